What follows belongs to an exercise in optimizing a design on an open flow for small area; a production flow would make more cautious choices. The RTL was checked by simulation tests, not by an equivalence proof against the original design. Runs are listed by start time; runs that overlapped did not see each other's results, and the first one shown may already differ from the original design. Some runs may be left out. An edit can pass the tests and still lose a function that they never use. The clock port is modelled as an ideal driver; clocking choices that lean on that would not hold on a real chip. No activity file was given, so power comes from the tool's default toggle rates.

==> design.v <==
module DECODER (
input wire [2:0]	destreg_i,
output wire [7:0]	destreg_o
);
assign destreg_o = 8'b00000001 << destreg_i;
endmodule
module REG_32 #(parameter W_width = 32) (
input wire			CLK,
input wire			we_i,
input wire [W_width-1:0]	writeData,
output reg [W_width-1:0]	outreg
);
always@(posedge CLK) begin
if (we_i) begin
	outreg	<= writeData;
end
end
endmodule
module REG_SET #(parameter W_width = 32) (
input wire			CLK, RST,
input wire			regWrite,
input wire [7:0]		decOut_i,
input wire [W_width-1:0]	writeData_i,
output reg [7:0]		valid_o,
output wire [8*W_width-1:0]	R_o
);
wire [7:0] we = decOut_i & {8{regWrite}};
always@(posedge CLK or negedge RST) begin
if(!RST) begin
	valid_o	<= 8'b0;
end
else begin
	valid_o	<= valid_o | we;
end
end
genvar i;
generate
for (i = 0; i < 8; i = i + 1) begin : g_reg
	REG_32 #(.W_width(W_width)) r (.CLK(CLK), .we_i(we[i]), .writeData(writeData_i), .outreg(R_o[i*W_width +: W_width]));
end
endgenerate
endmodule
module MUX #(parameter W_width = 32)(
input wire [8*W_width-1:0]	R_i,
input wire [7:0]		valid_i,
input wire [2:0]		select_i,
output wire [W_width-1:0]	outBus_o
);
wire [7:0] sel = (8'b00000001 << select_i) & valid_i;
wire [W_width-1:0] R0 = R_i[0*W_width +: W_width], R1 = R_i[1*W_width +: W_width],
                   R2 = R_i[2*W_width +: W_width], R3 = R_i[3*W_width +: W_width],
                   R4 = R_i[4*W_width +: W_width], R5 = R_i[5*W_width +: W_width],
                   R6 = R_i[6*W_width +: W_width], R7 = R_i[7*W_width +: W_width];
wire [W_width-1:0] g0 = ~((R0 & {W_width{sel[0]}}) | (R1 & {W_width{sel[1]}}) | (R2 & {W_width{sel[2]}}));
wire [W_width-1:0] g1 = ~((R3 & {W_width{sel[3]}}) | (R4 & {W_width{sel[4]}}) | (R5 & {W_width{sel[5]}}));
wire [W_width-1:0] g2 = ~((R6 & {W_width{sel[6]}}) | (R7 & {W_width{sel[7]}}));
assign outBus_o = ~(g0 & g1 & g2);
endmodule
module register_file #(parameter W_width = 32) (
input wire			CLK, RST,
input wire [2:0]		srcRegA,
input wire [2:0]		destReg,
input wire [W_width-1:0]	writeData,
input wire			regWrite,
input wire [2:0]		srcRegB,
output [W_width-1:0]		outBusA,
output [W_width-1:0]		outBusB
);
wire [7:0]		dec_o;
wire [7:0]		valid;
wire [8*W_width-1:0]	R;
DECODER decoder (.destreg_i(destReg), .destreg_o(dec_o));
REG_SET #(.W_width(W_width)) set (.CLK(CLK), .RST(RST), .regWrite(regWrite), .decOut_i(dec_o), .writeData_i(writeData), .valid_o(valid), .R_o(R));
MUX #(.W_width(W_width)) m1 (.R_i(R), .valid_i(valid), .select_i(srcRegA), .outBus_o(outBusA));
MUX #(.W_width(W_width)) m2 (.R_i(R), .valid_i(valid), .select_i(srcRegB), .outBus_o(outBusB));
endmodule
==> run.sh <==
#!/bin/bash
# synth_recipe.tcl (not shown) runs the flow's synth.tcl, then flattens the netlist and writes it again
# the make line also repeats each setting of config.mk as NAME=value (left out here)
make -C /OpenROAD-flow-scripts/flow DESIGN_CONFIG=/design/flow/config.mk WORK_HOME=/design/flow/orfs CLKGATE_MAP_FILE= SYNTH_SCRIPT=/design/flow/synth_recipe.tcl finish
==> config.mk <==
export PLATFORM = sky130hd
export DESIGN_NAME = register_file
export DESIGN_NICKNAME = register_file
export VERILOG_FILES = /design/flow/design.v
export SDC_FILE = /design/flow/constraint.sdc
export NUM_CORES = 4
export LEC_CHECK = 0
export CAP_MARGIN = 20
export CORE_MARGIN = 2
export CORE_UTILIZATION = 40
export SLEW_MARGIN = 20
==> constraint.sdc <==
create_clock -name core_clock -period 5.0 [get_ports {CLK}]
set_input_delay 1.0000 -clock core_clock [delete_from_list [all_inputs] [get_ports {CLK}]]
set_output_delay 1.0000 -clock core_clock [all_outputs]
set_load 0.01 [all_outputs]
==> reports/qor.csv, run 1 <==
metric,value,unit
Fin Clk Skew,0,ns
RSZ-0062 raised after global routing,false,
CP required,4.00,ns
r2r worst-path depth,1,
period utilisation layout,0.915,
Via density,6.56,
Startpoint Class,input pin,
CP Max Fanout,10,
final hold vios,0,
Synth top area share,0.701,
antenna violations before repair,1,
input/output buffers,107,
Lkg Pwr,4.44,nW
PwrDens,379,nW/um^2
Pre-antenna DRT Iters,9,
YS warnings,2,
starting DRC count in detailed routing,882,
I/O pin count,108,
Slew HR,0.338,
Placement Setup Slack,0.477,ns
Post-CTS Setup Inserts,0,
H-Tree Depth,1,
number of global-route vias before repair,7764,
DRT Wirelength,34000,um
worst slew pin tran,0.991,ns
R2R setup slack,4.17,ns
Max Buffers Root-to-Sink,3,
Critical R2R Launch,set.valid_o[0]$_DFF_PN0_,
CP arrival,3.57,ns
CTS tree,yes,
worst hold margin,0.507,ns
Final Critical Period,4.57,ns
Initial Util,0.407,
antenna cells,0,
Layout Utilization,0.506,
die area,28700,um^2
worst setup path start,srcRegA[2],
clk slew on worst S/H paths,0.06,ns
syn nets,727,
ratio of cells with drive above 1 in the final layout,0.154,
row cnt,60,
MaxCap Viol Count,0,
All-Layer GR Usage,0.233,
sequential-to-total area share from yosys stat,0.720,
clk sink count,264,
Syn-to-layout area delta,24.3,%
Worst VDD drop,252,uV
CP Class,input pin to primary output,
die height,170,um
Routability Congestion,0.782,
CP Capture Point,outBusA[0],
setup_tns,0,ns
Mapped Cells,683,
cts hold-fix bufs,0,
root buf cell,clkbuf_16,
"antenna viol nets, final",0,
final number of setup-violating endpoints,0,
"commonest non-fill, non-tap cell in the layout",edfxtp_1,
wire length per cell,29.4,um
first-pass GRT wire length,49400,um
fin worst setup slack,0.427,ns
Synth area leader,edfxtp_1,
"flops & latches, synth",264,
r2r endpoint,set.valid_o[0]$_DFF_PN0_,
Mapped Area,11000,um^2
post-synth cell types,19,
Slew Limit Fails,0,
Core Region,27000,um^2
status,"complete, no violations",
clk latency of the worst-skew pair,0.54,ns
most frequent cells in the layout,"edfxtp_1, clkdlybuf4s50_1, a22o_1, a22oi_1, nand3_1",
Resized Gates After CTS,0,
Synth area leaders,"edfxtp_1, a22o_1, a22oi_1",
DRC errors left,0,
total CTS buffers,29,
nets,840,
GR Overflow Total,0,
CP Capture Type,primary output,
Hold Crit Class,register to register,
FMAX,219,MHz
width of the die,170,um
hpwl dp,19000,um
routed via count,7595,
largest net degree at the start of global routing,34,
mean cell area of the mapped netlist,16.0,um^2
## power breakdown
part           leakage [nW]  switching (mW)  internal [mW]
logic                  1.61           0.339          0.294
registers              2.40          0.0389           2.51
clock network         0.425           0.844           1.14
total                  4.44            1.22           3.94
## logic make-up after synthesis
logic type | count (synthesis) | synth area share
DFF | 264 | 0.720
buffers and inverters | 59 | 0.0228
and+or+nand+nor | 136 | 0.0651
AOI/OAI and AO/OA | 224 | 0.192
## synthesized netlist by cell type, drive strengths merged
library cell  count
edfxtp          256
a221oi           64
a22o             64
a22oi            64
nand3            64
nand2            37
clkbuf           36
a222oi           32
buf              23
dfrtp             8
or2               8
and4b             6
nor2              6
nor3              5
nand2b            3
nor4bb            3
and4              2
nor4b             2
## worst min-delay path by stage
stage	from	endpoint	slack [ns]	cells past startpoint
floorplan	set.valid_o[0]$_DFF_PN0_	set.valid_o[0]$_DFF_PN0_	0.45	1
global placement	set.valid_o[5]$_DFF_PN0_	set.valid_o[5]$_DFF_PN0_	0.48	1
detailed placement	set.valid_o[6]$_DFF_PN0_	set.valid_o[6]$_DFF_PN0_	0.49	1
CTS	set.valid_o[6]$_DFF_PN0_	set.valid_o[6]$_DFF_PN0_	0.51	1
global route	set.valid_o[6]$_DFF_PN0_	set.valid_o[6]$_DFF_PN0_	0.52	1
finish	set.valid_o[6]$_DFF_PN0_	set.valid_o[6]$_DFF_PN0_	0.51	1
## worst max-delay path: stages
cell and delay [ns]:
clkdlybuf4s50_1 0.72, and4_1 0.71, buf_4 0.27, a221oi_1 0.10, nand3_1 0.18, clkdlybuf4s50_1 0.58
## state kept, by name, summed over array words and instances, names as in the netlist
name            flops
set.g.r.outreg    256
set.valid_o         8
## through the flow
stage	power, mW	instances	area, um^2
finish	5.16	1157	13600
CTS	5.21	1157	13600
detailed placement	3.22	1106	12700
floorplan	2.85	683	11000
global placement	3.21	1106	12700
global route	5.33	1157	13600
## routing by layer
metal	global-route usage	share of wire	vias up
met3	0.0436	0.091	95
met4	0.0777	0.030	2
met2	0.397	0.49	449
met1	0.302	0.39	3854
met5	0	0.00041	-
li1	-	-	3195
## layout make-up
class	instances	area, um^2
flip-flops and latches	264	7890
repair buffers	141	1480
clock buffers	41	781
clock inverters	10	97.6
well taps	341	427
fillers	2207	13300
multi-input cells	360	2960
==> run 2: changes to the inputs <==
==> flow/run.sh (new file) <==
#!/bin/bash
bash standard.sh > standard.log 2>&1
==> standard.sh (new file) <==
#!/bin/bash
# synth_recipe.tcl (not shown) runs the flow's synth.tcl, then flattens the netlist and writes it again
# the make line also repeats each setting of config.mk as NAME=value (left out here)
make -C /OpenROAD-flow-scripts/flow DESIGN_CONFIG=/design/flow/config.mk WORK_HOME=/design/flow/orfs CLKGATE_MAP_FILE= SYNTH_SCRIPT=/design/flow/synth_recipe.tcl "${@:-finish}"
removed: run.sh
==> reports/qor.csv, run 2 <==
metric,value,unit
worst slew pin tran,0.991,ns
sequential-to-total area share from yosys stat,0.720,
CP max stage delay,0.72,ns
largest registers,"set.g.r.outreg: 256 flops, set.valid_o: 8 flops",
H-Tree Depth,1,
Hold Crit Class,register to register,
Core Region,27000,um^2
r2r worst-path depth,1,
Synth top area share,0.701,
clk slew on worst S/H paths,0.06,ns
Register Area,7890,um^2
most frequent cells in the layout,"edfxtp_1, clkdlybuf4s50_1, a22o_1, a22oi_1, nand3_1",
hpwl dp,19000,um
setup_tns,0,ns
Mapped Area,11000,um^2
root buf cell,clkbuf_16,
I/O pin count,108,
cts hold-fix bufs,0,
clk sink count,264,
Multi-input gate area,2960,um^2
DRC errors left,0,
RSZ-0062 raised after global routing,false,
antenna cells,0,
CP Class,input pin to primary output,
starting DRC count in detailed routing,882,
syn nets,727,
Slew HR,0.338,
number of flip-flops in the largest register,256,
r2r endpoint,set.valid_o[0]$_DFF_PN0_,
Syn-to-layout area delta,24.3,%
met2 wire len,16700,um
Post-CTS Setup Inserts,0,
Synth area leader,edfxtp_1,
WHS Path Cells,1,
die area,28700,um^2
ratio of cells with drive above 1 in the final layout,0.154,
YS warnings,2,
row cnt,60,
CP required,4.00,ns
fin worst setup slack,0.427,ns
status,"complete, no violations",
PwrDens,379,nW/um^2
FMAX,219,MHz
nets,840,
Worst VDD drop,252,uV
Resized Gates After CTS,0,
Top Metal Used,met5,
final instance area,13600,um^2
asr flop ratio synth,0.0303,
total CTS buffers,29,
Max Buffers Root-to-Sink,3,
die height,170,um
post-synth cell types,19,
largest net degree at the start of global routing,34,
Metal-1 WL,13100,um
"antenna viol nets, final",0,
"Buf+Inv Stages, Crit Path",3,
Top reg by flops,set.g.r.outreg,
number of global-route vias before repair,7764,
All-Layer GR Usage,0.233,
mean cell area of the mapped netlist,16.0,um^2
met3 wire length,3100,um
CTS tree,yes,
antenna violations before repair,1,
ys flop type,edfxtp_1,
"EDFF count, synth",256,
routed via count,7595,
R2R setup slack,4.17,ns
Hold EP,set.valid_o[6]$_DFF_PN0_,
Final Critical Period,4.57,ns
CP Capture Type,primary output,
Slew Limit Fails,0,
worst hold margin,0.507,ns
"flops & latches, synth",264,
final number of setup-violating endpoints,0,
"commonest non-fill, non-tap cell in the layout",edfxtp_1,
"top cells by count, synth","edfxtp_1, a22o_1, a22oi_1, nand3_1, nand2_1",
clk latency of the worst-skew pair,0.54,ns
wire length per cell,29.4,um
worst path cell trace,"clkdlybuf4s50_1, and4_1, buf_4, a221oi_1, nand3_1, clkdlybuf4s50_1",
CP Max Fanout,10,
CP top delay family,buffers and inverters,
Routability Congestion,0.782,
Placement Setup Slack,0.477,ns
DRT Wirelength,34000,um
Synth area leaders,"edfxtp_1, a22o_1, a22oi_1",
Startpoint Class,input pin,
Critical R2R Launch,set.valid_o[0]$_DFF_PN0_,
Via density,6.56,
CP arrival,3.57,ns
DP Area,12700,um^2
input/output buffers,107,
Pre-antenna DRT Iters,9,
Initial Util,0.407,
width of the die,170,um
Lkg Pwr,4.44,nW
Filler cells,2207,
Fin Clk Skew,0,ns
most common cell in the netlist,edfxtp_1,
MaxCap Viol Count,0,
hold_sp,set.valid_o[6]$_DFF_PN0_,
period utilisation layout,0.915,
first-pass GRT wire length,49400,um
cell seen most often among critical-path stages,clkdlybuf4s50_1,
final hold vios,0,
CP max stage cell,clkdlybuf4s50_1,
Mapped Cells,683,
GR Overflow Total,0,
-- run 2: cell counts after synthesis --
Identical to the previous run, type by type.
-- run 2: metrics by stage --
stage	instances	util	power (mW)
detailed placement	1106	0.473	3.22
global route	1157	0.506	5.33
floorplan	683	-	2.85
finish	1157	0.506	5.16
global placement	1106	0.473	3.21
CTS	1157	0.506	5.21
-- run 2: final cells by class --
type | instances | share of cell area
flip-flops and latches | 264 | 0.579
well taps | 341 | 0.0313
multi-input cells | 360 | 0.217
clock inverters | 10 | 0.00716
clock buffers | 41 | 0.0573
repair buffers | 141 | 0.108
-- run 2: cells by family (layout without fill, tap and decap cells) --
kind of cell / count (synthesis) / after routing / synth area share
AOI/OAI and AO/OA: 224 / 224 / 0.192
and+or+nand+nor: 136 / 136 / 0.0651
buffers and inverters: 59 / 192 / 0.0228
DFF: 264 / 264 / 0.720
-- run 2: how the worst max path moves through the flow --
| stage | start | endpoint | slack [ns] | cells past startpoint |
|---|---|---|---|---|
| finish | srcRegA[2] | outBusA[0] | 0.43 | 6 |
| global route | srcRegA[2] | outBusA[0] | 0.38 | 6 |
| CTS | srcRegA[2] | outBusA[0] | 0.47 | 6 |
| detailed placement | srcRegA[2] | outBusA[0] | 0.48 | 6 |
| global placement | srcRegA[0] | outBusA[0] | 0.55 | 6 |
| floorplan | destReg[1] | set.g_reg[0].r.outreg[0]$_DFFE_PP_ | 1.12 | 2 |
-- run 2: power by group --
group,internal (mW),switching [mW],total (mW)
combinational,0.294,0.339,0.634
clock,1.14,0.844,1.98
sequential,2.51,0.0389,2.55
total,3.94,1.22,5.16
-- run 2: metal layers --
metal	track usage	vias to the layer above
li1	-	3195
met1	0.302	3854
met2	0.397	449
met3	0.0436	95
met4	0.0777	2
met5	0	-
==> run 3: changes to the inputs <==
--- a/design.v
+++ b/design.v
@@ -48,12 +48,32 @@
 );
 wire [7:0] sel = (8'b00000001 << select_i) & valid_i;
-wire [W_width-1:0] R0 = R_i[0*W_width +: W_width], R1 = R_i[1*W_width +: W_width],
-                   R2 = R_i[2*W_width +: W_width], R3 = R_i[3*W_width +: W_width],
-                   R4 = R_i[4*W_width +: W_width], R5 = R_i[5*W_width +: W_width],
-                   R6 = R_i[6*W_width +: W_width], R7 = R_i[7*W_width +: W_width];
-wire [W_width-1:0] g0 = ~((R0 & {W_width{sel[0]}}) | (R1 & {W_width{sel[1]}}) | (R2 & {W_width{sel[2]}}));
-wire [W_width-1:0] g1 = ~((R3 & {W_width{sel[3]}}) | (R4 & {W_width{sel[4]}}) | (R5 & {W_width{sel[5]}}));
-wire [W_width-1:0] g2 = ~((R6 & {W_width{sel[6]}}) | (R7 & {W_width{sel[7]}}));
-assign outBus_o = ~(g0 & g1 & g2);
+genvar b;
+generate
+for (b = 0; b < W_width; b = b + 1) begin : g_bit
+	MUX_BIT mb (.d_i({R_i[7*W_width+b], R_i[6*W_width+b], R_i[5*W_width+b], R_i[4*W_width+b],
+	                  R_i[3*W_width+b], R_i[2*W_width+b], R_i[1*W_width+b], R_i[0*W_width+b]}),
+	            .sel_i(sel), .out_o(outBus_o[b]));
+end
+endgenerate
+endmodule
+module MUX_BIT (
+input wire [7:0]	d_i,
+input wire [7:0]	sel_i,
+output wire		out_o
+);
+wire g0, g1, g2;
+AOI222 u0 (.a(d_i[0]), .b(sel_i[0]), .c(d_i[1]), .d(sel_i[1]), .e(d_i[2]), .f(sel_i[2]), .y(g0));
+AOI222 u1 (.a(d_i[3]), .b(sel_i[3]), .c(d_i[4]), .d(sel_i[4]), .e(d_i[5]), .f(sel_i[5]), .y(g1));
+AOI22  u2 (.a(d_i[6]), .b(sel_i[6]), .c(d_i[7]), .d(sel_i[7]), .y(g2));
+NAND3  u3 (.a(g0), .b(g1), .c(g2), .y(out_o));
+endmodule
+module AOI222 (input wire a, b, c, d, e, f, output wire y);
+assign y = ~((a & b) | (c & d) | (e & f));
+endmodule
+module AOI22 (input wire a, b, c, d, output wire y);
+assign y = ~((a & b) | (c & d));
+endmodule
+module NAND3 (input wire a, b, c, output wire y);
+assign y = ~(a & b & c);
 endmodule
 module register_file #(parameter W_width = 32) (
==> flow/run.sh (replaced) <==
#!/bin/bash
# Standard synthesis, then every combinational cell set to its smallest drive
# strength (the resizer upsizes where timing needs it), then the standard
# layout with port buffers of buf_1 and a clock tree of small buffers.
set -euo pipefail
R=orfs/results/sky130hd/register_file/base
LIB=$FLOW_HOME/platforms/sky130hd/lib/sky130_fd_sc_hd__tt_025C_1v80.lib
bash standard.sh synth > synth.log 2>&1
cp $R/1_2_yosys.v 1_2_yosys.std.v
python3 flow/downsize.py $LIB 1_2_yosys.std.v $R/1_2_yosys.v > downsize.log 2>&1
rm -f $R/1_synth.odb $R/1_synth.sdc
CTSBUF="sky130_fd_sc_hd__clkbuf_8"
bash standard.sh \
  "BUFFER_PORTS_ARGS=-buffer_cell sky130_fd_sc_hd__buf_1" \
  "CTS_ARGS=-sink_clustering_enable -repair_clock_nets -dont_use_dummy_load -buf_list {$CTSBUF} -sink_clustering_size 16 -sink_clustering_max_diameter 60" \
  finish > finish.log 2>&1
==> flow/downsize.py (new file) <==
# Replace each combinational cell in a netlist by the smallest-area cell of its
# family (same base name and pins), leaving flip-flops untouched.
import re,sys
lib=open(sys.argv[1]).read()
src=open(sys.argv[2]).read()
area={}; pins={}; seq=set()
for p in re.split(r'\n\s*cell\s*\(',lib)[1:]:
    n=re.match(r'\s*"?([\w]+)"?',p).group(1); a=re.search(r'area\s*:\s*([\d.]+)',p)
    if not a: continue
    area[n]=float(a.group(1))
    pins[n]=tuple(sorted(re.findall(r'\n\s*pin\s*\(\s*"?(\w+)"?\s*\)',p)))
    if re.search(r'\b(ff|latch|statetable)\s*\(',p): seq.add(n)
dont=set(sys.argv[4].split()) if len(sys.argv)>4 else set()
fam={}
for n in area:
    m=re.match(r'(sky130_fd_sc_hd__\w+?)_(\d+)$',n)
    if m and n not in seq and n not in dont: fam.setdefault((m.group(1),pins[n]),[]).append(n)
best={}
for k,v in fam.items():
    b=min(v,key=lambda n:(area[n],-int(n.rsplit('_',1)[1]==('1'))))
    for n in v: best[n]=b
cnt={}
def rep(m):
    n=m.group(2)
    if n in best and best[n]!=n:
        cnt[(n,best[n])]=cnt.get((n,best[n]),0)+1
        return m.group(1)+best[n]+m.group(3)
    return m.group(0)
out=re.sub(r'^(\s*)(sky130_fd_sc_hd__\w+)(\s)',rep,src,flags=re.M)
open(sys.argv[3],'w').write(out)
for k,v in sorted(cnt.items()): print(k[0],'->',k[1],v)
--- a/config.mk
+++ b/config.mk
@@ -8,4 +8,7 @@
 export CAP_MARGIN = 20
 export CORE_MARGIN = 2
-export CORE_UTILIZATION = 40
+export CORE_UTILIZATION = 65
+export PLACE_DENSITY = 0.75
 export SLEW_MARGIN = 20
+export SYNTH_HIERARCHICAL = 1
+export SYNTH_MINIMUM_KEEP_SIZE = 0
==> reports/qor.csv, run 3 <==
metric,value,unit
final instance area,11500,um^2
Mapped Cells,561,
Resized Gates After CTS,0,
first-pass GRT wire length,42500,um
routed via count,7489,
final cell count without fillers,927,
clk sink count,264,
I/O pin count,108,
Mapped Area,10300,um^2
mean cell area of the mapped netlist,18.4,um^2
"Buf+Inv Stages, Crit Path",3,
Pint,3.00,mW
die area,16900,um^2
wire length per cell,31.3,um
RSZ-0062 raised after global routing,false,
period utilisation layout,0.829,
root buf cell,clkbuf_8,
number of flip-flops in the largest register,256,
CP Max Fanout,21,
CP Class,input pin to primary output,
clk slew on worst S/H paths,0.10,ns
Top reg by flops,set.g.r.outreg,
worst slew pin tran,1.18,ns
final number of setup-violating endpoints,0,
All-Layer GR Usage,0.343,
Worst VDD drop,226,uV
CP max stage delay,1.04,ns
Reg power frac,0.640,
Lkg Pwr,3.58,nW
Initial Util,0.656,
"antenna viol nets, final",0,
Filler cells,952,
CP top delay family,simple AND/OR/NAND/NOR gates,
Syn-to-layout area delta,11.4,%
cell seen most often among critical-path stages,buf_1,
CP Capture Type,primary output,
largest registers,"set.g.r.outreg: 256 flops, set.valid_o: 8 flops",
Startpoint Class,input pin,
H-Tree Depth,1,
CP arrival,3.15,ns
CP required,4.00,ns
Max Buffers Root-to-Sink,3,
dpl cells,907,
Fin Clk Skew,0,ns
starting DRC count in detailed routing,1587,
antenna violations before repair,0,
width of the die,130,um
YS warnings,8,
DRT Wirelength,29100,um
row cnt,46,
cts hold-fix bufs,0,
Hold Crit Class,input pin to async pin,
number of global-route vias before repair,7427,
Sw Share,0.244,
combinational cell fraction of total power,0.109,
FMAX,241,MHz
input/output buffers,107,
nets,757,
"commonest non-fill, non-tap cell in the layout",edfxtp_1,
switching pwr,0.968,mW
MaxCap Viol Count,0,
PwrDens,345,nW/um^2
most frequent cells in the layout,"edfxtp_1, a222oi_1, buf_1",
status,"complete, no violations",
total CTS buffers,20,
Via density,8.08,
antenna cells,0,
GR Overflow Total,0,
syn nets,605,
hpwl dp,16300,um
setup_tns,0,ns
DRC errors left,0,
largest net degree at the start of global routing,33,
Final Critical Period,4.15,ns
Slew HR,0.215,
Core Region,15700,um^2
final hold vios,0,
Routability Congestion,0.806,
CTS tree,yes,
Pre-antenna DRT Iters,13,
CP max stage cell,and4b_1,
Slew Limit Fails,0,
clk latency of the worst-skew pair,0.53,ns
ratio of cells with drive above 1 in the final layout,0.0689,
die height,130,um
Post-CTS Setup Inserts,0,
worst path cell trace,"buf_1, and4b_1, buf_4, a222oi_1, nand3_1, buf_1",
Clock power frac,0.252,
DP Area,11200,um^2
run 3: final timing paths:
path | start | cells past startpoint | slack [ns] | to
hold / removal | RST | 1 | 0.38 | set.valid_o[4]$_DFF_PN0_
hold reg to reg | set.valid_o[4]$_DFF_PN0_ | 1 | 0.50 | set.valid_o[4]$_DFF_PN0_
setup reg to reg | set.valid_o[3]$_DFF_PN0_ | 1 | 4.31 | set.valid_o[3]$_DFF_PN0_
max in group asynchronous | RST | 1 | 4.31 | set.valid_o[1]$_DFF_PN0_
min in group core_clock | set.valid_o[4]$_DFF_PN0_ | 1 | 0.50 | set.valid_o[4]$_DFF_PN0_
setup / recovery | srcRegA[1] | 6 | 0.85 | outBusA[15]
run 3: power by group through the flow:
stage / logic, mW / clock network (mW) / registers [mW]
final: 0.431 / 0.999 / 2.54
after global placement: 0.411 / 0 / 2.58
after detailed placement: 0.420 / 0 / 2.59
after CTS: 0.422 / 0.994 / 2.54
after floorplan: 0.218 / 0 / 2.58
after global routing: 0.456 / 1.07 / 2.55
run 3: final cells by class:
cell class	instances	area [um^2]	area share
multi-input cells	296	2440	0.212
well taps	216	270	0.0235
repair buffers	131	619	0.0539
flip-flops and latches	264	7890	0.686
clock buffers	20	275	0.0240
run 3: routing by layer:
layer | share of wire | wire [um] | vias to the layer above | global-route usage
met5 | 0 | 0 | - | 0
met4 | 0.031 | 913 | 0 | 0.135
met3 | 0.15 | 4270 | 94 | 0.0681
met2 | 0.47 | 13600 | 743 | 0.536
met1 | 0.35 | 10300 | 3653 | 0.487
li1 | - | - | 2999 | -
run 3: through the flow:
stage | util | power (mW) | setup slack [ns] | hold slack (ns)
after floorplan | - | 2.80 | 0.00661 | 0.433
after global placement | 0.714 | 2.99 | 1.06 | 0.467
after detailed placement | 0.714 | 3.01 | 0.941 | 0.464
after CTS | 0.731 | 3.95 | 0.900 | 0.374
after global routing | 0.731 | 4.07 | 0.841 | 0.387
final | 0.731 | 3.97 | 0.853 | 0.377
==> run 4: changes to the inputs <==
--- a/config.mk
+++ b/config.mk
@@ -8,6 +8,5 @@
 export CAP_MARGIN = 20
 export CORE_MARGIN = 2
-export CORE_UTILIZATION = 65
-export PLACE_DENSITY = 0.75
+export CORE_UTILIZATION = 40
 export SLEW_MARGIN = 20
 export SYNTH_HIERARCHICAL = 1
==> reports/qor.csv, run 4 <==
metric,value,unit
ratio of cells with drive above 1 in the final layout,0.0712,
clk slew on worst S/H paths,0.10,ns
Hold Crit Class,input pin to async pin,
MaxCap Viol Count,0,
R2R setup slack,4.28,ns
most used routing layer,met2,
Resized Gates After CTS,0,
Max Buffers Root-to-Sink,3,
FMAX,252,MHz
Pre-antenna DRT Iters,12,
met1 usage,0.303,
status,"complete, no violations",
final hold vios,0,
CP top delay family,simple AND/OR/NAND/NOR gates,
number of flip-flops in the largest register,256,
Lkg Pwr,3.62,nW
clk latency of the worst-skew pair,0.55,ns
Register Area,7890,um^2
CP max stage delay,0.94,ns
clk sink count,264,
DP Area,11400,um^2
PwrDens,346,nW/um^2
Layout Utilization,0.464,
setup_tns,0,ns
largest registers,"set.g.r.outreg: 256 flops, set.valid_o: 8 flops",
Mapped Cells,561,
input/output buffers,107,
Placement Setup Slack,1.05,ns
"commonest non-fill, non-tap cell in the layout",edfxtp_1,
Worst VDD drop,206,uV
CP arrival,2.98,ns
cts hold-fix bufs,0,
dpl cells,1022,
Startpoint Class,input pin,
nets,762,
switching pwr,0.986,mW
CP Class,input pin to primary output,
DRT Wirelength,30700,um
Syn-to-layout area delta,13.5,%
r2r worst-path depth,1,
CP max stage cell,and4bb_1,
Sw Share,0.243,
Core Region,25300,um^2
hpwl dp,16800,um
worst path cell trace,"buf_1, and4bb_1, buf_4, a222oi_1, nand3_1, buf_1",
starting DRC count in detailed routing,1208,
All-Layer GR Usage,0.224,
r2r endpoint,set.valid_o[3]$_DFF_PN0_,
total CTS buffers,24,
Final Critical Period,3.98,ns
GR Overflow Total,0,
most frequent cells in the layout,"edfxtp_1, a222oi_1, buf_1",
CP required,4.00,ns
Routability Congestion,0.748,
Mapped Area,10300,um^2
root buf cell,clkbuf_8,
YS warnings,8,
Reg power frac,0.626,
die area,27100,um^2
Post-CTS Setup Inserts,0,
final cell count without fillers,1047,
Critical R2R Launch,set.valid_o[3]$_DFF_PN0_,
H-Tree Depth,1,
Pint,3.07,mW
wire length per cell,29.3,um
largest net degree at the start of global routing,33,
CP Capture Point,outBusA[2],
"antenna viol nets, final",0,
DRC errors left,0,
CP Capture Type,primary output,
I/O pin count,108,
Fin Clk Skew,0,ns
combinational cell fraction of total power,0.109,
Filler cells,2218,
routed via count,7200,
CP Max Fanout,20,
Clock power frac,0.265,
first-pass GRT wire length,44700,um
Via density,6.88,
Top reg by flops,set.g.r.outreg,
"Buf+Inv Stages, Crit Path",3,
M3 GR Usage,0.0532,
cell seen most often among critical-path stages,buf_1,
CTS tree,yes,
worst slew pin tran,1.04,ns
syn nets,605,
period utilisation layout,0.795,
Slew HR,0.306,
width of the die,165,um
number of global-route vias before repair,7298,
fin worst setup slack,1.02,ns
RSZ-0062 raised after global routing,false,
worst setup path start,srcRegA[1],
Multi-input gate area,2430,um^2
row cnt,58,
Slew Limit Fails,0,
Global Route met2 Usage,0.357,
final instance area,11700,um^2
mean cell area of the mapped netlist,18.4,um^2
Crit. path cell count,6,
die height,165,um
Initial Util,0.408,
antenna violations before repair,1,
final number of setup-violating endpoints,0,
-- run 4: power groups by stage --
stage	Combinational (mW)	Sequential, mW	Clock, mW
2_1_floorplan	0.218	2.58	0
3_3_place_gp	0.433	2.58	0
3_5_place_dp	0.441	2.59	0
4_1_cts	0.442	2.54	1.11
5_1_grt	0.476	2.55	1.19
6_report	0.441	2.54	1.08
-- run 4: area by class of cell --
| type | instances | area share |
|---|---|---|
| diodes | 1 | 0.000214 |
| clock buffers | 24 | 0.0282 |
| multi-input cells | 296 | 0.208 |
| flip-flops and latches | 264 | 0.674 |
| well taps | 330 | 0.0353 |
| repair buffers | 132 | 0.0546 |
-- run 4: stage by stage --
stage	total power, mW	hold slack [ns]
final	4.06	0.365
after global routing	4.21	0.366
after CTS	4.09	0.352
after detailed placement	3.03	0.474
after global placement	3.01	0.471
after floorplan	2.80	0.433
-- run 4: how the worst min path moves through the flow --
stage                                          end
after CTS                 set.valid_o[0]$_DFF_PN0_
after global placement    set.valid_o[4]$_DFF_PN0_
after detailed placement  set.valid_o[6]$_DFF_PN0_
after global routing      set.valid_o[7]$_DFF_PN0_
after floorplan           set.valid_o[2]$_DFF_PN0_
final                     set.valid_o[0]$_DFF_PN0_
-- run 4: layer usage --
metal / wire [um] / part of all wire
met1: 12200 / 0.40
met2: 14400 / 0.47
met3: 3510 / 0.11
met4: 573 / 0.019
met5: 0 / 0
==> run 5: changes to the inputs <==
==> flow/run.sh (replaced) <==
#!/bin/bash
# Standard synthesis (for the register names and cell types), then a
# hand-mapped netlist around those registers (flow/gen_netlist.py), then the
# standard layout with port buffers of buf_1 and a clock tree of small buffers.
set -euo pipefail
R=orfs/results/sky130hd/register_file/base
bash standard.sh synth > synth.log 2>&1
cp $R/1_2_yosys.v 1_2_yosys.std.v
python3 flow/gen_netlist.py 1_2_yosys.std.v $R/1_2_yosys.v > gen_netlist.log 2>&1
rm -f $R/1_synth.odb $R/1_synth.sdc
CTSBUF="sky130_fd_sc_hd__clkbuf_8"
bash standard.sh \
  "BUFFER_PORTS_ARGS=-buffer_cell sky130_fd_sc_hd__buf_1" \
  "CTS_ARGS=-sink_clustering_enable -repair_clock_nets -dont_use_dummy_load -buf_list {$CTSBUF} -sink_clustering_size 16 -sink_clustering_max_diameter 60" \
  finish > finish.log 2>&1
==> flow/gen_netlist.py (new file) <==
# Write the register file's gate-level netlist by hand: the flip-flops exactly
# as the standard synthesis named and typed them, and hand-mapped logic around
# them (address decoders of and4_4, read multiplexers of a222oi/a22oi/nand3).
# usage: gen_netlist.py STANDARD_NETLIST OUT_NETLIST
import re, sys

std = open(sys.argv[1]).read()
W = 32
P = 'sky130_fd_sc_hd__'

flops = {}
for cell, name in re.findall(r'^\s*(sky130_fd_sc_hd__\w+)\s+(\\\S+)\s*\(', std, re.M):
    m = re.match(r'\\set\.g_reg\[(\d)\]\.r\.outreg\[(\d+)\]\$_DFFE_PP_$', name)
    if m:
        flops[('d', int(m.group(1)), int(m.group(2)))] = (cell, name)
        continue
    m = re.match(r'\\set\.valid_o\[(\d)\]\$_DFF_PN0_$', name)
    if m:
        flops[('v', int(m.group(1)))] = (cell, name)
        continue
    if re.search(r'(edf|df|dl|sdf)\w*_\d$', cell):
        sys.exit('unexpected register ' + name)
assert len(flops) == 8 * W + 8, len(flops)
for k, (cell, name) in flops.items():
    assert cell == (P + 'edfxtp_1' if k[0] == 'd' else P + 'dfrtp_1'), (k, cell)

o = []
o.append('module register_file (CLK, RST, srcRegA, destReg, writeData, regWrite, srcRegB, outBusA, outBusB);')
o.append('  input CLK; input RST; input [2:0] srcRegA; input [2:0] destReg; input [31:0] writeData;')
o.append('  input regWrite; input [2:0] srcRegB; output [31:0] outBusA; output [31:0] outBusB;')
wires = []
for i in range(8):
    wires += ['we%d' % i, 'vld%d' % i, 'vnx%d' % i, 'selA%d' % i, 'selB%d' % i]
    wires += ['r%d_%d' % (i, b) for b in range(W)]
for p in 'ABD':
    wires += ['n%s%d' % (p, k) for k in range(3)]
for p in 'AB':
    for b in range(W):
        wires += ['g%s%d_%d' % (p, g, b) for g in range(3)]
o.append('  wire ' + ', '.join(wires) + ';')

n = [0]
def inst(cell, pins, name=None):
    if name is None:
        n[0] += 1
        name = 'u%d' % n[0]
    o.append('  %s%s %s (%s);' % ('' if cell.startswith(P) else P, cell, name,
             ', '.join('.%s(%s)' % kv for kv in pins)))

addr = {'A': 'srcRegA', 'B': 'srcRegB', 'D': 'destReg'}
for p, a in addr.items():
    for k in range(3):
        inst('inv_1', [('A', '%s[%d]' % (a, k)), ('Y', 'n%s%d' % (p, k))])

def bits(p, i):
    return ['%s[%d]' % (addr[p], k) if (i >> k) & 1 else 'n%s%d' % (p, k) for k in range(3)]

for i in range(8):
    b = bits('D', i)
    inst('and4_4', [('A', 'regWrite'), ('B', b[0]), ('C', b[1]), ('D', b[2]), ('X', 'we%d' % i)])
    for p in 'AB':
        b = bits(p, i)
        inst('and4_4', [('A', 'vld%d' % i), ('B', b[0]), ('C', b[1]), ('D', b[2]), ('X', 'sel%s%d' % (p, i))])
    inst('or2_1', [('A', 'vld%d' % i), ('B', 'we%d' % i), ('X', 'vnx%d' % i)])
    cell, name = flops[('v', i)]
    inst(cell, [('CLK', 'CLK'), ('D', 'vnx%d' % i), ('RESET_B', 'RST'), ('Q', 'vld%d' % i)], name + ' ')
    for b in range(W):
        cell, name = flops[('d', i, b)]
        inst(cell, [('CLK', 'CLK'), ('D', 'writeData[%d]' % b), ('DE', 'we%d' % i), ('Q', 'r%d_%d' % (i, b))], name + ' ')

for p in 'AB':
    for b in range(W):
        r = lambda i: 'r%d_%d' % (i, b)
        s = lambda i: 'sel%s%d' % (p, i)
        g = lambda k: 'g%s%d_%d' % (p, k, b)
        inst('a222oi_1', [('A1', r(0)), ('A2', s(0)), ('B1', r(1)), ('B2', s(1)), ('C1', r(2)), ('C2', s(2)), ('Y', g(0))])
        inst('a222oi_1', [('A1', r(3)), ('A2', s(3)), ('B1', r(4)), ('B2', s(4)), ('C1', r(5)), ('C2', s(5)), ('Y', g(1))])
        inst('a22oi_1', [('A1', r(6)), ('A2', s(6)), ('B1', r(7)), ('B2', s(7)), ('Y', g(2))])
        inst('nand3_1', [('A', g(0)), ('B', g(1)), ('C', g(2)), ('Y', 'outBus%s[%d]' % (p, b))])
o.append('endmodule')
open(sys.argv[2], 'w').write('\n'.join(o) + '\n')
print('wrote', n[0], 'cells and', len(flops), 'registers')
removed: flow/downsize.py
==> reports/qor.csv, run 5 <==
metric,value,unit
input/output buffers,107,
Filler cells,2232,
DP Area,11100,um^2
Mapped Cells,561,
CP required,4.00,ns
CP Class,input pin to primary output,
most frequent cells in the layout,"edfxtp_1, a222oi_1, buf_1",
Layout Utilization,0.452,
All-Layer GR Usage,0.226,
Slew Limit Fails,0,
die area,27100,um^2
clk slew on worst S/H paths,0.09,ns
fin worst setup slack,1.42,ns
row cnt,58,
CP max stage delay,0.50,ns
CTS tree,yes,
Slew HR,0.550,
wire length per cell,30.5,um
Placement Setup Slack,1.45,ns
Critical R2R Launch,set.valid_o[0]$_DFF_PN0_,
worst path cell trace,"buf_1, inv_1, and4_4, a222oi_1, nand3_1, buf_1",
CP arrival,2.58,ns
hpwl dp,15600,um
ratio of cells with drive above 1 in the final layout,0.0640,
number of flip-flops in the largest register,256,
routed via count,7141,
clk sink count,264,
Initial Util,0.409,
Final Critical Period,3.58,ns
largest net degree at the start of global routing,34,
MaxCap Viol Count,0,
CP Capture Type,primary output,
Post-CTS Setup Inserts,0,
Fin Clk Skew,0,ns
CP max stage cell,a222oi_1,
FMAX,280,MHz
H-Tree Depth,1,
Mapped Area,10300,um^2
nets,734,
CP Capture Point,outBusA[30],
"antenna viol nets, final",0,
Startpoint Class,input pin,
antenna violations before repair,1,
Routability Congestion,0.722,
worst slew pin tran,0.674,ns
starting DRC count in detailed routing,1231,
die height,165,um
mean cell area of the mapped netlist,18.4,um^2
Resized Gates After CTS,0,
final hold vios,0,
syn nets,605,
RSZ-0062 raised after global routing,false,
Max Buffers Root-to-Sink,3,
Pre-antenna DRT Iters,9,
status,"complete, no violations",
"commonest non-fill, non-tap cell in the layout",edfxtp_1,
Hold Crit Class,input pin to async pin,
r2r worst-path depth,1,
Top reg by flops,set.g.r.outreg,
GR Overflow Total,0,
DRC errors left,0,
cts hold-fix bufs,0,
Worst VDD drop,163,uV
CP top delay family,buffers and inverters,
CP Max Fanout,32,
cell seen most often among critical-path stages,buf_1,
root buf cell,clkbuf_8,
final instance area,11400,um^2
Via density,7.01,
Crit. path cell count,6,
total CTS buffers,20,
PwrDens,345,nW/um^2
"Buf+Inv Stages, Crit Path",3,
R2R setup slack,4.23,ns
I/O pin count,108,
YS warnings,8,
r2r endpoint,set.valid_o[0]$_DFF_PN0_,
Lkg Pwr,3.41,nW
final number of setup-violating endpoints,0,
setup_tns,0,ns
Syn-to-layout area delta,10.6,%
Core Region,25300,um^2
number of global-route vias before repair,7399,
clk latency of the worst-skew pair,0.52,ns
first-pass GRT wire length,44700,um
worst setup path start,srcRegA[0],
period utilisation layout,0.715,
DRT Wirelength,31100,um
width of the die,165,um
largest registers,"set.g.r.outreg: 256 flops, set.valid_o: 8 flops",
==> run 5: worst min path at each step <==
stage	end	slack (ns)	start	depth (start not counted)
finish	set.valid_o[6]$_DFF_PN0_	0.38	RST	1
global route	set.valid_o[6]$_DFF_PN0_	0.41	RST	1
global placement	set.valid_o[7]$_DFF_PN0_	0.48	set.valid_o[7]$_DFF_PN0_	1
CTS	set.valid_o[6]$_DFF_PN0_	0.36	RST	1
floorplan	set.valid_o[0]$_DFF_PN0_	0.46	set.valid_o[0]$_DFF_PN0_	1
detailed placement	set.valid_o[3]$_DFF_PN0_	0.48	set.valid_o[3]$_DFF_PN0_	1
==> run 5: layer usage <==
| layer | share of wire | vias up | global-route usage |
|---|---|---|---|
| li1 | - | 2949 | - |
| met1 | 0.36 | 3592 | 0.294 |
| met2 | 0.49 | 515 | 0.380 |
| met3 | 0.13 | 85 | 0.0434 |
| met4 | 0.028 | 0 | 0.0798 |
| met5 | 0 | - | 0 |
==> run 5: layout make-up <==
cell class                      count  area [um^2]  area share
Multi-Input combinational cell    288         2400       0.210
Tap cell                          330          413      0.0362
Clock buffer                       20          275      0.0241
Antenna cell                        1         2.50    0.000219
Timing Repair Buffer              107          402      0.0352
Inverter                            9         33.8     0.00296
Sequential cell                   264         7890       0.691
==> run 5: power by group <==
group          switching (mW)  total, mW  internal, mW
clock network           0.612      0.972         0.361
registers              0.0359       2.54          2.50
logic                   0.298      0.430         0.132
==> run 5: metrics by stage <==
stage	std cells	power, mW	hold WS (ns)
final	1019	3.94	0.383
after global routing	1018	4.08	0.409
after CTS	1018	3.97	0.364
after detailed placement	998	3.02	0.484
after global placement	998	3.00	0.480
after floorplan	561	2.80	0.456
==> run 6: changes to the inputs <==
--- a/flow/run.sh
+++ b/flow/run.sh
@@ -9,7 +9,7 @@
 python3 flow/gen_netlist.py 1_2_yosys.std.v $R/1_2_yosys.v > gen_netlist.log 2>&1
 rm -f $R/1_synth.odb $R/1_synth.sdc
-CTSBUF="sky130_fd_sc_hd__clkbuf_8"
+CTSBUF="sky130_fd_sc_hd__clkbuf_4"
 bash standard.sh \
   "BUFFER_PORTS_ARGS=-buffer_cell sky130_fd_sc_hd__buf_1" \
-  "CTS_ARGS=-sink_clustering_enable -repair_clock_nets -dont_use_dummy_load -buf_list {$CTSBUF} -sink_clustering_size 16 -sink_clustering_max_diameter 60" \
+  "CTS_ARGS=-sink_clustering_enable -repair_clock_nets -dont_use_dummy_load -buf_list {$CTSBUF} -sink_clustering_size 12 -sink_clustering_max_diameter 40" \
   finish > finish.log 2>&1
--- a/flow/gen_netlist.py
+++ b/flow/gen_netlist.py
@@ -1,5 +1,5 @@
 # Write the register file's gate-level netlist by hand: the flip-flops exactly
 # as the standard synthesis named and typed them, and hand-mapped logic around
-# them (address decoders of and4_4, read multiplexers of a222oi/a22oi/nand3).
+# them (address decoders of and4_1, read multiplexers of a222oi/a22oi/nand3).
 # usage: gen_netlist.py STANDARD_NETLIST OUT_NETLIST
 import re, sys
@@ -58,8 +58,8 @@
 for i in range(8):
     b = bits('D', i)
-    inst('and4_4', [('A', 'regWrite'), ('B', b[0]), ('C', b[1]), ('D', b[2]), ('X', 'we%d' % i)])
+    inst('and4_1', [('A', 'regWrite'), ('B', b[0]), ('C', b[1]), ('D', b[2]), ('X', 'we%d' % i)])
     for p in 'AB':
         b = bits(p, i)
-        inst('and4_4', [('A', 'vld%d' % i), ('B', b[0]), ('C', b[1]), ('D', b[2]), ('X', 'sel%s%d' % (p, i))])
+        inst('and4_1', [('A', 'vld%d' % i), ('B', b[0]), ('C', b[1]), ('D', b[2]), ('X', 'sel%s%d' % (p, i))])
     inst('or2_1', [('A', 'vld%d' % i), ('B', 'we%d' % i), ('X', 'vnx%d' % i)])
     cell, name = flops[('v', i)]
--- a/config.mk
+++ b/config.mk
@@ -8,6 +8,5 @@
 export CAP_MARGIN = 20
 export CORE_MARGIN = 2
-export CORE_UTILIZATION = 40
+export CORE_UTILIZATION = 55
+export PLACE_DENSITY = 0.65
 export SLEW_MARGIN = 20
-export SYNTH_HIERARCHICAL = 1
-export SYNTH_MINIMUM_KEEP_SIZE = 0
==> reports/qor.csv, run 6 <==
metric,value,unit
CTS tree,yes,
PwrDens,344,nW/um^2
dpl cells,913,
wire length per cell,30.2,um
Pre-antenna DRT Iters,13,
final cell count without fillers,949,
Register Area,7890,um^2
worst slew pin tran,1.13,ns
mean cell area of the mapped netlist,18.3,um^2
M3 GR Usage,0.0571,
number of global-route vias before repair,7429,
YS warnings,2,
final instance area,11400,um^2
RSZ-0062 raised after global routing,false,
syn nets,605,
Critical R2R Launch,set.valid_o[2]$_DFF_PN0_,
Max Buffers Root-to-Sink,3,
most used routing layer,met2,
CP Max Fanout,17,
Core Region,18100,um^2
DRT Wirelength,28700,um
clk latency of the worst-skew pair,0.60,ns
All-Layer GR Usage,0.287,
GR Overflow Total,0,
r2r endpoint,set.valid_o[2]$_DFF_PN0_,
FMAX,253,MHz
nets,764,
Fin Clk Skew,0,ns
r2r worst-path depth,1,
cts hold-fix bufs,0,
Top reg by flops,set.g.r.outreg,
CP arrival,2.95,ns
starting DRC count in detailed routing,1347,
Slew Limit Fails,0,
Multi-input gate area,2350,um^2
CP Capture Type,primary output,
row cnt,49,
"commonest non-fill, non-tap cell in the layout",edfxtp_1,
final hold vios,0,
Syn-to-layout area delta,10.8,%
clk slew on worst S/H paths,0.10,ns
largest net degree at the start of global routing,34,
Initial Util,0.566,
first-pass GRT wire length,42300,um
ratio of cells with drive above 1 in the final layout,0.0808,
Mapped Area,10300,um^2
die height,141,um
worst setup path start,srcRegB[2],
worst hold margin,0.270,ns
Hold Crit Class,input pin to async pin,
Post-CTS Setup Inserts,0,
Global Route met2 Usage,0.446,
H-Tree Depth,2,
Mapped Cells,561,
R2R setup slack,4.24,ns
Final Critical Period,3.95,ns
final number of setup-violating endpoints,0,
input/output buffers,107,
period utilisation layout,0.790,
clk sink count,264,
largest registers,"set.g.r.outreg: 256 flops, set.valid_o: 8 flops",
antenna violations before repair,1,
routed via count,7327,
Filler cells,1330,
total CTS buffers,34,
number of flip-flops in the largest register,256,
Resized Gates After CTS,0,
root buf cell,clkbuf_4,
Startpoint Class,input pin,
status,"complete, no violations",
I/O pin count,108,
Routability Congestion,0.793,
setup_tns,0,ns
Worst VDD drop,214,uV
Lkg Pwr,3.49,nW
DRC errors left,0,
CP required,4.00,ns
Slew HR,0.247,
Via density,7.72,
CP Class,input pin to primary output,
width of the die,141,um
"antenna viol nets, final",0,
met1 usage,0.391,
hpwl dp,15300,um
MaxCap Viol Count,0,
die area,19800,um^2
DP Area,11100,um^2
most frequent cells in the layout,"edfxtp_1, a222oi_1, buf_1",
-- run 6: how the worst max path moves through the flow --
stage / to / slack (ns) / depth (start not counted)
finish: outBusB[26] / 1.05 / 7
global route: outBusA[18] / 0.97 / 7
CTS: outBusA[17] / 1.11 / 7
detailed placement: outBusA[17] / 1.11 / 7
global placement: outBusB[21] / 1.19 / 7
floorplan: outBusA[0] / 1.88 / 4
-- run 6: where the power goes --
part | switching [mW] | leakage [nW] | internal, mW
logic | 0.289 | 0.935 | 0.136
clock network | 0.637 | 0.156 | 0.315
registers | 0.0355 | 2.40 | 2.50
-- run 6: layer usage --
layer	part of all wire	up-vias	wire length [um]
li1	-	3023	-
met1	0.38	3632	10800
met2	0.47	596	13500
met3	0.12	76	3470
met4	0.030	0	872
met5	0	-	0
-- run 6: through the flow --
stage	power (mW)	worst slack, ns	utilization
6_report	3.92	1.05	0.626
5_1_grt	4.06	0.970	0.626
4_1_cts	3.93	1.11	0.626
3_5_place_dp	3.01	1.11	0.612
3_3_place_gp	2.99	1.19	0.612
2_1_floorplan	2.80	1.88	-
-- run 6: layout make-up --
class	instances	area share
Sequential cell	264	0.694
Multi-Input combinational cell	288	0.207
Timing Repair Buffer	123	0.0481
Tap cell	229	0.0252
Clock buffer	34	0.0225
Inverter	9	0.00297
Antenna cell	2	0.000440
-- run 6: worst max-delay path: stages --
cell and delay, ns:
buf_1 0.11, inv_1 0.11, and4_1 0.88, buf_4 0.40, a222oi_1 0.13, nand3_1 0.14, buf_1 0.17
==> run 7: changes to the inputs <==
--- a/flow/run.sh
+++ b/flow/run.sh
@@ -12,4 +12,4 @@
 bash standard.sh \
   "BUFFER_PORTS_ARGS=-buffer_cell sky130_fd_sc_hd__buf_1" \
-  "CTS_ARGS=-sink_clustering_enable -repair_clock_nets -dont_use_dummy_load -buf_list {$CTSBUF} -sink_clustering_size 12 -sink_clustering_max_diameter 40" \
+  "CTS_ARGS=-sink_clustering_enable -repair_clock_nets -dont_use_dummy_load -buf_list {$CTSBUF} -sink_clustering_size 10 -sink_clustering_max_diameter 40" \
   finish > finish.log 2>&1
--- a/flow/gen_netlist.py
+++ b/flow/gen_netlist.py
@@ -1,5 +1,5 @@
 # Write the register file's gate-level netlist by hand: the flip-flops exactly
 # as the standard synthesis named and typed them, and hand-mapped logic around
-# them (address decoders of and4_1, read multiplexers of a222oi/a22oi/nand3).
+# them (address decoders of and4_2, read multiplexers of a222oi/a22oi/nand3).
 # usage: gen_netlist.py STANDARD_NETLIST OUT_NETLIST
 import re, sys
@@ -58,8 +58,8 @@
 for i in range(8):
     b = bits('D', i)
-    inst('and4_1', [('A', 'regWrite'), ('B', b[0]), ('C', b[1]), ('D', b[2]), ('X', 'we%d' % i)])
+    inst('and4_2', [('A', 'regWrite'), ('B', b[0]), ('C', b[1]), ('D', b[2]), ('X', 'we%d' % i)])
     for p in 'AB':
         b = bits(p, i)
-        inst('and4_1', [('A', 'vld%d' % i), ('B', b[0]), ('C', b[1]), ('D', b[2]), ('X', 'sel%s%d' % (p, i))])
+        inst('and4_2', [('A', 'vld%d' % i), ('B', b[0]), ('C', b[1]), ('D', b[2]), ('X', 'sel%s%d' % (p, i))])
     inst('or2_1', [('A', 'vld%d' % i), ('B', 'we%d' % i), ('X', 'vnx%d' % i)])
     cell, name = flops[('v', i)]
--- a/config.mk
+++ b/config.mk
@@ -11,2 +11,4 @@
 export PLACE_DENSITY = 0.65
 export SLEW_MARGIN = 20
+export SYNTH_HIERARCHICAL = 1
+export SYNTH_MINIMUM_KEEP_SIZE = 0
==> reports/qor.csv, run 7 <==
metric,value,unit
largest registers,"set.g.r.outreg: 256 flops, set.valid_o: 8 flops",
Slew Limit Fails,0,
Post-CTS Setup Inserts,0,
total CTS buffers,37,
CP Max Fanout,32,
YS warnings,8,
Startpoint Class,input pin,
root buf cell,clkbuf_4,
starting DRC count in detailed routing,1293,
period utilisation layout,0.767,
largest net degree at the start of global routing,34,
DRT Wirelength,28500,um
Mapped Area,10300,um^2
CP required,4.00,ns
die height,141,um
clk sink count,264,
Slew HR,0.214,
"commonest non-fill, non-tap cell in the layout",edfxtp_1,
row cnt,50,
CP Class,input pin to primary output,
width of the die,141,um
final hold vios,0,
Max Buffers Root-to-Sink,3,
Fin Clk Skew,0,ns
H-Tree Depth,2,
Mapped Cells,561,
MaxCap Viol Count,0,
Hold Crit Class,input pin to async pin,
worst hold margin,0.303,ns
Via density,7.62,
"antenna viol nets, final",0,
met3 wire length,3170,um
DRC errors left,0,
Top reg by flops,set.g.r.outreg,
Core Region,18500,um^2
cts hold-fix bufs,0,
Resized Gates After CTS,0,
status,"complete, no violations",
syn nets,605,
routed via count,7165,
Initial Util,0.556,
met2 wire len,13700,um
GR Overflow Total,0,
CP Capture Type,primary output,
FMAX,261,MHz
worst slew pin tran,1.18,ns
clk latency of the worst-skew pair,0.59,ns
CTS tree,yes,
All-Layer GR Usage,0.282,
Routability Congestion,0.751,
Final Critical Period,3.84,ns
RSZ-0062 raised after global routing,false,
clk slew on worst S/H paths,0.08,ns
Lkg Pwr,3.41,nW
hpwl dp,14200,um
number of global-route vias before repair,7230,
first-pass GRT wire length,41300,um
ratio of cells with drive above 1 in the final layout,0.0865,
nets,751,
Pre-antenna DRT Iters,10,
die area,19800,um^2
mean cell area of the mapped netlist,18.3,um^2
input/output buffers,107,
most frequent cells in the layout,"edfxtp_1, a222oi_1, buf_1",
final number of setup-violating endpoints,0,
antenna violations before repair,1,
Worst VDD drop,194,uV
wire length per cell,30.3,um
setup_tns,0,ns
Syn-to-layout area delta,9.47,%
number of flip-flops in the largest register,256,
Top Metal Used,met4,
Metal-1 WL,10800,um
PwrDens,349,nW/um^2
I/O pin count,108,
CP arrival,2.84,ns
## run 7: stage by stage
stage	setup WS, ns	cells	util	power [mW]	area [um^2]
after floorplan	2.07	561	-	2.80	10300
after global routing	1.10	940	0.609	4.08	11300
after CTS	1.19	939	0.608	3.95	11300
after detailed placement	1.22	902	0.593	2.99	11000
after global placement	1.28	902	0.593	2.97	11000
final	1.16	940	0.609	3.93	11300
## run 7: power by group
part	switching (mW)	internal [mW]	leakage, nW
Combinational	0.278	0.128	0.845
Sequential	0.0349	2.50	2.40
Clock	0.642	0.342	0.170
## run 7: worst max-delay path: stages
cell	delay, ns
buf_1	0.12
inv_1	0.12
and4_2	0.93
a22oi_1	0.31
nand3_1	0.16
buf_1	0.17
## run 7: layout make-up
type                       instances  area, um^2
multi-input combinational        288        2370
antenna                            1        2.50
sequential                       264        7890
tap                              234         293
inverter                           9        33.8
clock buffer                      37         278
timing repair buffer             107         402
fill                            1366        7250
## run 7: routing by layer
| metal | vias up | track usage |
|---|---|---|
| met3 | 74 | 0.0635 |
| li1 | 2993 | - |
| met2 | 521 | 0.440 |
| met5 | - | 0 |
| met1 | 3577 | 0.387 |
| met4 | 0 | 0.127 |
## run 7: final timing paths
kind,slack (ns),endpoint,from,cells past startpoint
max,1.16,outBusA[13],srcRegA[0],6
max reg2reg,4.23,set.valid_o[4]$_DFF_PN0_,set.valid_o[4]$_DFF_PN0_,1
min in group core_clock,0.50,set.valid_o[3]$_DFF_PN0_,set.valid_o[3]$_DFF_PN0_,1
min reg2reg,0.50,set.valid_o[3]$_DFF_PN0_,set.valid_o[3]$_DFF_PN0_,1
min,0.30,set.valid_o[7]$_DFF_PN0_,RST,1
max in group asynchronous,4.41,set.valid_o[5]$_DFF_PN0_,RST,1
==> run 8: changes to the inputs <==
==> flow/run.sh (replaced) <==
#!/bin/bash
# Standard synthesis (for the register names and cell types), then a
# hand-mapped netlist around those registers (flow/gen_netlist.py), then the
# standard layout with port buffers of buf_1 and a hand-built clock tree
# (flow/cts_hook.tcl, flow/mytree.tcl) in place of TritonCTS's.
set -euo pipefail
R=orfs/results/sky130hd/register_file/base
bash standard.sh synth > synth.log 2>&1
cp $R/1_2_yosys.v 1_2_yosys.std.v
python3 flow/gen_netlist.py 1_2_yosys.std.v $R/1_2_yosys.v > gen_netlist.log 2>&1
rm -f $R/1_synth.odb $R/1_synth.sdc
bash standard.sh \
  "BUFFER_PORTS_ARGS=-buffer_cell sky130_fd_sc_hd__buf_1" \
  "PRE_CTS_TCL=$PWD/flow/cts_hook.tcl" \
  "CTS_ARGS=-clk_nets CLK -dont_use_dummy_load" \
  finish > finish.log 2>&1
==> flow/cts_hook.tcl (new file) <==
# Runs before clock_tree_synthesis (which is then given no clock net to build):
# a hand-built two-level clock tree, clkbuf_16 root and clkbuf_4 leaves.
source [file join [file dirname [info script]] mytree.tcl]
my_clock_tree 30 sky130_fd_sc_hd__clkbuf_4 sky130_fd_sc_hd__clkbuf_16
==> flow/mytree.tcl (new file) <==
# Manual clock tree: cluster the clock sinks with k-means, put one leaf buffer
# at each cluster's centre, and drive all leaves from one root buffer.
proc my_clock_tree { nclusters leafcell rootcell } {
  set block [ord::get_db_block]
  set clknet [$block findNet CLK]
  set sinks {}
  foreach it [$clknet getITerms] {
    set inst [$it getInst]
    set bb [$inst getBBox]
    lappend sinks [list $it [expr {([$bb xMin] + [$bb xMax]) / 2.0}] [expr {([$bb yMin] + [$bb yMax]) / 2.0}]]
  }
  set n [llength $sinks]
  # initial centres: sinks sorted along x then chunked
  set sorted [lsort -real -index 1 $sinks]
  set cx {}; set cy {}
  for {set k 0} {$k < $nclusters} {incr k} {
    set s [lindex $sorted [expr {int(($k + 0.5) * $n / $nclusters)}]]
    lappend cx [lindex $s 1]; lappend cy [lindex $s 2]
  }
  # balanced k-means: each cluster takes at most cap sinks
  set cap [expr {int(ceil(double($n) / $nclusters)) + 1}]
  for {set iter 0} {$iter < 30} {incr iter} {
    set pairs {}
    set i 0
    foreach s $sinks {
      for {set k 0} {$k < $nclusters} {incr k} {
        set d [expr {abs([lindex $s 1] - [lindex $cx $k]) + abs([lindex $s 2] - [lindex $cy $k])}]
        lappend pairs [list $d $i $k]
      }
      incr i
    }
    set pairs [lsort -real -index 0 $pairs]
    set assign [lrepeat $n -1]
    set cnt [lrepeat $nclusters 0]
    foreach p $pairs {
      lassign $p d i k
      if {[lindex $assign $i] >= 0} continue
      if {[lindex $cnt $k] >= $cap} continue
      lset assign $i $k
      lset cnt $k [expr {[lindex $cnt $k] + 1}]
    }
    set sx [lrepeat $nclusters 0.0]; set sy [lrepeat $nclusters 0.0]
    set i 0
    foreach s $sinks {
      set k [lindex $assign $i]
      lset sx $k [expr {[lindex $sx $k] + [lindex $s 1]}]
      lset sy $k [expr {[lindex $sy $k] + [lindex $s 2]}]
      incr i
    }
    for {set k 0} {$k < $nclusters} {incr k} {
      if {[lindex $cnt $k] > 0} {
        lset cx $k [expr {[lindex $sx $k] / [lindex $cnt $k]}]
        lset cy $k [expr {[lindex $sy $k] / [lindex $cnt $k]}]
      }
    }
  }
  set lib [ord::get_db]
  set leafm [$lib findMaster $leafcell]
  set rootm [$lib findMaster $rootcell]
  # root buffer at the centre of the leaves
  set rx 0.0; set ry 0.0
  for {set k 0} {$k < $nclusters} {incr k} { set rx [expr {$rx + [lindex $cx $k]}]; set ry [expr {$ry + [lindex $cy $k]}] }
  set rx [expr {int($rx / $nclusters)}]; set ry [expr {int($ry / $nclusters)}]
  set root [odb::dbInst_create $block $rootm clkroot]
  $root setLocation $rx $ry
  $root setPlacementStatus PLACED
  set rootnet [odb::dbNet_create $block clknet_root]
  $rootnet setSigType CLOCK
  [$root findITerm A] connect $clknet
  [$root findITerm X] connect $rootnet
  set leafnets {}
  for {set k 0} {$k < $nclusters} {incr k} {
    set b [odb::dbInst_create $block $leafm clkleaf_$k]
    $b setLocation [expr {int([lindex $cx $k])}] [expr {int([lindex $cy $k])}]
    $b setPlacementStatus PLACED
    set net [odb::dbNet_create $block clknet_leaf_$k]
    $net setSigType CLOCK
    [$b findITerm A] connect $rootnet
    [$b findITerm X] connect $net
    lappend leafnets $net
  }
  set i 0
  foreach s $sinks {
    set it [lindex $s 0]
    $it disconnect
    $it connect [lindex $leafnets [lindex $assign $i]]
    incr i
  }
  puts "my_clock_tree: $n sinks, $nclusters leaves of $leafcell, counts $cnt"
}
--- a/config.mk
+++ b/config.mk
@@ -11,4 +11,2 @@
 export PLACE_DENSITY = 0.65
 export SLEW_MARGIN = 20
-export SYNTH_HIERARCHICAL = 1
-export SYNTH_MINIMUM_KEEP_SIZE = 0
==> reports/qor.csv, run 8 <==
metric,value,unit
status,"complete, no violations",
DRT Wirelength,28100,um
largest registers,"set.g.r.outreg: 256 flops, set.valid_o: 8 flops",
fin worst setup slack,1.17,ns
final cell count without fillers,933,
period utilisation layout,0.766,
setup_tns,0,ns
Top reg by flops,set.g.r.outreg,
die height,141,um
I/O pin count,108,
"Buf+Inv Stages, Crit Path",3,
die area,19800,um^2
hpwl dp,14200,um
nets,745,
DRC errors left,0,
cts hold-fix bufs,0,
CP required,4.00,ns
CP top delay family,simple AND/OR/NAND/NOR gates,
syn nets,605,
wire length per cell,30.2,um
dpl cells,902,
clk latency of the worst-skew pair,0.47,ns
Routability Congestion,0.751,
CP Capture Type,primary output,
final number of setup-violating endpoints,0,
"commonest non-fill, non-tap cell in the layout",edfxtp_1,
FMAX,261,MHz
Lkg Pwr,3.39,nW
worst hold margin,0.411,ns
CP Max Fanout,32,
final instance area,11200,um^2
Post-CTS Setup Inserts,0,
All-Layer GR Usage,0.275,
Hold Crit Class,input pin to async pin,
CP max stage delay,0.94,ns
Slew Limit Fails,0,
worst slew pin tran,1.14,ns
largest net degree at the start of global routing,34,
final hold vios,0,
CP max stage cell,and4_2,
Startpoint Class,input pin,
Layout Utilization,0.607,
Fin Clk Skew,0,ns
number of flip-flops in the largest register,256,
Mapped Cells,561,
RSZ-0062 raised after global routing,false,
antenna cells,0,
cell seen most often among critical-path stages,buf_1,
Initial Util,0.556,
ratio of cells with drive above 1 in the final layout,0.0787,
Via density,7.64,
YS warnings,2,
antenna violations before repair,0,
first-pass GRT wire length,41100,um
DP Area,11000,um^2
routed via count,7129,
GR Overflow Total,0,
mean cell area of the mapped netlist,18.3,um^2
Syn-to-layout area delta,9.18,%
starting DRC count in detailed routing,1225,
CP Class,input pin to primary output,
MaxCap Viol Count,0,
Placement Setup Slack,1.22,ns
PwrDens,345,nW/um^2
Worst VDD drop,239,uV
CP arrival,2.83,ns
most frequent cells in the layout,"edfxtp_1, a222oi_1, buf_1",
Final Critical Period,3.83,ns
clk slew on worst S/H paths,0.10,ns
worst path cell trace,"buf_1, inv_1, and4_2, a22oi_1, nand3_1, buf_1",
number of global-route vias before repair,7168,
input/output buffers,107,
Resized Gates After CTS,0,
Core Region,18500,um^2
row cnt,50,
Mapped Area,10300,um^2
width of the die,141,um
total power,3.87,mW
Slew HR,0.239,
"antenna viol nets, final",0,
Pre-antenna DRT Iters,7,
[run 8: area by class of cell]
class | instances | area (um^2)
fill | 1371 | 7280
tap | 234 | 293
buffer | 31 | 250
timing repair buffer | 107 | 402
sequential | 264 | 7890
inverter | 9 | 33.8
multi-input combinational | 288 | 2370
[run 8: per-layer routing]
metal / vias up / share of wire / track usage
met3: 81 / 0.13 / 0.0452
met4: 0 / 0.028 / 0.102
met2: 564 / 0.47 / 0.438
met5: - / 0 / 0
met1: 3513 / 0.37 / 0.389
li1: 2971 / - / -
[run 8: final timing paths]
kind,startpoint,slack [ns],cells after the start,endpoint
min,RST,0.41,1,set.valid_o[7]$_DFF_PN0_
min reg2reg,set.valid_o[3]$_DFF_PN0_,0.50,1,set.valid_o[3]$_DFF_PN0_
min in group core_clock,set.valid_o[3]$_DFF_PN0_,0.50,1,set.valid_o[3]$_DFF_PN0_
max in group asynchronous,RST,4.30,1,set.valid_o[0]$_DFF_PN0_
max,srcRegA[0],1.17,6,outBusA[13]
max reg2reg,set.valid_o[4]$_DFF_PN0_,4.23,1,set.valid_o[4]$_DFF_PN0_
[run 8: report_power, final]
group | switching [mW] | internal, mW | total (mW)
sequential | 0.0349 | 2.50 | 2.54
clock | 0.619 | 0.312 | 0.931
combinational | 0.278 | 0.128 | 0.406
==> run 9: changes to the inputs <==
==> flow/cts_hook.tcl (replaced) <==
# Runs before clock_tree_synthesis (which is then given no clock net to build):
# a hand-built two-level clock tree, clkbuf_8 root and clkbuf_4 leaves.
source [file join [file dirname [info script]] mytree.tcl]
my_clock_tree 28 sky130_fd_sc_hd__clkbuf_4 sky130_fd_sc_hd__clkbuf_8
==> reports/qor.csv, run 9 <==
metric,value,unit
status,"complete, no violations",
die area,19800,um^2
switching pwr,0.922,mW
Mapped Area,10300,um^2
total power,3.82,mW
"commonest non-fill, non-tap cell in the layout",edfxtp_1,
DRT Wirelength,28100,um
Pre-antenna DRT Iters,9,
syn nets,605,
CP max stage cell,and4_2,
antenna cells,0,
Slew Limit Fails,0,
R2R setup slack,4.23,ns
Post-CTS Setup Inserts,0,
CP max stage delay,0.92,ns
cell seen most often among critical-path stages,buf_1,
PwrDens,341,nW/um^2
wire length per cell,30.1,um
FMAX,262,MHz
MaxCap Viol Count,0,
All-Layer GR Usage,0.274,
starting DRC count in detailed routing,1375,
final number of setup-violating endpoints,0,
Fin Clk Skew,0,ns
antenna violations before repair,0,
worst slew pin tran,1.13,ns
Syn-to-layout area delta,8.92,%
number of global-route vias before repair,7111,
input/output buffers,107,
Filler cells,1376,
DRC errors left,0,
Startpoint Class,input pin,
Worst VDD drop,233,uV
CP required,4.00,ns
Initial Util,0.556,
largest net degree at the start of global routing,34,
CP Max Fanout,32,
Clock power frac,0.231,
Mapped Cells,561,
Critical R2R Launch,set.valid_o[4]$_DFF_PN0_,
Lkg Pwr,3.38,nW
CP Capture Type,primary output,
mean cell area of the mapped netlist,18.3,um^2
cts hold-fix bufs,0,
hpwl dp,14200,um
period utilisation layout,0.764,
nets,743,
row cnt,50,
Hold Crit Class,input pin to async pin,
Slew HR,0.250,
number of flip-flops in the largest register,256,
worst path cell trace,"buf_1, inv_1, and4_2, a22oi_1, nand3_1, buf_1",
Top reg by flops,set.g.r.outreg,
first-pass GRT wire length,40900,um
Placement Setup Slack,1.22,ns
worst hold margin,0.329,ns
"antenna viol nets, final",0,
Core Region,18500,um^2
Pint,2.90,mW
largest registers,"set.g.r.outreg: 256 flops, set.valid_o: 8 flops",
clk latency of the worst-skew pair,0.56,ns
CP arrival,2.82,ns
CP top delay family,simple AND/OR/NAND/NOR gates,
Via density,7.65,
Sw Share,0.241,
Reg power frac,0.663,
ratio of cells with drive above 1 in the final layout,0.0760,
Final Critical Period,3.82,ns
GR Overflow Total,0,
Layout Utilization,0.605,
fin worst setup slack,1.18,ns
YS warnings,2,
most frequent cells in the layout,"edfxtp_1, a222oi_1, buf_1",
combinational cell fraction of total power,0.106,
r2r worst-path depth,1,
die height,141,um
Resized Gates After CTS,0,
r2r endpoint,set.valid_o[4]$_DFF_PN0_,
routed via count,7122,
clk slew on worst S/H paths,0.08,ns
Routability Congestion,0.751,
I/O pin count,108,
width of the die,141,um
setup_tns,0,ns
final hold vios,0,
"Buf+Inv Stages, Crit Path",3,
RSZ-0062 raised after global routing,false,
CP Class,input pin to primary output,
## run 9: worst max-delay path by stage
stage                    start          end  slack [ns]  cells after the start
floorplan           srcRegA[2]   outBusA[0]        2.07                      4
global placement    srcRegB[0]  outBusB[13]        1.28                      6
detailed placement  srcRegA[0]  outBusA[13]        1.22                      6
CTS                 srcRegA[0]  outBusA[13]        1.22                      6
global route        srcRegA[0]  outBusA[29]        1.11                      6
finish              srcRegA[0]  outBusA[13]        1.18                      6
## run 9: metrics by stage
step / cell area [um^2] / instances
final: 11200 / 931
after detailed placement: 11000 / 902
after CTS: 11200 / 931
after global placement: 11000 / 902
after floorplan: 10300 / 561
after global routing: 11200 / 931
## run 9: layout make-up
type                       count  area, um^2  share of cell area
tap                          234         293              0.0261
sequential                   264        7890               0.703
inverter                       9        33.8             0.00301
timing repair buffer         107         402              0.0358
multi-input combinational    288        2370               0.212
buffer                        29         224              0.0200
## run 9: power by group through the flow
stage               clock (mW)  sequential [mW]  combinational [mW]
global placement             0             2.58               0.394
CTS                      0.640             2.59               0.403
detailed placement           0             2.59               0.402
finish                   0.882             2.54               0.405
floorplan                    0             2.58               0.222
global route             0.986             2.54               0.435
## run 9: per-layer routing
| metal | track usage | up-vias | part of all wire |
|---|---|---|---|
| li1 | - | 2977 | - |
| met1 | 0.391 | 3496 | 0.38 |
| met2 | 0.436 | 560 | 0.47 |
| met3 | 0.0462 | 89 | 0.13 |
| met4 | 0.0911 | 0 | 0.027 |
| met5 | 0 | - | 0 |
==> run 10: changes to the inputs <==
--- a/design.v
+++ b/design.v
@@ -7,12 +7,9 @@
 module REG_32 #(parameter W_width = 32) (
 input wire			CLK,
-input wire			we_i,
-input wire [W_width-1:0]	writeData,
+input wire [W_width-1:0]	d_i,
 output reg [W_width-1:0]	outreg
 );
 always@(posedge CLK) begin
-if (we_i) begin
-	outreg	<= writeData;
-end
+	outreg	<= d_i;
 end
 endmodule
@@ -37,7 +34,17 @@
 generate
 for (i = 0; i < 8; i = i + 1) begin : g_reg
-	REG_32 #(.W_width(W_width)) r (.CLK(CLK), .we_i(we[i]), .writeData(writeData_i), .outreg(R_o[i*W_width +: W_width]));
+	wire [W_width-1:0] d;
+	NEXT_32 #(.W_width(W_width)) n (.we_i(we[i]), .writeData(writeData_i), .q_i(R_o[i*W_width +: W_width]), .d_o(d));
+	REG_32 #(.W_width(W_width)) r (.CLK(CLK), .d_i(d), .outreg(R_o[i*W_width +: W_width]));
 end
 endgenerate
+endmodule
+module NEXT_32 #(parameter W_width = 32) (
+input wire			we_i,
+input wire [W_width-1:0]	writeData,
+input wire [W_width-1:0]	q_i,
+output wire [W_width-1:0]	d_o
+);
+assign d_o = (writeData & {W_width{we_i}}) | (q_i & {W_width{~we_i}});
 endmodule
 module MUX #(parameter W_width = 32)(
--- a/flow/gen_netlist.py
+++ b/flow/gen_netlist.py
@@ -1,5 +1,6 @@
 # Write the register file's gate-level netlist by hand: the flip-flops exactly
 # as the standard synthesis named and typed them, and hand-mapped logic around
-# them (address decoders of and4_2, read multiplexers of a222oi/a22oi/nand3).
+# them (address decoders of and4_2, an a22o hold multiplexer in front of each
+# data flip-flop, read multiplexers of a222oi/a22oi/nand3).
 # usage: gen_netlist.py STANDARD_NETLIST OUT_NETLIST
 import re, sys
@@ -11,5 +12,5 @@
 flops = {}
 for cell, name in re.findall(r'^\s*(sky130_fd_sc_hd__\w+)\s+(\\\S+)\s*\(', std, re.M):
-    m = re.match(r'\\set\.g_reg\[(\d)\]\.r\.outreg\[(\d+)\]\$_DFFE_PP_$', name)
+    m = re.match(r'\\set\.g_reg\[(\d)\]\.r\.outreg\[(\d+)\]\$_DFF_P_$', name)
     if m:
         flops[('d', int(m.group(1)), int(m.group(2)))] = (cell, name)
@@ -23,5 +24,5 @@
 assert len(flops) == 8 * W + 8, len(flops)
 for k, (cell, name) in flops.items():
-    assert cell == (P + 'edfxtp_1' if k[0] == 'd' else P + 'dfrtp_1'), (k, cell)
+    assert cell == (P + 'dfxtp_1' if k[0] == 'd' else P + 'dfrtp_1'), (k, cell)
 
 o = []
@@ -31,6 +32,7 @@
 wires = []
 for i in range(8):
-    wires += ['we%d' % i, 'vld%d' % i, 'vnx%d' % i, 'selA%d' % i, 'selB%d' % i]
+    wires += ['we%d' % i, 'nwe%d' % i, 'vld%d' % i, 'vnx%d' % i, 'selA%d' % i, 'selB%d' % i]
     wires += ['r%d_%d' % (i, b) for b in range(W)]
+    wires += ['d%d_%d' % (i, b) for b in range(W)]
 for p in 'ABD':
     wires += ['n%s%d' % (p, k) for k in range(3)]
@@ -59,4 +61,5 @@
     b = bits('D', i)
     inst('and4_2', [('A', 'regWrite'), ('B', b[0]), ('C', b[1]), ('D', b[2]), ('X', 'we%d' % i)])
+    inst('inv_2', [('A', 'we%d' % i), ('Y', 'nwe%d' % i)])
     for p in 'AB':
         b = bits(p, i)
@@ -67,5 +70,6 @@
     for b in range(W):
         cell, name = flops[('d', i, b)]
-        inst(cell, [('CLK', 'CLK'), ('D', 'writeData[%d]' % b), ('DE', 'we%d' % i), ('Q', 'r%d_%d' % (i, b))], name + ' ')
+        inst('a22o_1', [('A1', 'we%d' % i), ('A2', 'writeData[%d]' % b), ('B1', 'nwe%d' % i), ('B2', 'r%d_%d' % (i, b)), ('X', 'd%d_%d' % (i, b))])
+        inst(cell, [('CLK', 'CLK'), ('D', 'd%d_%d' % (i, b)), ('Q', 'r%d_%d' % (i, b))], name + ' ')
 
 for p in 'AB':
--- a/config.mk
+++ b/config.mk
@@ -11,2 +11,4 @@
 export PLACE_DENSITY = 0.65
 export SLEW_MARGIN = 20
+export SYNTH_HIERARCHICAL = 1
+export SYNTH_MINIMUM_KEEP_SIZE = 0
==> reports/qor.csv, run 10 <==
metric,value,unit
"antenna viol nets, final",0,
Pint,3.24,mW
CP arrival,2.84,ns
Syn-to-layout area delta,9.72,%
MaxCap Viol Count,0,
Final Critical Period,3.84,ns
Slew HR,0.306,
Filler cells,1454,
CP max stage cell,and4_2,
Resized Gates After CTS,0,
routed via count,9804,
Mapped Area,10000,um^2
mean cell area of the mapped netlist,12.1,um^2
most used routing layer,met2,
number of global-route vias before repair,9741,
status,"complete, no violations",
width of the die,139,um
die height,139,um
Lkg Pwr,4.43,nW
CP Capture Type,primary output,
wire length per cell,31.0,um
antenna cells,0,
final number of setup-violating endpoints,0,
Pre-antenna DRT Iters,12,
Mapped Cells,825,
starting DRC count in detailed routing,1879,
CP top delay family,simple AND/OR/NAND/NOR gates,
final hold vios,0,
final cell count without fillers,1198,
period utilisation layout,0.767,
antenna violations before repair,0,
number of flip-flops in the largest register,256,
DRT Wirelength,37100,um
ratio of cells with drive above 1 in the final layout,0.0712,
Layout Utilization,0.613,
Sw Share,0.309,
YS warnings,8,
Routability Congestion,0.784,
FMAX,261,MHz
Hold Crit Class,input pin to async pin,
cts hold-fix bufs,0,
combinational cell fraction of total power,0.194,
Clock power frac,0.197,
PwrDens,428,nW/um^2
row cnt,49,
first-pass GRT wire length,55800,um
All-Layer GR Usage,0.359,
CP max stage delay,0.90,ns
nets,1015,
CP required,4.00,ns
input/output buffers,107,
Via density,8.18,
"Buf+Inv Stages, Crit Path",3,
Global Route met2 Usage,0.581,
Top reg by flops,set.g.r.outreg,
hpwl dp,18700,um
Core Region,17900,um^2
Post-CTS Setup Inserts,0,
GR Overflow Total,0,
worst path cell trace,"buf_1, inv_1, and4_2, a222oi_1, nand3_1, buf_1",
Register Area,5330,um^2
worst slew pin tran,1.04,ns
largest registers,"set.g.r.outreg: 256 flops, set.valid_o: 8 flops",
total power,4.69,mW
cell seen most often among critical-path stages,buf_1,
Initial Util,0.559,
CP Max Fanout,32,
Worst VDD drop,276,uV
met1 usage,0.462,
Startpoint Class,input pin,
DRC errors left,0,
most frequent cells in the layout,"dfxtp_1, a22o_1, a222oi_1",
clk latency of the worst-skew pair,0.58,ns
die area,19300,um^2
Multi-input gate area,4610,um^2
RSZ-0062 raised after global routing,false,
Reg power frac,0.609,
dpl cells,1169,
M3 GR Usage,0.0601,
largest net degree at the start of global routing,35,
CP Class,input pin to primary output,
syn nets,869,
setup_tns,0,ns
Slew Limit Fails,0,
clk slew on worst S/H paths,0.11,ns
switching pwr,1.45,mW
Fin Clk Skew,0,ns
I/O pin count,108,
-- run 10: area by class of cell --
class                           instances  share of cell area
Sequential cell                       264               0.485
Inverter                               17             0.00581
Buffer                                 29              0.0204
Tap cell                              229              0.0261
Multi-Input combinational cell        544               0.420
Timing Repair Buffer                  115              0.0421
-- run 10: through the flow --
stage | hold WS (ns) | cell area [um^2] | setup WS, ns
after global placement | 0.468 | 10800 | 1.34
final | 0.277 | 11000 | 1.16
after detailed placement | 0.460 | 10800 | 1.29
after CTS | 0.462 | 11000 | 1.29
after global routing | 0.316 | 11000 | 1.13
after floorplan | 0.440 | 10000 | 2.07
-- run 10: power by group through the flow --
| stage | logic (mW) | clock network, mW | registers, mW |
|---|---|---|---|
| 2_1_floorplan | 0.619 | 0 | 2.79 |
| 3_3_place_gp | 0.861 | 0 | 2.84 |
| 3_5_place_dp | 0.893 | 0 | 2.87 |
| 4_1_cts | 0.896 | 0.646 | 2.89 |
| 5_1_grt | 0.972 | 1.00 | 2.90 |
| 6_report | 0.909 | 0.925 | 2.86 |
-- run 10: path summary, 6_finish.rpt --
path,startpoint,to,slack [ns],cells after the start
max reg2reg,set.valid_o[0]$_DFF_PN0_,set.valid_o[0]$_DFF_PN0_,4.22,1
max in group asynchronous,RST,set.valid_o[5]$_DFF_PN0_,4.42,1
min,RST,set.valid_o[0]$_DFF_PN0_,0.28,1
min in group core_clock,set.valid_o[1]$_DFF_PN0_,set.valid_o[1]$_DFF_PN0_,0.49,1
min reg2reg,set.valid_o[1]$_DFF_PN0_,set.valid_o[1]$_DFF_PN0_,0.49,1
max,srcRegA[0],outBusA[16],1.16,6
-- run 10: routing by layer --
metal | part of all wire | wire length [um]
met1 | 0.37 | 13700
met2 | 0.46 | 17100
met3 | 0.12 | 4500
met4 | 0.049 | 1810
met5 | 0 | 0
==> run 11: changes to the inputs <==
--- a/flow/gen_netlist.py
+++ b/flow/gen_netlist.py
@@ -1,5 +1,6 @@
 # Write the register file's gate-level netlist by hand: the flip-flops exactly
 # as the standard synthesis named and typed them, and hand-mapped logic around
-# them (address decoders of and4_2, an a22o hold multiplexer in front of each
+# them (address decoders of and4_2 and, for the
+# write enables, and4_4; an a22o hold multiplexer in front of each
 # data flip-flop, read multiplexers of a222oi/a22oi/nand3).
 # usage: gen_netlist.py STANDARD_NETLIST OUT_NETLIST
@@ -60,5 +61,5 @@
 for i in range(8):
     b = bits('D', i)
-    inst('and4_2', [('A', 'regWrite'), ('B', b[0]), ('C', b[1]), ('D', b[2]), ('X', 'we%d' % i)])
+    inst('and4_4', [('A', 'regWrite'), ('B', b[0]), ('C', b[1]), ('D', b[2]), ('X', 'we%d' % i)])
     inst('inv_2', [('A', 'we%d' % i), ('Y', 'nwe%d' % i)])
     for p in 'AB':
==> reports/qor.csv, run 11 <==
metric,value,unit
combinational cell fraction of total power,0.193,
Routability Congestion,0.824,
final hold vios,0,
cell seen most often among critical-path stages,buf_1,
CP top delay family,simple AND/OR/NAND/NOR gates,
Syn-to-layout area delta,9.11,%
"antenna viol nets, final",0,
routed via count,9744,
CP max stage cell,and4_2,
DRC errors left,0,
GR Overflow Total,0,
cts hold-fix bufs,0,
Startpoint Class,input pin,
Reg power frac,0.610,
largest net degree at the start of global routing,35,
Pint,3.24,mW
hpwl dp,18600,um
I/O pin count,108,
total power,4.69,mW
die height,139,um
DRT Wirelength,37700,um
"Buf+Inv Stages, Crit Path",3,
Clock power frac,0.198,
RSZ-0062 raised after global routing,false,
Slew Limit Fails,0,
wire length per cell,31.7,um
Core Region,17900,um^2
width of the die,139,um
worst path cell trace,"buf_1, inv_1, and4_2, a22oi_1, nand3_1, buf_1",
number of flip-flops in the largest register,256,
Sw Share,0.309,
clk slew on worst S/H paths,0.09,ns
first-pass GRT wire length,57100,um
Fin Clk Skew,0,ns
PwrDens,430,nW/um^2
Slew HR,0.254,
largest registers,"set.g.r.outreg: 256 flops, set.valid_o: 8 flops",
antenna cells,0,
All-Layer GR Usage,0.371,
Hold Crit Class,input pin to async pin,
mean cell area of the mapped netlist,12.1,um^2
nets,1007,
most frequent cells in the layout,"dfxtp_1, a22o_1, a222oi_1",
period utilisation layout,0.770,
CP Max Fanout,32,
starting DRC count in detailed routing,1826,
MaxCap Viol Count,0,
CP Capture Type,primary output,
Top reg by flops,set.g.r.outreg,
FMAX,260,MHz
CP max stage delay,0.97,ns
final number of setup-violating endpoints,0,
switching pwr,1.45,mW
worst slew pin tran,1.12,ns
input/output buffers,107,
number of global-route vias before repair,9823,
ratio of cells with drive above 1 in the final layout,0.0635,
Mapped Cells,825,
antenna violations before repair,0,
Via density,8.19,
setup_tns,0,ns
clk latency of the worst-skew pair,0.59,ns
Pre-antenna DRT Iters,9,
Resized Gates After CTS,0,
Lkg Pwr,4.39,nW
row cnt,49,
Mapped Area,10000,um^2
Final Critical Period,3.85,ns
CP arrival,2.85,ns
Worst VDD drop,282,uV
Initial Util,0.559,
die area,19300,um^2
CP Class,input pin to primary output,
Post-CTS Setup Inserts,0,
status,"complete, no violations",
CP required,4.00,ns
YS warnings,8,
syn nets,869,
## run 11: power by group through the flow
stage / clock network [mW] / registers (mW) / logic [mW]
2_1_floorplan: 0 / 2.79 / 0.620
6_report: 0.928 / 2.86 / 0.905
3_3_place_gp: 0 / 2.84 / 0.862
3_5_place_dp: 0 / 2.88 / 0.893
5_1_grt: 1.02 / 2.90 / 0.970
4_1_cts: 0.646 / 2.89 / 0.894
## run 11: cell type report
class / instances / area (um^2)
multi-input combinational: 544 / 4620
fill: 1502 / 6980
tap: 229 / 287
inverter: 17 / 63.8
sequential: 264 / 5330
timing repair buffer: 107 / 402
buffer: 29 / 224
## run 11: worst paths after layout
| check | end | slack (ns) | cells past startpoint | start |
|---|---|---|---|---|
| min in group core_clock | set.valid_o[7]$_DFF_PN0_ | 0.50 | 1 | set.valid_o[7]$_DFF_PN0_ |
| max reg2reg | set.valid_o[0]$_DFF_PN0_ | 4.21 | 1 | set.valid_o[0]$_DFF_PN0_ |
| min reg2reg | set.valid_o[7]$_DFF_PN0_ | 0.50 | 1 | set.valid_o[7]$_DFF_PN0_ |
| max in group asynchronous | set.valid_o[4]$_DFF_PN0_ | 4.44 | 1 | RST |
| min | set.valid_o[5]$_DFF_PN0_ | 0.29 | 1 | RST |
| max | outBusA[9] | 1.15 | 6 | srcRegA[0] |
## run 11: metal layers
metal / wire, um / vias up / track usage
met5: 0 / - / 0
met4: 1640 / 0 / 0.173
met3: 5150 / 157 / 0.0684
met2: 17200 / 841 / 0.593
met1: 13700 / 4719 / 0.491
li1: - / 4027 / -
## run 11: stage by stage
stage                     hold WS [ns]  area [um^2]  worst slack (ns)   util  instances
after floorplan                  0.440        10000              2.07      -        825
after global placement           0.469        10700              1.31  0.598       1161
after detailed placement         0.475        10700              1.24  0.598       1161
after CTS                        0.479        10900              1.23  0.610       1190
after global routing             0.282        10900              1.13  0.610       1190
final                            0.291        10900              1.15  0.610       1190
==> run 12: changes to the inputs <==
==> flow/cts_hook.tcl (replaced) <==
# Runs before clock_tree_synthesis (which is then given no clock net to build):
# a hand-built two-level clock tree, clkbuf_16 root and clkbuf_4 leaves.
source [file join [file dirname [info script]] mytree.tcl]
my_clock_tree 30 sky130_fd_sc_hd__clkbuf_4 sky130_fd_sc_hd__clkbuf_16
==> reports/qor.csv, run 12 <==
metric,value,unit
status,"complete, no violations",
routed via count,9843,
PwrDens,433,nW/um^2
final hold vios,0,
Initial Util,0.559,
Hold Crit Class,input pin to async pin,
syn nets,869,
"antenna viol nets, final",0,
Critical R2R Launch,set.valid_o[0]$_DFF_PN0_,
MaxCap Viol Count,0,
Worst VDD drop,325,uV
Syn-to-layout area delta,9.37,%
I/O pin count,108,
hpwl dp,18600,um
worst hold margin,0.394,ns
Mapped Area,10000,um^2
Fin Clk Skew,0,ns
Top Metal Used,met4,
CP required,4.00,ns
cts hold-fix bufs,0,
final cell count without fillers,1192,
R2R setup slack,4.22,ns
CP Class,input pin to primary output,
Lkg Pwr,4.40,nW
most frequent cells in the layout,"dfxtp_1, a22o_1, a222oi_1",
die height,139,um
input/output buffers,107,
r2r endpoint,set.valid_o[0]$_DFF_PN0_,
Post-CTS Setup Inserts,0,
largest net degree at the start of global routing,35,
Slew HR,0.266,
clk latency of the worst-skew pair,0.49,ns
YS warnings,8,
met2 wire len,17100,um
period utilisation layout,0.780,
Pre-antenna DRT Iters,10,
RSZ-0062 raised after global routing,false,
setup_tns,0,ns
Top reg by flops,set.g.r.outreg,
number of global-route vias before repair,9785,
final number of setup-violating endpoints,0,
starting DRC count in detailed routing,1824,
clk slew on worst S/H paths,0.09,ns
row cnt,49,
Metal-1 WL,13700,um
die area,19300,um^2
nets,1009,
Core Region,17900,um^2
Layout Utilization,0.612,
mean cell area of the mapped netlist,12.1,um^2
CP Capture Type,primary output,
number of flip-flops in the largest register,256,
wire length per cell,31.8,um
Final Critical Period,3.90,ns
ratio of cells with drive above 1 in the final layout,0.0654,
DRT Wirelength,37900,um
antenna cells,0,
Resized Gates After CTS,0,
Mapped Cells,825,
All-Layer GR Usage,0.370,
worst slew pin tran,1.10,ns
DRC errors left,0,
first-pass GRT wire length,57000,um
Via density,8.26,
Slew Limit Fails,0,
width of the die,139,um
dpl cells,1161,
GR Overflow Total,0,
CP Max Fanout,32,
FMAX,257,MHz
Startpoint Class,input pin,
largest registers,"set.g.r.outreg: 256 flops, set.valid_o: 8 flops",
r2r worst-path depth,1,
Routability Congestion,0.824,
met3 wire length,5300,um
CP arrival,2.90,ns
antenna violations before repair,0,
-- run 12: layout make-up --
cell class / instances / area, um^2
fill: 1504 / 6950
sequential: 264 / 5330
multi-input combinational: 544 / 4620
timing repair buffer: 107 / 402
tap: 229 / 287
buffer: 31 / 250
inverter: 17 / 63.8
-- run 12: per-layer routing --
metal,global-route usage,vias up
li1,-,4029
met1,0.491,4755
met2,0.590,880
met3,0.0708,179
met4,0.172,0
met5,0,-
-- run 12: stage by stage --
step / power [mW] / worst slack [ns] / cell area, um^2
finish: 4.74 / 1.10 / 11000
global route: 4.93 / 1.12 / 11000
CTS: 4.47 / 1.24 / 11000
detailed placement: 3.77 / 1.24 / 10700
global placement: 3.71 / 1.31 / 10700
floorplan: 3.41 / 2.07 / 10000
-- run 12: worst max-delay path by stage --
| stage | start | to | slack, ns |
|---|---|---|---|
| finish | srcRegA[0] | outBusA[9] | 1.10 |
| global route | srcRegB[0] | outBusB[11] | 1.12 |
| CTS | srcRegA[0] | outBusA[9] | 1.24 |
| detailed placement | srcRegA[0] | outBusA[9] | 1.24 |
| global placement | srcRegB[0] | outBusB[26] | 1.31 |
| floorplan | srcRegA[2] | outBusA[0] | 2.07 |
-- run 12: critical path, cell delays in order --
cell     delay (ns)
buf_1          0.12
inv_1          0.12
and4_2         0.99
a22oi_1        0.27
nand3_1        0.20
buf_1          0.17
-- run 12: report_power, final --
part	internal [mW]	leakage, nW	total [mW]	switching (mW)
Combinational	0.449	2.04	0.907	0.458
Clock	0.312	0.150	0.978	0.666
Sequential	2.52	2.22	2.86	0.340

## re-timing with driven ports
The results above use ideal ports. As a check the final layouts listed here were re-extracted and re-timed, cells and wires unchanged.
Step 1 (the two cells are an assumption about what drives the block):
set clk [get_ports {CLK}]
set_driving_cell -lib_cell sky130_fd_sc_hd__clkbuf_16 $clk
set_driving_cell -lib_cell sky130_fd_sc_hd__buf_2 [delete_from_list [all_inputs] $clk]
Step 2, shift: input delay + t, output delay - t, t = (earliest + latest rising clock arrival at the registers) / 2. This alone moves slack from input paths to output paths.
Slacks: ideal / step 1 / step 2; pairs: ideal / step 1.
run	shift t [ns]	slack for setup (ns)	worst setup path at the end
run 1	0.599	0.427 / 0.402 / 0.402	input to output
run 2	0.599	0.427 / 0.402 / 0.402	input to output
run 3	0.556	0.853 / 0.830 / 0.830	input to output
run 4	0.569	1.024 / 0.998 / 0.998	input to output
run 5	0.554	1.423 / 1.399 / 1.399	input to output
run 6	0.642	1.052 / 1.023 / 1.023	input to output
run 7	0.650	1.163 / 1.135 / 1.135	input to output
run 8	0.504	1.168 / 1.140 / 1.140	input to output
run 9	0.607	1.182 / 1.154 / 1.154	input to output
run 10	0.627	1.164 / 1.140 / 1.140	input to output
run 11	0.633	1.151 / 1.129 / 1.129	input to output
run 12	0.531	1.102 / 1.080 / 1.080	input to output
After both steps setup and hold are still met in every run listed. The setup slack of run 6, which loses most, moves by -0.029 ns with the drivers and by -0.029 ns with both steps.
